Source: an optimization exercise on an open RTL-to-GDS flow (aim: small area, a short achievable clock period and few clock cycles). Production flows keep margins and buffers that such runs may drop. Only simulation tests tie the RTL to the original design; equivalence was not proved. The runs stand in the order in which they began. Some may have run side by side, so a run need not build on the results above it, and the first need not be the original design. Not every run is shown, and edits may drop behaviour that the tests do not exercise. Power figures rest on the tool's default switching activity, not on a simulated workload.

[config.mk]
export PLATFORM = sky130hd
export DESIGN_NAME = mmu_4x4
export DESIGN_NICKNAME = mmu_4x4
export VERILOG_FILES = /design/flow/design.v
export SDC_FILE = /design/flow/constraint.sdc
export NUM_CORES = 4
export LEC_CHECK = 0
export CAP_MARGIN = 20
export CORE_MARGIN = 2
export CORE_UTILIZATION = 40
export PLACE_DENSITY = 0.6
export SLEW_MARGIN = 20
[constraint.sdc]
create_clock -name core_clock -period 10.0 [get_ports {clk}]
set_input_delay 2.0000 -clock core_clock [delete_from_list [all_inputs] [get_ports {clk}]]
set_output_delay 2.0000 -clock core_clock [all_outputs]
set_load 0.01 [all_outputs]
[design.v]
module mac (
    input logic rst_n,
    input logic clk,
    input logic run,
    input logic [7:0] weight_in,
    output logic [7:0] weight_out,
    input logic load_weight,
    input logic swap_weights,
    input  logic [7:0] data_in,
    output logic [7:0] data_out,
    input  logic [31:0] acc_in,
    output logic [31:0] acc_out
);
  logic [7:0] weight_buf[2];
  logic active_weight;
  always_ff @(posedge clk or negedge rst_n) begin
    if (~rst_n) begin
      weight_buf[0] <= 0;
      weight_buf[1] <= 0;
    end else if (load_weight) begin
      weight_buf[~active_weight] <= weight_in;
    end
  end
  always_ff @(posedge clk) begin
    if (load_weight) begin
      weight_out <= weight_in;
    end
  end
  always_ff @(posedge clk or negedge rst_n) begin
    if (~rst_n) begin
      active_weight <= 1;
    end else if (swap_weights) begin
      active_weight <= ~active_weight;
    end
  end
  always_ff @(posedge clk or negedge rst_n) begin
    if (~rst_n) begin
      acc_out  <= 0;
      data_out <= 0;
    end else if (run) begin
      acc_out  <= weight_buf[active_weight] * data_in + acc_in;
      data_out <= data_in;
    end
  end
endmodule
module mmu_array #(
    parameter SIZE = 2
) (
    input logic clk,
    input logic rst_n,
    input logic run,
    input logic load_weight,
    input logic swap_weights,
    input  logic [SIZE-1:0][ 7:0] weight_in,   
    input  logic [SIZE-1:0][ 7:0] data_in,     
    output logic [SIZE-1:0][31:0] acc_out      
);
  logic [SIZE-1:0][SIZE-1:0][7:0] mac_weight_out;
  logic [SIZE-1:0][SIZE-1:0][7:0] mac_data_out;
  logic [SIZE-1:0][SIZE-1:0][31:0] mac_acc_out;
  genvar row;
  genvar col;
  generate
    for (row = 0; row < SIZE; row++) begin
      for (col = 0; col < SIZE; col++) begin
        mac mac_unit (
            .clk(clk),
            .rst_n(rst_n),
            .run(run),
            .load_weight(load_weight),
            .swap_weights(swap_weights),
            .weight_in(col == 0 ? weight_in[row] : mac_weight_out[row][col-1]),
            .weight_out(mac_weight_out[row][col]),
            .data_in(col == 0 ? data_in[row] : mac_data_out[row][col-1]),
            .data_out(mac_data_out[row][col]),
            .acc_in(row == 0 ? 0 : mac_acc_out[row-1][col]),
            .acc_out(mac_acc_out[row][col])
        );
      end
    end
  endgenerate
  generate
    for (col = 0; col < SIZE; col++) begin
      assign acc_out[col] = mac_acc_out[SIZE-1][col];
    end
  endgenerate
endmodule
module tile_fifo #(
    parameter BITS  = 8,
    parameter SIZE  = 2,
    parameter DEPTH = 3
) (
    input logic rst_n,
    input logic clk,
    input  logic push,
    output logic push_rdy,
    input  logic pop,
    output logic pop_rdy,
    input logic [SIZE-1:0][SIZE-1:0][BITS-1:0] din,
    output logic [SIZE-1:0][SIZE-1:0][BITS-1:0] dout,
    output logic [$clog2(DEPTH + 1) - 1:0] count
);
  logic [$clog2(DEPTH + 1) - 1:0] head, tail, count_pad;
  logic [SIZE-1:0][SIZE-1:0][BITS-1:0] fifo_buf[DEPTH + 1];
  assign count = (tail >= head) ? (tail - head) : (DEPTH - head + tail + 1);
  assign push_rdy = count < DEPTH;
  assign pop_rdy = count > 0;
  always_ff @(posedge clk or negedge rst_n) begin
    if (~rst_n) begin
      tail <= 0;
    end else begin
      if (push_rdy && push) begin
        tail <= tail + 1;
      end
    end
  end
  always_ff @(posedge clk) begin
    if (push_rdy && push) begin
      fifo_buf[tail] <= din;
    end
  end
  always_ff @(posedge clk or negedge rst_n) begin
    if (~rst_n) begin
      head <= 0;
    end else begin
      if (pop_rdy && pop) begin
        head <= head + 1;
      end
    end
  end
  always_ff @(posedge clk) begin
    if (pop_rdy && pop) begin
      dout <= fifo_buf[head];
    end
  end
endmodule
module mmu #(
    parameter SIZE = 2,
    parameter WEIGHT_FIFO_DEPTH = 3,
    parameter DATA_FIFO_DEPTH = 3,
    parameter OUT_FIFO_DEPTH = 3
) (
    input logic rst_n,
    input logic clk,
    input logic [SIZE-1:0][SIZE-1:0][7:0] new_weight_in,
    output logic new_weight_rdy,
    input logic new_weight_push,
    input logic [SIZE-1:0][SIZE-1:0][7:0] data_in,
    output logic data_in_rdy,
    input logic data_in_push,
    output logic [SIZE-1:0][SIZE-1:0][31:0] acc_out,
    output logic acc_out_rdy,
    input logic acc_out_pop,
    output logic weight_ld_rdy,
    input  logic weight_ld_start,
    output logic weight_ld_done,
    input  logic weight_swap,
    output logic mult_rdy,
    input  logic mult_start,
    output logic mult_done
);
  logic mmu_arr_run, mmu_arr_ld_weight;
  logic [SIZE-1:0][7:0] mmu_arr_weight_in;
  logic [SIZE-1:0][7:0] mmu_arr_din;
  logic [SIZE-1:0][31:0] mmu_arr_acc_out;
  mmu_array #(
      .SIZE(SIZE)
  ) mmu_array_unit (
      .clk(clk),
      .rst_n(rst_n),
      .run(mmu_arr_run),
      .load_weight(mmu_arr_ld_weight),
      .swap_weights(weight_swap),
      .weight_in(mmu_arr_weight_in),
      .data_in(mmu_arr_din),
      .acc_out(mmu_arr_acc_out)
  );
  typedef enum logic [3:0] {
    WEIGHT_LD_IDLE,
    WEIGHT_LD_POP_1,
    WEIGHT_LD_POP_2,
    WEIGHT_LD_SHIFT,
    WEIGHT_LD_DONE
  } weight_ld_state_t;
  logic weight_fifo_pop, weight_fifo_pop_rdy;
  logic [SIZE-1:0][SIZE-1:0][7:0] weight_fifo_out;
  weight_ld_state_t weight_ld_cur_state, weight_ld_next_state;
  logic [$clog2(SIZE):0] weight_ld_cnt;
  assign weight_ld_rdy = weight_fifo_pop_rdy && weight_ld_cur_state == WEIGHT_LD_IDLE;
  tile_fifo #(
      .BITS (8),
      .SIZE (SIZE),
      .DEPTH(WEIGHT_FIFO_DEPTH)
  ) weight_fifo_unit (
      .rst_n(rst_n),
      .clk(clk),
      .push(new_weight_push),
      .push_rdy(new_weight_rdy),
      .pop(weight_fifo_pop),
      .pop_rdy(weight_fifo_pop_rdy),
      .din(new_weight_in),
      .dout(weight_fifo_out),
      .count()
  );
  always_ff @(posedge clk or negedge rst_n) begin
    if (~rst_n) weight_ld_cur_state <= WEIGHT_LD_IDLE;
    else weight_ld_cur_state <= weight_ld_next_state;
  end
  always_comb begin
    case (weight_ld_cur_state)
      WEIGHT_LD_IDLE: begin
        if (weight_ld_rdy && weight_ld_start) weight_ld_next_state = WEIGHT_LD_POP_1;
        else weight_ld_next_state = weight_ld_cur_state;
      end
      WEIGHT_LD_POP_1: weight_ld_next_state = WEIGHT_LD_POP_2;
      WEIGHT_LD_POP_2: weight_ld_next_state = WEIGHT_LD_SHIFT;
      WEIGHT_LD_SHIFT: begin
        if (weight_ld_cnt == SIZE) weight_ld_next_state = WEIGHT_LD_DONE;
        else weight_ld_next_state = weight_ld_cur_state;
      end
      WEIGHT_LD_DONE: weight_ld_next_state = WEIGHT_LD_IDLE;
      default: weight_ld_next_state = WEIGHT_LD_IDLE;
    endcase
  end
  always_comb begin
    weight_fifo_pop = 0;
    mmu_arr_ld_weight = 0;
    weight_ld_done = 0;
    case (weight_ld_cur_state)
      WEIGHT_LD_POP_1: weight_fifo_pop = 1;
      WEIGHT_LD_SHIFT: mmu_arr_ld_weight = 1;
      WEIGHT_LD_DONE:  weight_ld_done = 1;
      default: begin
        weight_fifo_pop = 0;
        mmu_arr_ld_weight = 0;
        weight_ld_done = 0;
      end
    endcase
  end
  always_ff @(posedge clk or negedge rst_n) begin
    if (~rst_n) begin
      weight_ld_cnt <= 0;
    end else begin
      case (weight_ld_next_state)
        WEIGHT_LD_SHIFT: begin
          weight_ld_cnt <= weight_ld_cnt + 1;
        end
        default: weight_ld_cnt <= 0;
      endcase
    end
  end
  genvar row;
  for (row = 0; row < SIZE; row++) begin
    always_ff @(posedge clk) begin
      if (weight_ld_next_state == WEIGHT_LD_SHIFT)
        mmu_arr_weight_in[row] <= weight_fifo_out[SIZE-weight_ld_cnt-1][row];
    end
  end
  logic data_fifo_pop;
  logic [SIZE-1:0][SIZE-1:0][7:0] data_fifo_out;
  logic [31:0] mult_count;
  tile_fifo #(
      .BITS (8),
      .SIZE (SIZE),
      .DEPTH(DATA_FIFO_DEPTH)
  ) data_fifo_unit (
      .rst_n(rst_n),
      .clk(clk),
      .push(data_in_push),
      .push_rdy(data_in_rdy),
      .pop(data_fifo_pop),
      .pop_rdy(mult_rdy),
      .din(data_in),
      .dout(data_fifo_out),
      .count()
  );
  logic acc_out_fifo_rdy, acc_out_fifo_push;
  logic [SIZE-1:0][SIZE-1:0][31:0] acc_out_fifo_in;
  tile_fifo #(
      .BITS (32),
      .SIZE (SIZE),
      .DEPTH(OUT_FIFO_DEPTH)
  ) out_fifo_unit (
      .rst_n(rst_n),
      .clk(clk),
      .push(acc_out_fifo_push),
      .push_rdy(acc_out_fifo_rdy),
      .pop(acc_out_pop),
      .pop_rdy(acc_out_rdy),
      .din(acc_out_fifo_in),
      .dout(acc_out),
      .count()
  );
  typedef enum logic [3:0] {
    MMU_STATE_IDLE,
    MMU_STATE_DATA_POP_1,
    MMU_STATE_DATA_POP_2,
    MMU_STATE_RUN,
    MMU_STATE_OUT_PUSH_1,
    MMU_STATE_OUT_PUSH_2,
    MMU_STATE_DONE
  } mmu_state_t;
  mmu_state_t cur_state, next_state;
  always_ff @(posedge clk or negedge rst_n) begin
    if (~rst_n) cur_state <= MMU_STATE_IDLE;
    else cur_state <= next_state;
  end
  always_comb begin
    case (cur_state)
      MMU_STATE_IDLE: begin
        if (mult_rdy && mult_start) next_state = MMU_STATE_DATA_POP_1;
        else next_state = cur_state;
      end
      MMU_STATE_DATA_POP_1: next_state = MMU_STATE_DATA_POP_2;
      MMU_STATE_DATA_POP_2: next_state = MMU_STATE_RUN;
      MMU_STATE_RUN: begin
        if (mult_count > (3 * SIZE - 2)) next_state = MMU_STATE_OUT_PUSH_1;
        else next_state = cur_state;
      end
      MMU_STATE_OUT_PUSH_1: next_state = MMU_STATE_OUT_PUSH_2;
      MMU_STATE_OUT_PUSH_2: next_state = MMU_STATE_DONE;
      MMU_STATE_DONE: next_state = MMU_STATE_IDLE;
      default: begin
        next_state = MMU_STATE_IDLE;
      end
    endcase
  end
  always_comb begin
    data_fifo_pop = 0;
    mmu_arr_run = 0;
    acc_out_fifo_push = 0;
    case (cur_state)
      MMU_STATE_DATA_POP_1: data_fifo_pop = 1;
      MMU_STATE_RUN: mmu_arr_run = 1;
      MMU_STATE_OUT_PUSH_2: acc_out_fifo_push = 1;
      default: begin
        data_fifo_pop = 0;
        mmu_arr_run = 0;
        acc_out_fifo_push = 0;
      end
    endcase
  end
  always_ff @(posedge clk or negedge rst_n) begin
    if (~rst_n) begin
      mult_count <= 0;
      mult_done  <= 0;
    end else begin
      case (next_state)
        MMU_STATE_RUN:  mult_count <= mult_count + 1;
        MMU_STATE_DONE: mult_done <= 1;
        default: begin
          mult_count <= 0;
          mult_done  <= 0;
        end
      endcase
    end
  end
  generate
    for (row = 0; row < SIZE; row++) begin
      always_ff @(posedge clk or negedge rst_n) begin
        if (~rst_n) begin
          mmu_arr_din[row] <= 0;
        end else begin
          case (next_state)
            MMU_STATE_RUN:
            if ((row > 0 && mult_count < row) || ((mult_count - row) >= SIZE))
              mmu_arr_din[row] <= 0;
            else mmu_arr_din[row] <= data_fifo_out[row][mult_count-row];
            default: mmu_arr_din[row] <= 0;
          endcase
        end
      end
    end
  endgenerate
  always_ff @(posedge clk) begin
    for (int col = 0; col < SIZE; col++) begin
      for (int i = 0; i < SIZE; i++) begin
        if (cur_state == MMU_STATE_RUN && mult_count == SIZE + col + 1 + i) begin
          acc_out_fifo_in[col][i] <= mmu_arr_acc_out[col];
        end
      end
    end
  end
endmodule
module mmu_4x4 (
    input logic rst_n,
    input logic clk,
    input  logic [127:0] new_weight_in,
    output logic new_weight_rdy,
    input  logic new_weight_push,
    input  logic [127:0] data_in,
    output logic data_in_rdy,
    input  logic data_in_push,
    output logic [511:0] acc_out,
    output logic acc_out_rdy,
    input  logic acc_out_pop,
    output logic weight_ld_rdy,
    input  logic weight_ld_start,
    output logic weight_ld_done,
    input  logic weight_swap,
    output logic mult_rdy,
    input  logic mult_start,
    output logic mult_done
);
  mmu #(
      .SIZE(4),
      .WEIGHT_FIFO_DEPTH(3),
      .DATA_FIFO_DEPTH(3),
      .OUT_FIFO_DEPTH(3)
  ) mmu_unit (
      .*
  );
endmodule
[run.sh]
#!/bin/bash
# synth_recipe.tcl (not shown) runs the flow's synth.tcl, then flattens the netlist and writes it again
# the make line also repeats each setting of config.mk as NAME=value (left out here)
make -C /OpenROAD-flow-scripts/flow DESIGN_CONFIG=/design/flow/config.mk WORK_HOME=/design/flow/orfs CLKGATE_MAP_FILE= SYNTH_SCRIPT=/design/flow/synth_recipe.tcl finish
==> flow_summary.yaml, run 1 <==
place:
  port_buffers: 574
  hpwl_um: 296000
  dp_cells: 18600
  place.gp.congestion: 0.838
setup_path:
  arrival_ns: 7.68
  critPathMaxFanout: 11
  rrSetupSlack_ns: 3.26
  critPathRequiredTime_ns: 10.93
  path_cells: "mux2i_1, nor2b_1, fa_1, inv_1, fa_1, inv_1, fa_1, inv_1, fa_1, inv_1, ha_1, nor2b_1, o21a_1, nor2_1, xnor2_1, ha_1, and3_1, nand2_1, o211ai_1, nand4_1, a41oi_1, a21oi_1, or4b_2, nand3_1"
  crit_family: "adder cells"
  max_stage_delay_ns: 0.70
  critPathLaunchType: "register"
  crit_buf_inv: 4
  critPathSlowestCell: "dfstp_2"
  endpoint_kind: "register"
  reg2regPathDepth: 24
  path_class: "register to register"
yosys:
  postSynthAreaPerCell_um2: 15.5
  synth_area_um2: 188000
  syn-instance-count: 12100
  synth_flop_cell: "edfxtp_1"
  yosysWarnings: 5
  synth.distinct_cells: 83
  seq_area_frac_synth_pct: 61.4
  synthArstFlopShare_pct: 18.5
  yosys_register_bits: 3968
  synth_edf_count: 3232
sta:
  fin_skew_ns: 0.0943
  max_freq_mhz: 148
  slew_headroom_pct: 28.2
  finalSetupViolations: 0
  tightest_slew_ns: 1.08
  rsz0062_at_grt: "no"
  setup_tns_ns: 0
  period_minus_slack_ns: 6.74
  slew_violations: 0
  finalHoldViolCount: 0
  post-route-period-util_pct: 67.4
worst_hold_path:
  worstHoldStart: "mmu_unit.acc_out_fifo_in[7]"
  hold_depth: 0
  whs_endpoint: "mmu_unit.out_fifo_unit.fifo_buf[0][7]"
  hold_path.class: "register to register"
drt:
  drt_iter0_drc: 7140
  drt_wl_total_um: 431000
  vias: 98900
  drc_errors: 0
  vias_per_cell: 5.10
  ant_nets: 0
  wl_per_cell_um: 22.2
  drt-pass1-iter-count: 5
layout:
  seq_area_um2: 116000
  final_cells: 19400
  mostFrequentLayoutCells: "edfxtp_1 (3,232), nand2_1 (1,020), inv_1 (907)"
  final_common_cell: "edfxtp_1"
  layout-area-overhead-vs-synth_pct: 13.7
  multi_input_area_um2: 67100
  finish.utilization_pct: 45.7
  fillers: 40700
  nNetsFinal: 14500
  drive_above_1_share_pct: 14.0
power:
  p_clk_share_pct: 36.2
  internal_power_mw: 30.6
  cellPowerDensity_nw_per_um2: 192
  p_seq_share_pct: 50.9
  switching_share_pct: 25.4
  netSwitchingPower_mw: 10.4
  p_leak_nw: 79.1
  power_frac_comb_pct: 13.0
  peakVddDrop_v: 0.000197
clocking:
  clock_sinks: 3968
  cts_tree: "yes"
  cts_inserted_buffers: 408
  holdBufCountCts: 0
  insertion_delay_ns: 1.02
  cts_setup_buffers: 0
  cts_buffer_depth: 4
  path_clk_slew_ns: 0.07
  cts_resized: 0
  root_buffer: "clkbuf_16"
  htreeDepth: 5
global_routing:
  grt_use_total_pct: 18.0
  grt_pass1_vias: 101000
  grt_max_degree: 157
  antenna_found_initial: 54
  gr-total-overflow: 0
  grt_pass1_wl_um: 651000
floorplan:
  rows: 251
  die_y_um: 690
  die_w_um: 690
  start_util_pct: 40.2
  fp.coreArea_um2: 468000
  design.die.area_um2: 476000
  ios: 783
status:
  status: "complete, no violations"
job:
  max_cap_violations: 0
-- flip-flops by register name (all words and copies together) (netlist names), 32 cells and up, named ones only --
signal / cells
mmu_unit.mmu_arr_din: 32
mmu_unit.mult_count: 32
mmu_unit.out_fifo_unit.dout: 304
mmu_unit.mmu_arr_weight_in: 32
mmu_unit.mmu_array_unit.genblk1.genblk1.mac_unit.weight_out: 96
mmu_unit.data_fifo_unit.fifo_buf: 512
mmu_unit.mmu_array_unit.genblk1.genblk1.mac_unit.acc_out: 280
mmu_unit.weight_fifo_unit.dout: 128
mmu_unit.out_fifo_unit.fifo_buf: 1216
mmu_unit.acc_out_fifo_in: 304
mmu_unit.weight_fifo_unit.fifo_buf: 512
mmu_unit.mmu_array_unit.genblk1.genblk1.mac_unit.data_out: 96
mmu_unit.data_fifo_unit.dout: 128
mmu_unit.mmu_array_unit.genblk1.genblk1.mac_unit.weight_buf: 256
-- synth_stat cells (all sizes together), types with 34 or more instances --
cell type / count / area [um2]
fa: 588 / 11800
a21oi: 263 / 1320
xor2: 194 / 1700
inv: 909 / 3410
and3: 34 / 213
or3: 36 / 230
xnor2: 231 / 2020
and2: 220 / 1380
nand2: 1021 / 3830
mux2i: 128 / 1280
nor2b: 654 / 4090
nor2: 224 / 841
nor3: 108 / 546
buf: 347 / 2160
o21ai: 328 / 1640
o21a: 49 / 368
clkbuf: 235 / 883
dfrtp: 720 / 18000
mux2: 314 / 3540
ha: 809 / 10100
a211oi: 54 / 445
nand2b: 135 / 845
edfxtp: 3232 / 97100
mux4: 704 / 15900
nand3: 101 / 505
a21o: 91 / 683
o211ai: 34 / 255
-- kinds of logic after synthesis --
kind of cell | synth area share (%)
buffers and inverters | 3.43
and+or+nand+nor | 7.11
adders and majority gates | 11.6
muxes | 11.0
xor gates and xnor gates | 1.98
other | 0.00199
AOI/OAI and AO/OA | 3.44
DFF | 61.4
-- routing by layer --
metal	track usage, %	wire, um
met3	2.59	22400
met5	0	330
met1	25.3	192000
met4	4.22	9970
met2	29.7	206000
-- power groups by stage --
stage | combinational [mW] | clock (mW) | sequential (mW)
after floorplan | 4.00 | 0 | 20.7
after global placement | 5.40 | 0 | 21.2
after detailed placement | 5.44 | 0 | 21.2
after CTS | 5.45 | 15.2 | 20.9
after global routing | 5.76 | 15.9 | 21.0
final | 5.32 | 14.8 | 20.9
-- cell type report --
cell class | count | area share [%]
diodes | 20 | 0.0234
clock buffers | 526 | 5.11
clock inverters | 231 | 1.02
inverters | 909 | 1.60
multi-input cells | 6856 | 31.4
flip-flops and latches | 3968 | 54.0
well taps | 6198 | 3.63
repair buffers | 686 | 3.20
-- stage by stage --
step	setup WS, ns	hold WS (ns)	power, mW	cell area (um2)
after CTS	3.19	0.432	41.6	214000
after detailed placement	3.22	0.463	26.7	201000
after global placement	3.35	0.458	26.6	201000
after floorplan	0.209	0.440	24.7	189000
after global routing	2.80	0.476	42.6	214000
final	3.26	0.438	41.0	214000
-- how the worst max path moves through the flow --
stage	end	slack (ns)	cells after the start
5_1_grt	register	2.80	24
6_report	register	3.26	24
4_1_cts	register	3.19	24
3_5_place_dp	register	3.22	24
3_3_place_gp	register	3.35	24
2_1_floorplan	mmu_unit.out_fifo_unit.head[1]	0.21	3
Testbench counts, summed over its fixed seeds: cycles 2,946.
==> run 2, diff against run 1 <==
==> design.v (replaced) <==
module mac (
    input  logic [ 7:0] a0,
    input  logic [ 7:0] d0,
    input  logic [ 7:0] a1,
    input  logic [ 7:0] d1,
    output logic [16:0] sum
);
  assign sum = 17'(a0 * d0) + 17'(a1 * d1);
endmodule
module mmu_array (
    input  logic clk,
    input  logic [1:0][3:0][7:0] a,     
    input  logic [3:0][3:0][7:0] d,     
    output logic [1:0][3:0][17:0] res   
);
  logic [1:0][3:0][16:0] p01, p23;
  genvar r, j;
  for (r = 0; r < 2; r++) begin : g_row
    for (j = 0; j < 4; j++) begin : g_col
      logic [16:0] s01, s23;
      mac m01 (.a0(a[r][0]), .d0(d[0][j]), .a1(a[r][1]), .d1(d[1][j]), .sum(s01));
      mac m23 (.a0(a[r][2]), .d0(d[2][j]), .a1(a[r][3]), .d1(d[3][j]), .sum(s23));
      always_ff @(posedge clk) begin
        p01[r][j] <= s01;
        p23[r][j] <= s23;
      end
      assign res[r][j] = 18'(p01[r][j]) + 18'(p23[r][j]);
    end
  end
endmodule
module tile_fifo (
    input  logic rst_n,
    input  logic clk,
    input  logic wr_lo,                   
    input  logic wr_hi,                   
    input  logic [1:0][3:0][17:0] din,    
    input  logic pop,
    output logic pop_rdy,
    output logic [3:0][3:0][17:0] dout
);
  logic [3:0][3:0][17:0] q[3];
  logic [1:0] ndone;   
  logic [1:0] wpos;    
  logic do_pop;
  assign pop_rdy = ndone != 0;
  assign do_pop  = pop && pop_rdy;
  logic [1:0] lo_pos, hi_pos;
  assign lo_pos = ndone - 2'(do_pop);
  assign hi_pos = wpos - 2'(do_pop);
  always_ff @(posedge clk or negedge rst_n) begin
    if (~rst_n) begin
      ndone <= 0;
      wpos  <= 0;
    end else begin
      ndone <= ndone + 2'(wr_hi) - 2'(do_pop);
      if (wr_lo) wpos <= lo_pos;
    end
  end
  always_ff @(posedge clk) begin
    if (do_pop) dout <= q[0];
  end
  genvar e;
  for (e = 0; e < 3; e++) begin : g_ent
    logic lo_here, hi_here;
    assign lo_here = wr_lo && lo_pos == e;
    assign hi_here = wr_hi && hi_pos == e;
    if (e < 2) begin : g_shift
      always_ff @(posedge clk) begin
        if (lo_here) q[e][1:0] <= din;
        else if (do_pop) q[e][1:0] <= q[e+1][1:0];
        if (hi_here) q[e][3:2] <= din;
        else if (do_pop) q[e][3:2] <= q[e+1][3:2];
      end
    end else begin : g_last
      always_ff @(posedge clk) begin
        if (lo_here) q[e][1:0] <= din;
        if (hi_here) q[e][3:2] <= din;
      end
    end
  end
endmodule
module mmu (
    input logic rst_n,
    input logic clk,
    input  logic [3:0][3:0][7:0] new_weight_in,
    output logic new_weight_rdy,
    input  logic new_weight_push,
    input  logic [3:0][3:0][7:0] data_in,
    output logic data_in_rdy,
    input  logic data_in_push,
    output logic [3:0][3:0][17:0] acc_out,
    output logic acc_out_rdy,
    input  logic acc_out_pop,
    output logic weight_ld_rdy,
    input  logic weight_ld_start,
    output logic weight_ld_done,
    input  logic weight_swap,
    output logic mult_rdy,
    input  logic mult_start,
    output logic mult_done
);
  logic [3:0][3:0][7:0] wq, wa, ws;   
  logic wq_v;   
  logic za, zs;   
  logic swapped;   
  logic push_w, ld;
  assign new_weight_rdy = ~wq_v;
  assign push_w = new_weight_push & ~wq_v;
  assign weight_ld_rdy = wq_v & ~(swapped & mult_rdy);
  assign ld = weight_ld_start & weight_ld_rdy;
  always_ff @(posedge clk or negedge rst_n) begin
    if (~rst_n) begin
      wq_v <= 0;
      za <= 1;
      zs <= 1;
      swapped <= 0;
      weight_ld_done <= 0;
    end else begin
      if (push_w) wq_v <= 1;
      else if (ld) wq_v <= 0;
      if (weight_swap) begin
        za <= zs;
        zs <= za;
      end else if (ld) zs <= 0;
      swapped <= weight_swap;
      weight_ld_done <= ld;
    end
  end
  always_ff @(posedge clk) begin
    if (push_w) wq <= new_weight_in;
    if (weight_swap) wa <= ws;
    if (weight_swap) ws <= wa;
    else if (ld) ws <= wq;
  end
  logic [3:0][3:0][7:0] dh, dt;   
  logic dh_v, dt_v;
  logic phase;   
  logic push_d, start;
  assign mult_rdy = dh_v & ~phase;
  assign start = mult_start & mult_rdy;
  assign data_in_rdy = ~(dh_v & dt_v) | phase;
  assign push_d = data_in_push & data_in_rdy;
  always_ff @(posedge clk or negedge rst_n) begin
    if (~rst_n) begin
      dh_v <= 0;
      dt_v <= 0;
      phase <= 0;
      mult_done <= 0;
    end else begin
      if (phase) begin
        dh_v <= dt_v | push_d;
        dt_v <= dt_v & push_d;
      end else if (push_d) begin
        if (dh_v) dt_v <= 1;
        else dh_v <= 1;
      end
      phase <= start;
      mult_done <= start;
    end
  end
  always_ff @(posedge clk) begin
    if (phase) dh <= dt_v ? dt : data_in;
    else if (push_d & ~dh_v) dh <= data_in;
    if (push_d & (phase ? dt_v : dh_v)) dt <= data_in;
  end
  logic [1:0][3:0][7:0] arow;
  logic [1:0][3:0][17:0] res;
  logic wr_hi;
  assign arow = za ? '0 : phase ? wa[3:2] : wa[1:0];
  mmu_array array_unit (
      .clk(clk),
      .a  (arow),
      .d  (dh),
      .res(res)
  );
  always_ff @(posedge clk or negedge rst_n) begin
    if (~rst_n) wr_hi <= 0;
    else wr_hi <= phase;
  end
  tile_fifo out_fifo_unit (
      .rst_n(rst_n),
      .clk(clk),
      .wr_lo(phase),
      .wr_hi(wr_hi),
      .din(res),
      .pop(acc_out_pop),
      .pop_rdy(acc_out_rdy),
      .dout(acc_out)
  );
endmodule
module mmu_4x4 (
    input logic rst_n,
    input logic clk,
    input  logic [127:0] new_weight_in,
    output logic new_weight_rdy,
    input  logic new_weight_push,
    input  logic [127:0] data_in,
    output logic data_in_rdy,
    input  logic data_in_push,
    output logic [511:0] acc_out,
    output logic acc_out_rdy,
    input  logic acc_out_pop,
    output logic weight_ld_rdy,
    input  logic weight_ld_start,
    output logic weight_ld_done,
    input  logic weight_swap,
    output logic mult_rdy,
    input  logic mult_start,
    output logic mult_done
);
  logic [3:0][3:0][17:0] acc;
  mmu mmu_unit (
      .rst_n(rst_n),
      .clk(clk),
      .new_weight_in(new_weight_in),
      .new_weight_rdy(new_weight_rdy),
      .new_weight_push(new_weight_push),
      .data_in(data_in),
      .data_in_rdy(data_in_rdy),
      .data_in_push(data_in_push),
      .acc_out(acc),
      .acc_out_rdy(acc_out_rdy),
      .acc_out_pop(acc_out_pop),
      .weight_ld_rdy(weight_ld_rdy),
      .weight_ld_start(weight_ld_start),
      .weight_ld_done(weight_ld_done),
      .weight_swap(weight_swap),
      .mult_rdy(mult_rdy),
      .mult_start(mult_start),
      .mult_done(mult_done)
  );
  for (genvar e = 0; e < 16; e++) begin : g_out
    assign acc_out[e*32+:32] = {14'b0, acc[e/4][e%4]};
  end
endmodule
==> run 2 against run 1 <==
Against the previous run: count of clock-buffer cells in the layout down 256; sequential share of layout area down 19 points; non-clock buffer count up 61; worst hold slack worse by 0.051 ns; critical path depth up 4; die area down 20%; global-route usage up 3.5 points; routed wire length down 5.0%; flip-flop and latch count down 1891; cell count about the same; largest cell class is now multi-input combinational cells.
==> flow_summary.yaml, run 2 <==
sta:
  post-route-period-util_pct: 91.5
  worst_hold_slack_ns: 0.387
  period_minus_slack_ns: 9.15
  finalSetupViolations: 0
  rsz0062_at_grt: "no"
  timing.final.ws_setup_ns: 0.854
  slew_violations: 0
  tightest_slew_ns: 1.23
  fin_skew_ns: 0.103
  slew_headroom_pct: 17.8
  max_freq_mhz: 109
  finalHoldViolCount: 0
layout:
  layout-area-overhead-vs-synth_pct: 12.1
  top_regs: "mmu_unit.out_fifo_unit.q: 864 flops, mmu_unit.out_fifo_unit.dout: 288 flops"
  mostFrequentLayoutCells: "inv_1 (2,215), edfxtp_1 (1,792), nand2_1 (1,706)"
  top_register: "mmu_unit.out_fifo_unit.q"
  final_cells: 19400
  drive_above_1_share_pct: 6.83
  final_common_cell: "inv_1"
  largest_reg_flops: 864
  fillers: 35000
  nNetsFinal: 17200
setup_path:
  path_class: "register to register"
  endpoint_kind: "register"
  crit_top_cell: "fa_1"
  crit_buf_inv: 6
  critPathLaunchType: "register"
  reg2regPathDepth: 28
  critPathSlowestCell: "dfrtp_4"
  arrival_ns: 9.94
  critical_path_depth: 28
  crit_family: "adder cells"
  critPathMaxFanout: 31
  max_stage_delay_ns: 0.88
  critPathRequiredTime_ns: 10.79
yosys:
  synth_top_cell_area_share_pct: 35.6
  synth.distinct_cells: 81
  yosys.area.top_type: "edfxtp_1"
  yosysWarnings: 4
  synth_flop_cell: "edfxtp_1"
  synthMuxAreaShare_pct: 2.80
  synth_compound_area_share_pct: 5.42
  postSynthAreaPerCell_um2: 11.0
  synth.top_cells.by_area: "edfxtp_1 (36%), fa_1 (18%), ha_1 (11%), and2_1 (5.5%), inv_1 (5.5%)"
  synth_top_family_by_area: "adder cells"
  synth_area_um2: 151000
  yosys_register_bits: 2077
  seq_area_frac_synth_pct: 39.4
  synth_edf_count: 1792
  synth.most_common_cell: "inv_1"
  synthArstFlopShare_pct: 0.626
  syn-instance-count: 13800
  synth_commonest_cells: "inv_1 (2,216), edfxtp_1 (1,792), nand2_1 (1,711), fa_1 (1,386), and2_1 (1,338)"
  synth_fa_ha_area_share_pct: 29.2
  synthSimpleGateAreaFrac_pct: 12.4
  synthXorXnorAreaFrac_pct: 2.77
place:
  place_ws_ns: 0.907
  dp_cells: 19000
  place.gp.congestion: 0.894
  port_buffers: 558
  hpwl_um: 313000
floorplan:
  start_util_pct: 40.2
  die_w_um: 619
  die_y_um: 619
  rows: 225
  design.die.area_um2: 383000
  ios: 783
  fp.coreArea_um2: 376000
status:
  status: "complete, no violations"
worst_hold_path:
  hold_path.class: "register to register"
  hold_depth: 0
clocking:
  insertion_delay_ns: 0.96
  root_buffer: "clkbuf_16"
  clock_sinks: 2077
  cts_buffer_depth: 4
  holdBufCountCts: 0
  path_clk_slew_ns: 0.06
  cts_setup_buffers: 0
  cts_inserted_buffers: 227
  htreeDepth: 4
  cts_tree: "yes"
  cts_resized: 0
drt:
  vias_per_cell: 4.96
  ant_nets: 0
  wl_per_cell_um: 21.1
  drt_wl_total_um: 409000
  vias: 96200
  drc_errors: 0
  drt-pass1-iter-count: 6
  drt_iter0_drc: 6666
global_routing:
  grt_max_degree: 152
  gr-total-overflow: 0
  grt_use_total_pct: 21.4
  grt_pass1_vias: 97300
  antenna_found_initial: 35
  grt_pass1_wl_um: 618000
job:
  max_cap_violations: 0
-- run 2: cell types whose count changed after synthesis, sizes merged, moves of 553 or more --
cell    before   now
edfxtp    3232  1792
inv        909  2216
and2       220  1338
fa         588  1386
dfrtp      720    11
mux4       704     0
nand2     1021  1711
nor2b      654   101
-- run 2: kinds of logic after synthesis --
kind of cell / count (synthesis)
AND/OR/NAND/NOR: 3797
multiplexers: 381
buffers and inverters: 2966
other: 1
flip-flops: 2077
AO/OA/AOI/OAI: 1358
XOR/XNOR: 478
adder cells (fa/ha/maj): 2694
-- run 2: layout make-up --
cell class                      instances  area [um2]  share of cell area, %
Timing Repair Buffer                  747        7180                   4.24
Antenna cell                           21        52.6                 0.0310
Clock inverter                        147        1330                  0.785
Sequential cell                      2077       59600                   35.2
Tap cell                             4994        6250                   3.69
Clock buffer                          270        5920                   3.50
Inverter                             2216        8320                   4.91
Multi-Input combinational cell       8932       80700                   47.7
-- run 2: path summary, 6_finish.rpt --
path,start,slack (ns),to
max in group asynchronous,rst_n,8.15,mmu_unit.za
min,mmu_unit.out_fifo_unit.q[0][37],0.39,mmu_unit.out_fifo_unit.dout[37]
min in group asynchronous,rst_n,1.47,mmu_unit.out_fifo_unit.wpos[0]
min reg2reg,mmu_unit.out_fifo_unit.q[0][37],0.39,mmu_unit.out_fifo_unit.dout[37]
max reg2reg,mmu_unit.mult_done,0.85,mmu_unit.array_unit.p23[31]
max,mmu_unit.mult_done,0.85,mmu_unit.array_unit.p23[31]
-- run 2: through the flow --
| stage | instance area, um2 | util, % | TNS (ns) |
|---|---|---|---|
| finish | 169000 | 45.1 | 0 |
| global route | 169000 | 45.1 | 0 |
| CTS | 169000 | 45.0 | 0 |
| floorplan | 152000 | - | -982.68 |
| global placement | 162000 | 43.1 | 0 |
| detailed placement | 162000 | 43.1 | 0 |
-- run 2: metal layers --
metal | share of wire, % | track usage [%] | routed length (um) | up-vias
li1 | - | - | - | 44900
met1 | 47 | 30.9 | 191000 | 48100
met2 | 44 | 33.1 | 179000 | 2613
met3 | 6.1 | 3.29 | 25100 | 481
met4 | 3.4 | 6.99 | 14000 | 24
met5 | 0.038 | 0 | 157 | -
Testbench counts for the RTL of run 2, summed over its fixed seeds: cycles 445.
Power of run 2 is not shown: default switching activity piles up to over one toggle a cycle in this logic, so the estimate is an artifact.
## Run 3: large edit since run 2, in outline
design.v: 235 -> 12860 lines; modules unchanged: 1
  mac: edited, 9 -> 10 lines
  mmu_array: edited, 21 -> 12657 lines, shown in part
  tile_fifo: edited, 51 -> 46 lines
  mmu: edited, 109 -> 102 lines
==> module mac as of run 3 <==
module mac (
    input  logic [1:0][3:0][7:0] d,
    output logic [1:0][3:0][9:0] t
);
  for (genvar r = 0; r < 2; r++) begin : g_r
    for (genvar k = 0; k < 4; k++) begin : g_k
      assign t[r][k] = {2'b0, d[r][k]} + {1'b0, d[r][k], 1'b0};
    end
  end
endmodule
==> module mmu_array, changes in run 3, first 71 of 12667 lines <==
@@ -5,17 +5,12653 @@
     output logic [1:0][3:0][17:0] res   
 );
-  logic [1:0][3:0][16:0] p01, p23;
-  genvar r, j;
-  for (r = 0; r < 2; r++) begin : g_row
-    for (j = 0; j < 4; j++) begin : g_col
-      logic [16:0] s01, s23;
-      mac m01 (.a0(a[r][0]), .d0(d[0][j]), .a1(a[r][1]), .d1(d[1][j]), .sum(s01));
-      mac m23 (.a0(a[r][2]), .d0(d[2][j]), .a1(a[r][3]), .d1(d[3][j]), .sum(s23));
-      always_ff @(posedge clk) begin
-        p01[r][j] <= s01;
-        p23[r][j] <= s23;
-      end
-      assign res[r][j] = 18'(p01[r][j]) + 18'(p23[r][j]);
-    end
+  logic r0j0_p0_0_0;
+  logic r0j0_p0_0_1;
+  logic r0j0_p0_0_2;
+  logic r0j0_p0_0_3;
+  logic r0j0_p0_0_4;
+  logic r0j0_p0_0_5;
+  logic r0j0_p0_0_6;
+  logic r0j0_p0_0_7;
+  logic r0j0_p0_1_0;
+  logic r0j0_p0_1_1;
+  logic r0j0_p0_1_2;
+  logic r0j0_p0_1_3;
+  logic r0j0_p0_1_4;
+  logic r0j0_p0_1_5;
+  logic r0j0_p0_1_6;
+  logic r0j0_p0_1_7;
+  logic r0j0_p0_2_0;
+  logic r0j0_p0_2_1;
+  logic r0j0_p0_2_2;
+  logic r0j0_p0_2_3;
+  logic r0j0_p0_2_4;
+  logic r0j0_p0_2_5;
+  logic r0j0_p0_2_6;
+  logic r0j0_p0_2_7;
+  logic r0j0_p0_3_0;
+  logic r0j0_p0_3_1;
+  logic r0j0_p0_3_2;
+  logic r0j0_p0_3_3;
+  logic r0j0_p0_3_4;
+  logic r0j0_p0_3_5;
+  logic r0j0_p0_3_6;
+  logic r0j0_p0_3_7;
+  logic r0j0_p0_4_0;
+  logic r0j0_p0_4_1;
+  logic r0j0_p0_4_2;
+  logic r0j0_p0_4_3;
+  logic r0j0_p0_4_4;
+  logic r0j0_p0_4_5;
+  logic r0j0_p0_4_6;
+  logic r0j0_p0_4_7;
+  logic r0j0_p0_5_0;
+  logic r0j0_p0_5_1;
+  logic r0j0_p0_5_2;
+  logic r0j0_p0_5_3;
+  logic r0j0_p0_5_4;
+  logic r0j0_p0_5_5;
+  logic r0j0_p0_5_6;
+  logic r0j0_p0_5_7;
+  logic r0j0_p0_6_0;
+  logic r0j0_p0_6_1;
+  logic r0j0_p0_6_2;
+  logic r0j0_p0_6_3;
+  logic r0j0_p0_6_4;
+  logic r0j0_p0_6_5;
+  logic r0j0_p0_6_6;
==> module tile_fifo as of run 3 <==
module tile_fifo (
    input  logic rst_n,
    input  logic clk,
    input  logic wr_lo,                   
    input  logic wr_hi,                   
    input  logic [1:0][3:0][17:0] din,    
    input  logic pop,
    output logic pop_rdy,
    output logic [3:0][3:0][17:0] dout
);
  logic [3:0][3:0][17:0] q[3];
  logic [1:0] ndone;   
  logic [2:0] wsel;   
  logic [2:0] rsel;   
  logic do_pop;
  assign do_pop = pop & pop_rdy;
  logic [1:0] ndone_n;
  assign ndone_n = ndone + 2'(wr_hi) - 2'(do_pop);
  always_ff @(posedge clk or negedge rst_n) begin
    if (~rst_n) begin
      ndone <= 0;
      pop_rdy <= 0;
      wsel <= 3'b001;
      rsel <= 3'b001;
    end else begin
      ndone <= ndone_n;
      pop_rdy <= ndone_n != 0;
      if (wr_hi) wsel <= {wsel[1:0], wsel[2]};
      if (do_pop) rsel <= {rsel[1:0], rsel[2]};
    end
  end
  logic [3:0][3:0][17:0] head;
  always_comb begin
    head = '0;
    for (int e = 0; e < 3; e++) if (rsel[e]) head = head | q[e];
  end
  always_ff @(posedge clk) begin
    if (do_pop) dout <= head;
  end
  for (genvar e = 0; e < 3; e++) begin : g_ent
    always_ff @(posedge clk) begin
      if (wr_lo & wsel[e]) q[e][1:0] <= din;
      if (wr_hi & wsel[e]) q[e][3:2] <= din;
    end
  end
endmodule
==> module mmu as of run 3 <==
module mmu (
    input logic rst_n,
    input logic clk,
    input  logic [3:0][3:0][7:0] new_weight_in,
    output logic new_weight_rdy,
    input  logic new_weight_push,
    input  logic [3:0][3:0][7:0] data_in,
    output logic data_in_rdy,
    input  logic data_in_push,
    output logic [3:0][3:0][17:0] acc_out,
    output logic acc_out_rdy,
    input  logic acc_out_pop,
    output logic weight_ld_rdy,
    input  logic weight_ld_start,
    output logic weight_ld_done,
    input  logic weight_swap,
    output logic mult_rdy,
    input  logic mult_start,
    output logic mult_done
);
  logic wq_v;   
  logic act;   
  logic [1:0] zero;   
  logic dh_v;   
  logic phase;   
  logic push_w, ld, push_d, start;
  assign push_w = new_weight_push & new_weight_rdy;
  assign ld = weight_ld_start & weight_ld_rdy;
  assign push_d = data_in_push & data_in_rdy;
  assign start = mult_start & mult_rdy;
  logic wq_v_n, dh_v_n;
  assign wq_v_n = push_w | (wq_v & ~ld);
  assign dh_v_n = push_d | (dh_v & ~phase);
  always_ff @(posedge clk or negedge rst_n) begin
    if (~rst_n) begin
      wq_v <= 0;
      act <= 0;
      zero <= 2'b11;
      dh_v <= 0;
      phase <= 0;
      mult_done <= 0;
      weight_ld_done <= 0;
      new_weight_rdy <= 1;
      data_in_rdy <= 1;
      mult_rdy <= 0;
      weight_ld_rdy <= 0;
    end else begin
      wq_v <= wq_v_n;
      if (weight_swap) act <= ~act;
      else if (ld) zero[~act] <= 0;
      dh_v <= dh_v_n;
      phase <= start;
      mult_done <= start;
      weight_ld_done <= ld;
      new_weight_rdy <= ~wq_v_n;
      data_in_rdy <= ~dh_v_n | start;
      mult_rdy <= dh_v_n & ~start;
      weight_ld_rdy <= wq_v_n & ~(weight_swap & dh_v_n & ~start);
    end
  end
  logic [3:0][3:0][7:0] wq;   
  logic [3:0][3:0][7:0] wset[2];
  always_ff @(posedge clk) begin
    if (push_w) wq <= new_weight_in;
    if (ld & ~weight_swap) wset[~act] <= wq;
  end
  logic [3:0][3:0][7:0] dh;   
  always_ff @(posedge clk) begin
    if (push_d) dh <= data_in;
  end
  logic [1:0][3:0][7:0] arow_n, arow;
  logic [1:0][3:0][17:0] res;
  logic wr_hi;
  logic nact;   
  assign nact = act ^ (weight_swap & ~start);
  always_comb begin
    if (zero[nact]) arow_n = '0;
    else if (start) arow_n = wset[nact][3:2];
    else arow_n = wset[nact][1:0];
  end
  always_ff @(posedge clk) arow <= arow_n;
  mmu_array array_unit (
      .clk(clk),
      .a  (arow),
      .d  (dh),
      .res(res)
  );
  always_ff @(posedge clk or negedge rst_n) begin
    if (~rst_n) wr_hi <= 0;
    else wr_hi <= phase;
  end
  tile_fifo out_fifo_unit (
      .rst_n(rst_n),
      .clk(clk),
      .wr_lo(phase),
      .wr_hi(wr_hi),
      .din(res),
      .pop(acc_out_pop),
      .pop_rdy(acc_out_rdy),
      .dout(acc_out)
  );
endmodule
removed: run.sh
==> flow/run.sh (new file) <==
#!/bin/bash
set -euo pipefail
export SETUP_SLACK_MARGIN=6.2
bash standard.sh > standard.log 2>&1
==> standard.sh (new file) <==
#!/bin/bash
# synth_recipe.tcl (not shown) runs the flow's synth.tcl, then flattens the netlist and writes it again
# the make line also repeats each setting of config.mk as NAME=value (left out here)
make -C /OpenROAD-flow-scripts/flow DESIGN_CONFIG=/design/flow/config.mk WORK_HOME=/design/flow/orfs CLKGATE_MAP_FILE= SYNTH_SCRIPT=/design/flow/synth_recipe.tcl "${@:-finish}"
==> run 3 against run 2 <==
Against the previous run: clock skew is 0.0058 ns higher; sequential share of layout area is 4.9 points higher; critical path type unchanged; die area is 13% lower; via count is 16% lower.
==> flow_summary.yaml, run 3 <==
setup_path:
  rrSetupSlack_ns: 5.92
  path_class: "register to register"
  critPathLaunchType: "register"
  endpoint_kind: "register"
  arrival_ns: 4.92
  critPathMaxFanout: 8
  critPathRequiredTime_ns: 10.84
floorplan:
  die_y_um: 578
  fp.coreArea_um2: 327000
  rows: 210
  die_w_um: 578
  design.die.area_um2: 334000
  ios: 783
  start_util_pct: 40.2
layout:
  drive_above_1_share_pct: 12.3
  top_regs: "mmu_unit.out_fifo_unit.q: 864 flops, mmu_unit.out_fifo_unit.dout: 288 flops, mmu_unit.wset: 256 flops"
  layout-area-overhead-vs-synth_pct: 17.8
  mostFrequentLayoutCells: "edfxtp_1 (1,664), fa_1 (1,663), inv_1 (1,662)"
  final_common_cell: "edfxtp_1"
  largest_reg_flops: 864
  nNetsFinal: 13200
  top_register: "mmu_unit.out_fifo_unit.q"
sta:
  rsz0062_at_grt: "yes"
  finalHoldViolCount: 0
  tightest_slew_ns: 1.20
  slew_violations: 0
  period_minus_slack_ns: 4.08
  slew_headroom_pct: 19.8
  post-route-period-util_pct: 40.8
  setup_tns_ns: 0
  fin_skew_ns: 0.109
  max_freq_mhz: 245
  finalSetupViolations: 0
global_routing:
  antenna_found_initial: 64
  gr-total-overflow: 0
  grt_pass1_vias: 86100
  grt_pass1_wl_um: 565000
  grt_max_degree: 122
  grt_use_total_pct: 23.2
worst_hold_path:
  hold_path.class: "register to register"
yosys:
  syn-instance-count: 10100
  yosys.area.top_type: "edfxtp_1"
  seq_area_frac_synth_pct: 47.1
  synthArstFlopShare_pct: 0.929
  synth.most_common_cell: "fa_1"
  synth_commonest_cells: "fa_1 (1,784), inv_1 (1,782), edfxtp_1 (1,664), and2_1 (1,473), nand2_1 (639)"
  postSynthAreaPerCell_um2: 13.1
  synth_top_cell_area_share_pct: 37.9
  yosys_register_bits: 2261
  yosysWarnings: 4
  synth_flop_cell: "edfxtp_1"
  synth.top_cells.by_area: "edfxtp_1 (38%), fa_1 (27%), dfxtp_1 (8.8%), and2_1 (7.0%), inv_1 (5.1%)"
  synth.distinct_cells: 75
  synth_area_um2: 132000
  synth_edf_count: 1664
clocking:
  root_buffer: "clkbuf_16"
  cts_inserted_buffers: 241
  cts_buffer_depth: 4
  insertion_delay_ns: 0.98
  clock_sinks: 2261
  cts_tree: "yes"
  htreeDepth: 4
  path_clk_slew_ns: 0.06
place:
  place.gp.congestion: 0.875
  port_buffers: 558
  hpwl_um: 256000
drt:
  ant_nets: 0
  wl_per_cell_um: 25.2
  vias: 80600
  drt_wl_total_um: 391000
  drt_iter0_drc: 8806
  drt-pass1-iter-count: 11
  vias_per_cell: 5.20
  drc_errors: 0
job:
  max_cap_violations: 0
status:
  status: "complete, no violations"
-- run 3: cell types whose count changed in the layout (fill, tap and decap cells not counted), moves of 249 or more --
cell             change
dfxtp_1            +261
a21oi_1            -249
clkdlybuf4s50_1    -294
ha_1              -1067
nand2_1           -1073
fa_1               +277
a222oi_1           +288
o21ai_0            -486
mux2_2             -301
xnor2_1            -261
inv_1              -553
dlygate4sd2_1      +293
-- run 3: critical path, cell delays in order, from the launching register on --
cell     delay (ns)
dfxtp_4        0.37
buf_12         0.16
and2_4         0.15
fa_2           0.56
inv_2          0.04
fa_2           0.45
fa_1           0.51
inv_2          0.04
fa_2           0.57
inv_2          0.04
fa_2           0.56
inv_2          0.04
fa_2           0.51
-- run 3: repair_timing --
| action | 4_1_cts | 5_1_grt |
|---|---|---|
| cloned | 10 | 6 |
| pin swaps | 152 | 164 |
| buffers inserted | 295 | 46 |
| hold buffers | 0 | 0 |
| setup endpoints to repair | 996 | 612 |
| resized for setup | 647 | 272 |
-- run 3: final timing paths --
kind	startpoint	endpoint	depth (start not counted)
min	mmu_unit.wq_v	mmu_unit.new_weight_rdy	1
max	mmu_unit.arow[1]	mmu_unit.array_unit.r0j3_q2044	12
min in group asynchronous	rst_n	mmu_unit.out_fifo_unit.wsel[1]	2
max reg2reg	mmu_unit.arow[1]	mmu_unit.array_unit.r0j3_q2044	12
min reg2reg	mmu_unit.wq_v	mmu_unit.new_weight_rdy	1
max in group asynchronous	rst_n	mmu_unit.phase	2
-- run 3: kinds of logic (layout without fill, tap and decap cells) --
group           after synthesis  count (layout)  share of synthesized area, %
compound gates              760             760                          4.68
buf+inv                    2473            3305                          7.70
mux                          75              75                         0.575
other cells                   1             276                       0.00285
simple gates               2358            2358                          9.83
fa+ha+maj                  2026            2026                          29.4
flops                      2261            2261                          47.1
xor+xnor                    101             101                         0.672
-- run 3: per-stage QoR --
step	instance area [um2]	utilization [%]	worst slack [ns]	std cells	hold WS (ns)
2_1_floorplan	133000	-	2.29	10300	0.393
3_3_place_gp	141000	43.2	4.91	14600	0.414
3_5_place_dp	141000	43.2	4.80	14600	0.430
4_1_cts	154000	46.9	5.84	15400	0.442
5_1_grt	155000	47.4	5.86	15500	0.455
6_report	155000	47.4	5.92	15500	0.435
-- run 3: routing by layer --
| layer | vias up | track usage [%] | routed length (um) |
|---|---|---|---|
| met1 | 41800 | 30.7 | 154000 |
| li1 | 33600 | - | - |
| met4 | 30 | 9.29 | 17300 |
| met5 | - | 0 | 330 |
| met2 | 4200 | 36.2 | 177000 |
| met3 | 979 | 6.48 | 43000 |
-- run 3: cell type report --
class,count,area [um2]
Timing Repair Buffer,1070,11100
Sequential cell,2261,62100
Clock inverter,135,1560
Clock buffer,318,6540
Tap cell,4346,5440
Antenna cell,52,130
Inverter,1782,6690
Multi-Input combinational cell,5544,61600
Fill cell,28800,172000
Testbench counts for the RTL of run 3, summed over its fixed seeds: cycles 445.
Power of run 3 is left out for the same reason.
## Run 4: large edit since run 3, in outline
design.v: 12860 -> 8022 lines; modules unchanged: 3
  mmu_array: edited, 12657 -> 7810 lines, shown in part
  mmu: edited, 102 -> 111 lines
==> module mmu_array, changes in run 4, first 79 of 18200 lines <==
@@ -2,4 +2,5 @@
     input  logic clk,
     input  logic [1:0][3:0][7:0] a,     
+    input  logic [1:0][3:0][9:0] a3,    
     input  logic [3:0][3:0][7:0] d,     
     output logic [1:0][3:0][17:0] res   
@@ -13,4 +14,6 @@
   logic r0j0_p0_0_6;
   logic r0j0_p0_0_7;
+  logic r0j0_p0_0_8;
+  logic r0j0_p0_0_9;
   logic r0j0_p0_1_0;
   logic r0j0_p0_1_1;
@@ -21,4 +24,6 @@
   logic r0j0_p0_1_6;
   logic r0j0_p0_1_7;
+  logic r0j0_p0_1_8;
+  logic r0j0_p0_1_9;
   logic r0j0_p0_2_0;
   logic r0j0_p0_2_1;
@@ -29,4 +34,6 @@
   logic r0j0_p0_2_6;
   logic r0j0_p0_2_7;
+  logic r0j0_p0_2_8;
+  logic r0j0_p0_2_9;
   logic r0j0_p0_3_0;
   logic r0j0_p0_3_1;
@@ -37,36 +44,6 @@
   logic r0j0_p0_3_6;
   logic r0j0_p0_3_7;
-  logic r0j0_p0_4_0;
-  logic r0j0_p0_4_1;
-  logic r0j0_p0_4_2;
-  logic r0j0_p0_4_3;
-  logic r0j0_p0_4_4;
-  logic r0j0_p0_4_5;
-  logic r0j0_p0_4_6;
-  logic r0j0_p0_4_7;
-  logic r0j0_p0_5_0;
-  logic r0j0_p0_5_1;
-  logic r0j0_p0_5_2;
-  logic r0j0_p0_5_3;
-  logic r0j0_p0_5_4;
-  logic r0j0_p0_5_5;
-  logic r0j0_p0_5_6;
-  logic r0j0_p0_5_7;
-  logic r0j0_p0_6_0;
-  logic r0j0_p0_6_1;
-  logic r0j0_p0_6_2;
-  logic r0j0_p0_6_3;
-  logic r0j0_p0_6_4;
-  logic r0j0_p0_6_5;
-  logic r0j0_p0_6_6;
-  logic r0j0_p0_6_7;
-  logic r0j0_p0_7_0;
-  logic r0j0_p0_7_1;
-  logic r0j0_p0_7_2;
-  logic r0j0_p0_7_3;
-  logic r0j0_p0_7_4;
-  logic r0j0_p0_7_5;
-  logic r0j0_p0_7_6;
-  logic r0j0_p0_7_7;
+  logic r0j0_p0_3_8;
+  logic r0j0_p0_3_9;
   logic r0j0_p1_0_0;
   logic r0j0_p1_0_1;
@@ -77,4 +54,6 @@
   logic r0j0_p1_0_6;
   logic r0j0_p1_0_7;
+  logic r0j0_p1_0_8;
+  logic r0j0_p1_0_9;
   logic r0j0_p1_1_0;
   logic r0j0_p1_1_1;
@@ -85,4 +64,6 @@
   logic r0j0_p1_1_6;
   logic r0j0_p1_1_7;
+  logic r0j0_p1_1_8;
+  logic r0j0_p1_1_9;
   logic r0j0_p1_2_0;
==> module mmu, changes in run 4 <==
@@ -70,4 +70,5 @@
   end
   logic [1:0][3:0][7:0] arow_n, arow;
+  logic [1:0][3:0][9:0] arow3_n, arow3;
   logic [1:0][3:0][17:0] res;
   logic wr_hi;
@@ -79,8 +80,16 @@
     else arow_n = wset[nact][1:0];
   end
-  always_ff @(posedge clk) arow <= arow_n;
+  mac triple_unit (
+      .d(arow_n),
+      .t(arow3_n)
+  );
+  always_ff @(posedge clk) begin
+    arow  <= arow_n;
+    arow3 <= arow3_n;
+  end
   mmu_array array_unit (
       .clk(clk),
       .a  (arow),
+      .a3 (arow3),
       .d  (dh),
       .res(res)
==> run 4 against run 3 <==
Against the previous run: still clean; non-clock buffer count grew 96; critical path depth decreased by 1; core utilization is 0.19 points higher; synthesized cell count decreased by 4.9%; count of clock-buffer cells in the layout fell by 21; global-route usage up 5.5 points; flip-flop and latch count shrank 32; register-to-register slack improved by 0.04 ns; routed wire length increased by 21%; final area fell by 3.3%.
==> flow_summary.yaml, run 4 <==
status:
  status: "complete, no violations"
sta:
  fin_skew_ns: 0.131
  finalSetupViolations: 0
  max_freq_mhz: 248
  rsz0062_at_grt: "yes"
  tightest_slew_ns: 1.15
  slew_headroom_pct: 22.6
  period_minus_slack_ns: 4.04
  slew_violations: 0
  finalHoldViolCount: 0
  post-route-period-util_pct: 40.4
  setup_tns_ns: 0
place:
  place_area_um2: 137000
  hpwl_um: 317000
  place.gp.congestion: 0.955
  port_buffers: 558
yosys:
  synth_top_cell_area_share_pct: 39.4
  synthArstFlopShare_pct: 0.942
  synth.most_common_cell: "edfxtp_1"
  yosys.area.top_type: "edfxtp_1"
  synth_flop_cell: "edfxtp_1"
  synth.distinct_cells: 77
  synth_area_um2: 127000
  yosys_register_bits: 2229
  seq_area_frac_synth_pct: 48.4
  synth.top_cells.by_area: "edfxtp_1 (39%), fa_1 (16%), mux2_2 (8.7%), dfxtp_1 (8.6%), inv_1 (3.5%)"
  postSynthAreaPerCell_um2: 13.3
  synth_edf_count: 1664
  synth_commonest_cells: "edfxtp_1 (1,664), inv_1 (1,192), fa_1 (1,016), mux2_2 (975), clkbuf_1 (663)"
  yosysWarnings: 4
  syn-instance-count: 9558
setup_path:
  crit_start: "mmu_unit.dh[28]"
  endpoint_kind: "register"
  r2r-start: "mmu_unit.dh[28]"
  critPathSlowestCell: "fa_2"
  crit_buf_inv: 4
  arrival_ns: 4.82
  critPathRequiredTime_ns: 10.78
  path_class: "register to register"
  critPathMaxFanout: 5
  max_stage_delay_ns: 0.56
  critPathLaunchType: "register"
  crit_top_cell: "fa_2"
  path_cells: "buf_6, clkbuf_16, mux2_2, a22o_1, fa_2, inv_2, fa_2, fa_2, inv_1, fa_2, fa_2"
  crit_family: "adder cells"
floorplan:
  start_util_pct: 40.2
  fp.coreArea_um2: 315000
  rows: 206
  ios: 783
  design.die.area_um2: 322000
  die_y_um: 567
  die_w_um: 567
global_routing:
  grt_use_total_pct: 28.7
  grt_max_degree: 159
  grt_pass1_wl_um: 660000
  antenna_found_initial: 60
  gr-total-overflow: 0
  grt_pass1_vias: 85000
layout:
  layout-area-overhead-vs-synth_pct: 18.3
  top_regs: "mmu_unit.out_fifo_unit.q: 864 flops, mmu_unit.out_fifo_unit.dout: 288 flops, mmu_unit.wset: 256 flops"
  drive_above_1_share_pct: 25.2
  largest_reg_flops: 864
  nNetsFinal: 11800
  final_common_cell: "edfxtp_1"
  finish.instance_area_um2: 150000
  mostFrequentLayoutCells: "edfxtp_1 (1,664), inv_1 (1,068), mux2_2 (971)"
  top_register: "mmu_unit.out_fifo_unit.q"
  finish.utilization_pct: 47.6
drt:
  drt-pass1-iter-count: 10
  drt_iter0_drc: 12800
  wl_per_cell_um: 32.5
  ant_nets: 0
  drc_errors: 0
  vias_per_cell: 5.90
  drt_wl_total_um: 476000
  vias: 86200
clocking:
  cts_buffer_depth: 4
  cts_tree: "yes"
  clock_sinks: 2229
  cts_inserted_buffers: 236
  htreeDepth: 4
  path_clk_slew_ns: 0.06
  root_buffer: "clkbuf_16"
  insertion_delay_ns: 0.96
worst_hold_path:
  worstHoldStart: "mmu_unit.wq[11]"
  hold_path.class: "register to register"
job:
  max_cap_violations: 0
[run 4: cell count changes after synthesis, moves of 63 or more]
| cell | change |
|---|---|
| nand2_1 | -425 |
| clkbuf_1 | +220 |
| a22oi_1 | +380 |
| ha_1 | +72 |
| fa_1 | -768 |
| mux2_2 | +970 |
| and3_1 | +96 |
| mux2i_1 | +63 |
| inv_1 | -590 |
| nor2b_1 | +124 |
| and2_1 | -1374 |
| a22o_1 | +495 |
[run 4: routing by layer]
layer  vias up  wire (um)  track usage, %
li1      35200          -               -
met1     43800     202000            41.7
met2      6076     190000            39.1
met3      1146      60300            8.83
met4        30      23100            12.7
met5         -        189               0
[run 4: metrics by stage]
| step | hold WS (ns) | worst slack, ns | instances |
|---|---|---|---|
| 2_1_floorplan | 0.393 | 2.29 | 9781 |
| 3_3_place_gp | 0.416 | 3.42 | 13800 |
| 3_5_place_dp | 0.423 | 3.38 | 13800 |
| 4_1_cts | 0.416 | 6.00 | 14500 |
| 5_1_grt | 0.421 | 5.95 | 14600 |
| 6_report | 0.434 | 5.96 | 14600 |
[run 4: area by class of cell]
| type | count | area [um2] |
|---|---|---|
| Antenna cell | 32 | 80.1 |
| Clock buffer | 297 | 6320 |
| Clock inverter | 142 | 1670 |
| Fill cell | 27600 | 165000 |
| Inverter | 1192 | 4490 |
| Multi-Input combinational cell | 5405 | 59300 |
| Sequential cell | 2229 | 61600 |
| Tap cell | 4160 | 5200 |
| Timing Repair Buffer | 1166 | 11300 |
[run 4: repair_timing]
item	in CTS	in global routing
gates resized for setup	692	256
setup buffers	240	82
endpoints found under the hold margin	0	0
pin swaps	171	211
cloned	15	8
setup endpoints to repair	793	230
hold buffers	0	0
[run 4: cell families (layout without fill, tap and decap cells)]
group	after synthesis	after routing	share of synthesized area, %
flip-flops	2229	2229	48.4
buffers and inverters	2152	2797	7.08
AO/OA/AOI/OAI	1746	1746	11.1
adder cells (fa/ha/maj)	1330	1330	19.1
multiplexers	1109	1110	9.72
AND/OR/NAND/NOR	822	826	3.43
XOR/XNOR	169	169	1.17
other	1	256	0.00296
[run 4: path summary, 6_finish.rpt]
kind / endpoint / slack, ns / cells after the start
min reg2reg: mmu_unit.wset[1][11] / 0.43 / 0
min: mmu_unit.wset[1][11] / 0.43 / 0
max reg2reg: mmu_unit.array_unit.r0j3_q1258 / 5.96 / 11
min in group asynchronous: mmu_unit.wq_v / 1.49 / 2
max in group asynchronous: mmu_unit.out_fifo_unit.rsel[1] / 8.04 / 2
max: mmu_unit.array_unit.r0j3_q1258 / 5.96 / 11
Testbench counts for the RTL of run 4, summed over its fixed seeds: cycles 445.
Power of run 4 is left out for the same reason.
==> run 5, diff against run 4 <==
==> design.v: back to that of run 3 <==
--- a/config.mk
+++ b/config.mk
@@ -8,5 +8,5 @@
 export CAP_MARGIN = 20
 export CORE_MARGIN = 2
-export CORE_UTILIZATION = 40
-export PLACE_DENSITY = 0.6
+export CORE_UTILIZATION = 46
+export PLACE_DENSITY = 0.65
 export SLEW_MARGIN = 20
==> run 5 against run 4 <==
Against the previous run: critical path depth increased by 1; non-clock buffer count decreased by 92; count of clock-buffer cells in the layout decreased by 7; synthesized area increased by 3.8%; core utilization increased by 6.5 points; global-route usage decreased by 2.3 points; cell count increased by 2.0%; setup slack got worse by 0.052 ns; fmax decreased by 1.3%; critical path type unchanged.
==> flow_summary.yaml, run 5 <==
status:
  status: "complete, no violations"
yosys:
  synth.most_common_cell: "fa_1"
  syn-instance-count: 10100
  synth_edf_count: 1664
  synth_area_um2: 132000
  postSynthAreaPerCell_um2: 13.1
  synth_commonest_cells: "fa_1 (1,784), inv_1 (1,782), edfxtp_1 (1,664), and2_1 (1,473), nand2_1 (639)"
  synth_top_cell_area_share_pct: 37.9
  synth_flop_cell: "edfxtp_1"
  yosysWarnings: 4
  seq_area_frac_synth_pct: 47.1
  synth.top_cells.by_area: "edfxtp_1 (38%), fa_1 (27%), dfxtp_1 (8.8%), and2_1 (7.0%), inv_1 (5.1%)"
  yosys_register_bits: 2261
  yosys.area.top_type: "edfxtp_1"
  synth.distinct_cells: 75
  synthArstFlopShare_pct: 0.929
global_routing:
  grt_pass1_wl_um: 560000
  antenna_found_initial: 42
  gr-total-overflow: 0
  grt_pass1_vias: 85100
  grt_use_total_pct: 26.4
  grt_max_degree: 137
setup_path:
  critPathMaxFanout: 3
  critPathLaunchType: "register"
  path_class: "register to register"
  critPathRequiredTime_ns: 10.88
  reg2regPathDepth: 12
  endpoint_kind: "register"
  arrival_ns: 4.96
clocking:
  clock_sinks: 2261
  cts_tree: "yes"
  path_clk_slew_ns: 0.07
  htreeDepth: 4
  cts_inserted_buffers: 235
  root_buffer: "clkbuf_16"
  insertion_delay_ns: 0.94
  cts_buffer_depth: 4
job:
  max_cap_violations: 0
layout:
  finish.utilization_pct: 54.1
  top_regs: "mmu_unit.out_fifo_unit.q: 864 flops, mmu_unit.out_fifo_unit.dout: 288 flops, mmu_unit.wset: 256 flops"
  final_common_cell: "edfxtp_1"
  layout-area-overhead-vs-synth_pct: 17.1
  largest_reg_flops: 864
  top_register: "mmu_unit.out_fifo_unit.q"
  nNetsFinal: 13200
  mostFrequentLayoutCells: "edfxtp_1 (1,664), inv_1 (1,655), fa_1 (1,627)"
  drive_above_1_share_pct: 12.8
drt:
  drt_wl_total_um: 387000
  drt-pass1-iter-count: 9
  drt_iter0_drc: 10100
  wl_per_cell_um: 26.0
  drc_errors: 0
  ant_nets: 0
  vias_per_cell: 5.47
  vias: 81700
worst_hold_path:
  hold_depth: 0
  hold_path.class: "register to register"
floorplan:
  fp.coreArea_um2: 285000
  design.die.area_um2: 291000
  start_util_pct: 46.2
  die_w_um: 539
  ios: 783
  rows: 196
  die_y_um: 539
sta:
  finalHoldViolCount: 0
  slew_violations: 0
  tightest_slew_ns: 1.14
  fin_skew_ns: 0.0951
  setup_tns_ns: 0
  rsz0062_at_grt: "yes"
  slew_headroom_pct: 23.7
  worst_hold_slack_ns: 0.432
  max_freq_mhz: 245
  finalSetupViolations: 0
  period_minus_slack_ns: 4.09
  post-route-period-util_pct: 40.9
place:
  port_buffers: 558
  hpwl_um: 244000
  place.gp.congestion: 0.879
-- run 5: cell types whose count changed after synthesis, sizes merged, moves of 72 or more --
cell    delta
inv      +590
a22o     -495
nor2b    -124
ha        -72
mux2     -971
a22oi    -380
and2    +1375
and3      -96
nand2    +424
fa       +768
clkbuf   -222
-- run 5: through the flow --
| stage | cell area (um2) | worst slack (ns) | std cells |
|---|---|---|---|
| after floorplan | 133000 | 2.29 | 10300 |
| after global placement | 141000 | 5.05 | 14000 |
| after detailed placement | 141000 | 5.03 | 14000 |
| after CTS | 153000 | 5.91 | 14800 |
| after global routing | 154000 | 5.86 | 14900 |
| final | 154000 | 5.91 | 14900 |
-- run 5: worst paths after layout --
check                      slack [ns]                        endpoint            start
max in group asynchronous        8.05  mmu_unit.out_fifo_unit.rsel[1]            rst_n
max reg2reg                      5.91  mmu_unit.array_unit.r1j0_q2578   mmu_unit.dh[2]
min in group asynchronous        1.52                   mmu_unit.wq_v            rst_n
min reg2reg                      0.43            mmu_unit.wset[1][21]  mmu_unit.wq[21]
max                              5.91  mmu_unit.array_unit.r1j0_q2578   mmu_unit.dh[2]
min                              0.43            mmu_unit.wset[1][21]  mmu_unit.wq[21]
-- run 5: what timing repair did --
item,4_1_cts,5_1_grt
pin swaps,149,204
resized for setup,611,285
setup buffers,302,61
endpoints found under the setup margin,718,456
hold buffers,0,0
gates cloned,13,2
-- run 5: final cells by class --
cell class	instances	area, um2
Clock buffer	290	6220
Multi-Input combinational cell	5544	61700
Fill cell	23300	131000
Clock inverter	150	1710
Timing Repair Buffer	1074	10900
Inverter	1782	6690
Tap cell	3762	4710
Sequential cell	2261	62200
Timing Repair inverter	1	5.00
Antenna cell	51	128
-- run 5: routing by layer --
metal / part of all wire, % / track usage (%) / vias up
li1: - / - / 33600
met1: 39 / 36.6 / 42000
met2: 43 / 38.7 / 5076
met3: 13 / 7.93 / 985
met4: 5.0 / 11.2 / 10
met5: 0.018 / 0 / -
-- run 5: critical path, cell delays in order (launching register included) --
cell,delay [ns]
edfxtp_1,0.51
buf_6,0.19
and2_4,0.16
fa_2,0.57
inv_2,0.04
fa_2,0.38
fa_2,0.54
inv_2,0.04
fa_1,0.49
inv_2,0.04
fa_2,0.53
inv_2,0.04
fa_2,0.51
-- run 5: cells by family after synthesis --
| kind of cell | share of synthesized area, % |
|---|---|
| AOI/OAI and AO/OA | 4.68 |
| xor gates and xnor gates | 0.672 |
| adders and majority gates | 29.4 |
| buffers and inverters | 7.70 |
| DFF | 47.1 |
| muxes | 0.575 |
| other | 0.00285 |
| and+or+nand+nor | 9.83 |
Testbench counts for the RTL of run 5, summed over its fixed seeds: cycles 445.
Power of run 5 is left out for the same reason.
==> run 6, diff against run 5 <==
==> design.v: back to that of run 4 <==
==> flow/run.sh (replaced) <==
#!/bin/bash
set -euo pipefail
export SETUP_SLACK_MARGIN=6.0
bash standard.sh > standard.log 2>&1
--- a/config.mk
+++ b/config.mk
@@ -8,5 +8,5 @@
 export CAP_MARGIN = 20
 export CORE_MARGIN = 2
-export CORE_UTILIZATION = 46
-export PLACE_DENSITY = 0.65
+export CORE_UTILIZATION = 40
+export PLACE_DENSITY = 0.6
 export SLEW_MARGIN = 20
==> run 6 against run 5 <==
Against the previous run: still clean; setup slack better by 0.013 ns; flip-flop and latch count down 32; via count up 4.8%; global-route usage up 2.0 points; register-to-register slack about the same; die area up 11%.
==> flow_summary.yaml, run 6 <==
yosys:
  synth_commonest_cells: "edfxtp_1 (1,664), inv_1 (1,192), fa_1 (1,016), mux2_2 (975), clkbuf_1 (663)"
  yosysWarnings: 4
  synth_area_um2: 127000
  synth_edf_count: 1664
  synth_flop_cell: "edfxtp_1"
  synth.most_common_cell: "edfxtp_1"
  seq_area_frac_synth_pct: 48.4
  synth.top_cells.by_area: "edfxtp_1 (39%), fa_1 (16%), mux2_2 (8.7%), dfxtp_1 (8.6%), inv_1 (3.5%)"
  synth_top_cell_area_share_pct: 39.4
  synth.distinct_cells: 77
  synthArstFlopShare_pct: 0.942
  yosys_register_bits: 2229
  syn-instance-count: 9558
  yosys.area.top_type: "edfxtp_1"
  postSynthAreaPerCell_um2: 13.3
setup_path:
  crit_buf_inv: 4
  critPathLaunchType: "register"
  path_class: "register to register"
  reg2regPathDepth: 11
  crit_start: "mmu_unit.dh[27]"
  critPathRequiredTime_ns: 10.73
  path_cells: "buf_12, buf_4, mux2_2, a22o_1, fa_1, inv_2, fa_2, inv_1, fa_1, fa_1, fa_1"
  r2r-start: "mmu_unit.dh[27]"
  endpoint_kind: "register"
  crit_top_cell: "fa_1"
  critPathMaxFanout: 7
  rrSetupSlack_ns: 5.93
  critPathSlowestCell: "edfxtp_1"
  crit_family: "adder cells"
  max_stage_delay_ns: 0.54
  timing.rr.end: "mmu_unit.array_unit.r1j3_q2563"
  crit_path_end: "mmu_unit.array_unit.r1j3_q2563"
  critical_path_depth: 11
  arrival_ns: 4.80
layout:
  final_cells: 14500
  largest_reg_flops: 864
  fillers: 27700
  multi_input_area_um2: 58600
  drive_above_1_share_pct: 21.1
  final_common_cell: "edfxtp_1"
  seq_area_um2: 61600
  mostFrequentLayoutCells: "edfxtp_1 (1,664), inv_1 (1,164), mux2_2 (974)"
  top_regs: "mmu_unit.out_fifo_unit.q: 864 flops, mmu_unit.out_fifo_unit.dout: 288 flops, mmu_unit.wset: 256 flops"
  finish.utilization_pct: 46.8
  nNetsFinal: 11700
  top_register: "mmu_unit.out_fifo_unit.q"
  layout-area-overhead-vs-synth_pct: 16.4
floorplan:
  rows: 206
  start_util_pct: 40.2
  design.die.area_um2: 322000
  die_y_um: 567
  die_w_um: 567
  ios: 783
  fp.coreArea_um2: 315000
drt:
  ant_nets: 0
  drt_wl_total_um: 470000
  wl_per_cell_um: 32.5
  drc_errors: 0
  drt_iter0_drc: 12900
  drt-pass1-iter-count: 9
  vias_per_cell: 5.91
  vias: 85600
clocking:
  cts_tree: "yes"
  insertion_delay_ns: 0.96
  clock_sinks: 2229
  root_buffer: "clkbuf_16"
  htreeDepth: 4
  cts_inserted_buffers: 236
  holdBufCountCts: 0
  cts_buffer_depth: 4
  path_clk_slew_ns: 0.06
place:
  place.gp.congestion: 0.955
  port_buffers: 558
  place_ws_ns: 3.38
  hpwl_um: 317000
  dp_cells: 13800
global_routing:
  gr-total-overflow: 0
  grt_pass1_vias: 84100
  grt_pass1_wl_um: 654000
  grt_max_degree: 163
  grt_use_total_pct: 28.4
  antenna_found_initial: 51
sta:
  post-route-period-util_pct: 40.7
  finalSetupViolations: 0
  fin_skew_ns: 0.136
  timing.final.ws_setup_ns: 5.93
  setup_tns_ns: 0
  slew_violations: 0
  tightest_slew_ns: 1.16
  max_freq_mhz: 245
  slew_headroom_pct: 22.4
  finalHoldViolCount: 0
  rsz0062_at_grt: "yes"
  period_minus_slack_ns: 4.07
worst_hold_path:
  worstHoldStart: "mmu_unit.wq[11]"
  hold_path.class: "register to register"
status:
  status: "complete, no violations"
job:
  max_cap_violations: 0
[run 6: final cells by class]
class	instances	share of cell area, %
flip-flops and latches	2229	41.7
clock inverters	142	1.13
diodes	46	0.0780
repair buffers	1012	6.58
multi-input cells	5404	39.7
well taps	4160	3.53
clock buffers	297	4.28
inverters	1192	3.04
[run 6: worst min-delay path by stage]
stage                         endpoint  cells after the start
2_1_floorplan  mmu_unit.new_weight_rdy                      1
3_3_place_gp   mmu_unit.new_weight_rdy                      1
3_5_place_dp   mmu_unit.new_weight_rdy                      1
4_1_cts           mmu_unit.wset[1][11]                      0
5_1_grt           mmu_unit.wset[0][11]                      0
6_report          mmu_unit.wset[1][11]                      0
[run 6: worst reg2reg max path: stages (launching register included)]
cell and delay (ns):
edfxtp_1 0.54, buf_12 0.18, buf_4 0.13, mux2_2 0.33
a22o_1 0.21, fa_1 0.52, inv_2 0.06, fa_2 0.39
inv_1 0.10, fa_1 0.52, fa_1 0.48, fa_1 0.45
[run 6: kinds of logic after synthesis]
kind of cell | share of synthesized area [%]
xor+xnor | 1.17
other cells | 0.00296
mux | 9.72
fa+ha+maj | 19.1
compound gates | 11.1
buf+inv | 7.08
flops | 48.4
simple gates | 3.43
[run 6: routing by layer]
layer	share of wire, %	vias to the layer above	GRT usage (%)
met4	4.8	22	12.2
met1	43	43600	41.4
met3	13	1085	8.71
li1	-	34900	-
met2	40	5989	38.8
met5	0.028	-	0
[run 6: per-stage QoR]
step | hold WS, ns | area [um2]
floorplan | 0.393 | 128000
global placement | 0.416 | 137000
detailed placement | 0.423 | 137000
CTS | 0.416 | 147000
global route | 0.421 | 148000
finish | 0.427 | 148000
[run 6: repair_timing]
| item | in CTS | in global routing |
|---|---|---|
| pin swaps | 21 | 44 |
| gates cloned | 5 | 4 |
| setup buffers | 134 | 47 |
| setup endpoints to repair | 489 | 258 |
| gates resized for setup | 142 | 143 |
| hold endpoints to repair | 0 | 0 |
Testbench counts for the RTL of run 6, summed over its fixed seeds: cycles 445.
Power of run 6 is left out for the same reason.
==> run 7, diff against run 6 <==
--- a/config.mk
+++ b/config.mk
@@ -9,4 +9,6 @@
 export CORE_MARGIN = 2
 export CORE_UTILIZATION = 40
+export CTS_CLUSTER_DIAMETER = 60
+export CTS_CLUSTER_SIZE = 30
 export PLACE_DENSITY = 0.6
 export SLEW_MARGIN = 20
==> run 7 against run 6 <==
Against the previous run: cell count fell by 0.65%; worst hold slack gained 0.0095 ns; count of clock-buffer cells in the layout is 116 lower; die area stayed put; routed wire length down 0.19%; first-iteration DRC count grew 2.4%; global-route usage fell by 0.10 points; critical path type unchanged; critical endpoint is now mmu_unit.array_unit.r0j3_q1246; largest cell class unchanged.
==> flow_summary.yaml, run 7 <==
status:
  status: "complete, no violations"
clocking:
  path_clk_slew_ns: 0.09
  cts_buffer_depth: 4
  insertion_delay_ns: 0.93
  cts_inserted_buffers: 175
  root_buffer: "clkbuf_16"
  clock_sinks: 2229
  cts_tree: "yes"
  holdBufCountCts: 0
  htreeDepth: 4
sta:
  tightest_slew_ns: 1.15
  rsz0062_at_grt: "yes"
  slew_violations: 0
  finalSetupViolations: 0
  max_freq_mhz: 244
  finalHoldViolCount: 0
  setup_tns_ns: 0
  slew_headroom_pct: 22.9
  period_minus_slack_ns: 4.10
  post-route-period-util_pct: 41.0
  fin_skew_ns: 0.117
setup_path:
  critPathMaxFanout: 6
  endpoint_kind: "register"
  reg2regPathDepth: 13
  critPathRequiredTime_ns: 10.70
  arrival_ns: 4.79
  path_class: "register to register"
  critPathLaunchType: "register"
  crit_start: "mmu_unit.dh[27]"
  r2r-start: "mmu_unit.dh[27]"
yosys:
  yosysWarnings: 4
  syn-instance-count: 9558
  synth_top_family_by_area: "adder cells"
  synth_compound_area_share_pct: 11.1
  synth_edf_count: 1664
  synth_top_cell_area_share_pct: 39.4
  yosys.area.top_type: "edfxtp_1"
  postSynthAreaPerCell_um2: 13.3
  synth_fa_ha_area_share_pct: 19.1
  synth.top_cells.by_area: "edfxtp_1 (39%), fa_1 (16%), mux2_2 (8.7%), dfxtp_1 (8.6%), inv_1 (3.5%)"
  synth_flop_cell: "edfxtp_1"
  synthArstFlopShare_pct: 0.942
  synth.distinct_cells: 77
  synth.most_common_cell: "edfxtp_1"
  synthSimpleGateAreaFrac_pct: 3.43
  synthMuxAreaShare_pct: 9.72
  synth_commonest_cells: "edfxtp_1 (1,664), inv_1 (1,192), fa_1 (1,016), mux2_2 (975), clkbuf_1 (663)"
  yosys_register_bits: 2229
  synthXorXnorAreaFrac_pct: 1.17
  synth_area_um2: 127000
  seq_area_frac_synth_pct: 48.4
layout:
  top_regs: "mmu_unit.out_fifo_unit.q: 864 flops, mmu_unit.out_fifo_unit.dout: 288 flops, mmu_unit.wset: 256 flops"
  drive_above_1_share_pct: 21.1
  top_register: "mmu_unit.out_fifo_unit.q"
  fillers: 27800
  largest_reg_flops: 864
  mostFrequentLayoutCells: "edfxtp_1 (1,664), inv_1 (1,165), mux2_2 (974)"
  finish.utilization_pct: 46.5
  nNetsFinal: 11600
  final_cells: 14400
  final_common_cell: "edfxtp_1"
  layout-area-overhead-vs-synth_pct: 15.5
worst_hold_path:
  hold_path.class: "register to register"
  hold_depth: 1
  worstHoldStart: "mmu_unit.wq_v"
drt:
  drt_wl_total_um: 469000
  ant_nets: 0
  vias_per_cell: 5.91
  drc_errors: 0
  wl_per_cell_um: 32.6
  drt-pass1-iter-count: 12
  vias: 85100
  drt_iter0_drc: 13200
floorplan:
  ios: 783
  rows: 206
  design.die.area_um2: 322000
  start_util_pct: 40.2
  die_y_um: 567
  die_w_um: 567
  fp.coreArea_um2: 315000
place:
  dp_cells: 13800
  place.gp.congestion: 0.955
  hpwl_um: 317000
  port_buffers: 558
global_routing:
  grt_pass1_wl_um: 652000
  grt_pass1_vias: 83600
  grt_use_total_pct: 28.3
  gr-total-overflow: 0
  antenna_found_initial: 53
  grt_max_degree: 163
job:
  max_cap_violations: 0
run 7: path summary, 6_finish.rpt:
path,endpoint,slack [ns]
hold reg to reg,mmu_unit.new_weight_rdy,0.44
max in group asynchronous,mmu_unit.out_fifo_unit.rsel[1],8.07
min in group asynchronous,mmu_unit.dh_v,1.50
hold / removal,mmu_unit.new_weight_rdy,0.44
setup reg to reg,mmu_unit.array_unit.r0j3_q1246,5.90
setup / recovery,mmu_unit.array_unit.r0j3_q1246,5.90
run 7: final cells by class:
type | instances | area, um2 | area share, %
clock inverter | 142 | 1990 | 1.36
multi-input combinational | 5404 | 58600 | 40.0
sequential | 2229 | 61600 | 42.0
tap | 4160 | 5200 | 3.55
clock buffer | 181 | 4480 | 3.06
inverter | 1192 | 4480 | 3.06
timing repair buffer | 1034 | 10000 | 6.83
antenna | 46 | 115 | 0.0786
run 7: through the flow:
stage          instance area (um2)  setup WS [ns]  hold WS [ns]
6_report                    146000           5.90         0.437
5_1_grt                     146000           5.89         0.465
4_1_cts                     145000           5.87         0.429
3_5_place_dp                137000           3.38         0.423
3_3_place_gp                137000           3.42         0.416
2_1_floorplan               128000           2.29         0.393
run 7: cell families after synthesis:
kind of cell             after synthesis
flip-flops                          2229
buffers and inverters               2152
AO/OA/AOI/OAI                       1746
adder cells (fa/ha/maj)             1330
multiplexers                        1109
AND/OR/NAND/NOR                      822
XOR/XNOR                             169
other                                  1
run 7: worst max-delay path: stages, from the launching register on:
cell and delay [ns]:
edfxtp_1 0.53, buf_12 0.17, buf_4 0.12, mux2_2 0.32, a22o_1 0.19, fa_2 0.54
inv_2 0.05, fa_2 0.58, inv_2 0.05, fa_2 0.33, inv_2 0.06, fa_1 0.41
inv_2 0.08, fa_2 0.45
run 7: what timing repair did:
item,4_1_cts,5_1_grt
setup endpoints to repair,501,264
cloned,7,2
buffers inserted,134,69
gates resized for setup,154,145
pin swaps,28,61
run 7: per-layer routing:
metal  wire length (um)  up-vias  share of wire (%)  global-route usage, %
met5                161        -              0.034                      0
met4              21600       18                4.6                   11.9
met3              58000     1029                 12                   8.77
met2             187000     5719                 40                   38.6
met1             202000    43500                 43                   41.3
li1                   -    34800                  -                      -
Power of run 7 is left out for the same reason.
==> run 8, diff against run 7 <==
--- a/config.mk
+++ b/config.mk
@@ -13,2 +13,3 @@
 export PLACE_DENSITY = 0.6
 export SLEW_MARGIN = 20
+export TNS_END_PERCENT = 5
==> run 8 against run 7 <==
Against the previous run: worst hold slack got worse by 0.015 ns; setup slack got worse by 0.14 ns; fmax decreased by 3.2%; first-iteration DRC count about the same; highest routed layer unchanged; final area decreased by 1.4%; global-route usage decreased by 0.14 points; routed wire length decreased by 1.0%; critical path depth decreased by 5; via count decreased by 0.49%; non-clock buffer count decreased by 103.
==> flow_summary.yaml, run 8 <==
setup_path:
  critPathLaunchType: "register"
  crit_start: "mmu_unit.dh[78]"
  critPathRequiredTime_ns: 10.76
  path_class: "register to register"
  timing.rr.end: "mmu_unit.array_unit.r0j1_q610"
  arrival_ns: 5.00
  critPathMaxFanout: 21
  reg2regPathDepth: 8
  rrSetupSlack_ns: 5.77
  endpoint_kind: "register"
  r2r-start: "mmu_unit.dh[78]"
yosys:
  postSynthAreaPerCell_um2: 13.3
  yosys.area.top_type: "edfxtp_1"
  synth_flop_cell: "edfxtp_1"
  synth.distinct_cells: 77
  synth.most_common_cell: "edfxtp_1"
  synth_area_um2: 127000
  yosysWarnings: 4
  synth.top_cells.by_area: "edfxtp_1 (39%), fa_1 (16%), mux2_2 (8.7%), dfxtp_1 (8.6%), inv_1 (3.5%)"
  synth_top_cell_area_share_pct: 39.4
  syn-instance-count: 9558
  seq_area_frac_synth_pct: 48.4
  synth_commonest_cells: "edfxtp_1 (1,664), inv_1 (1,192), fa_1 (1,016), mux2_2 (975), clkbuf_1 (663)"
  synth_edf_count: 1664
  yosys_register_bits: 2229
  synthArstFlopShare_pct: 0.942
drt:
  drc_errors: 0
  vias: 84700
  wl_per_cell_um: 32.5
  drt-pass1-iter-count: 14
  drt_iter0_drc: 13200
  vias_per_cell: 5.93
  drt_wl_total_um: 464000
  ant_nets: 0
sta:
  setup_tns_ns: 0
  rsz0062_at_grt: "yes"
  tightest_slew_ns: 1.19
  period_minus_slack_ns: 4.23
  slew_violations: 0
  finalHoldViolCount: 0
  fin_skew_ns: 0.121
  finalSetupViolations: 0
  post-route-period-util_pct: 42.3
  max_freq_mhz: 236
  slew_headroom_pct: 20.4
global_routing:
  antenna_found_initial: 57
  grt_use_total_pct: 28.2
  grt_pass1_vias: 83700
  grt_max_degree: 168
  gr-total-overflow: 0
  grt_pass1_wl_um: 650000
clocking:
  insertion_delay_ns: 0.92
  htreeDepth: 4
  path_clk_slew_ns: 0.09
  clock_sinks: 2229
  cts_tree: "yes"
  cts_buffer_depth: 4
  cts_inserted_buffers: 174
  root_buffer: "clkbuf_16"
layout:
  largest_reg_flops: 864
  nNetsFinal: 11500
  mostFrequentLayoutCells: "edfxtp_1 (1,664), inv_1 (1,191), fa_1 (1,016)"
  layout-area-overhead-vs-synth_pct: 13.9
  drive_above_1_share_pct: 18.6
  top_register: "mmu_unit.out_fifo_unit.q"
  top_regs: "mmu_unit.out_fifo_unit.q: 864 flops, mmu_unit.out_fifo_unit.dout: 288 flops, mmu_unit.wset: 256 flops"
  final_common_cell: "edfxtp_1"
place:
  place.gp.congestion: 0.957
  hpwl_um: 316000
  port_buffers: 558
status:
  status: "complete, no violations"
floorplan:
  die_y_um: 567
  rows: 206
  die_w_um: 567
  design.die.area_um2: 322000
  ios: 783
  start_util_pct: 40.2
  fp.coreArea_um2: 315000
worst_hold_path:
  hold_path.class: "register to register"
  whs_endpoint: "mmu_unit.new_weight_rdy"
  worstHoldStart: "mmu_unit.wq_v"
  hold_depth: 1
job:
  max_cap_violations: 0
## run 8: metrics by stage
stage | utilization (%) | instances | instance area, um2 | worst slack (ns) | hold WS, ns
4_1_cts | 45.7 | 14200 | 144000 | 5.83 | 0.424
3_3_place_gp | 43.2 | 13800 | 136000 | 3.75 | 0.405
5_1_grt | 45.8 | 14200 | 144000 | 5.77 | 0.450
6_report | 45.8 | 14300 | 144000 | 5.77 | 0.422
2_1_floorplan | - | 9781 | 128000 | 2.29 | 0.393
3_5_place_dp | 43.2 | 13800 | 136000 | 3.56 | 0.411
## run 8: routing by layer
layer	vias up	wire length, um	share of wire (%)	GRT usage, %
met3	1039	58200	13	8.92
li1	34600	-	-	-
met1	43100	197000	42	40.9
met4	24	21500	4.6	10.9
met2	5918	188000	40	39.0
met5	-	153	0.033	0
## run 8: worst max-delay path by stage
| stage | end | slack, ns | depth (start not counted) |
|---|---|---|---|
| 2_1_floorplan | mmu_unit.out_fifo_unit.pop_rdy | 2.29 | 8 |
| 3_3_place_gp | mmu_unit.arow3[49] | 3.75 | 18 |
| 3_5_place_dp | mmu_unit.arow3[18] | 3.56 | 12 |
| 4_1_cts | mmu_unit.array_unit.r1j2_q2236 | 5.83 | 9 |
| 5_1_grt | mmu_unit.array_unit.r1j2_q2230 | 5.77 | 11 |
| 6_report | mmu_unit.array_unit.r0j1_q610 | 5.77 | 8 |
## run 8: worst max-delay path: stages (launching register included)
cell	delay [ns]
edfxtp_1	1.13
nor2b_2	0.43
a22o_1	0.37
fa_1	0.45
fa_1	0.61
inv_1	0.08
fa_1	0.41
inv_1	0.09
fa_1	0.47
## run 8: layout make-up
type,count,area [um2]
Inverter,1192,4480
Fill cell,27900,171000
Sequential cell,2229,61500
Tap cell,4160,5200
Clock inverter,133,1790
Clock buffer,186,4520
Timing Repair Buffer,931,8820
Antenna cell,32,80.1
Multi-Input combinational cell,5405,58000
## run 8: repair_timing
action                     4_1_cts  5_1_grt
hold endpoints to repair         0        0
cloned                           7        1
hold buffers                     0        0
pin swaps                        4        0
buffers inserted                80       22
setup endpoints to repair      490      358
gates resized for setup        114       14
## run 8: cells by family (layout without fill, tap and decap cells)
| group | after synthesis | after routing | share of synthesized area, % |
|---|---|---|---|
| buffers and inverters | 2152 | 2442 | 7.08 |
| multiplexers | 1109 | 1113 | 9.72 |
| AO/OA/AOI/OAI | 1746 | 1746 | 11.1 |
| adder cells (fa/ha/maj) | 1330 | 1330 | 19.1 |
| flip-flops | 2229 | 2229 | 48.4 |
| other | 1 | 256 | 0.00296 |
| AND/OR/NAND/NOR | 822 | 823 | 3.43 |
| XOR/XNOR | 169 | 169 | 1.17 |
Power of run 8 is left out for the same reason.

## what the ideal ports hide
No port has a modelled driver above. Below, the same layouts with a new extraction and two added sets of constraints. Step 1 sets driving cells, clkbuf_16 on the clock port and buf_2 on the other inputs (assumed; they add their load-dependent delay and slew). Step 2 times the ports against the registers' clock, not the clock port: input delays grow and output delays shrink by t, the midpoint of the rising clock arrivals with the driver on. Three values: ideal, step 1, step 2; two values: the first two.
run | t (ns) | setup WS [ns] | hold slack, ns | worst setup path after step 2
run 1 | 1.086 | 3.255 / 3.255 / 3.255 | 0.438 / 0.438 / 0.438 | register to register
run 2 | 1.020 | 0.854 / 0.854 / 0.854 | 0.387 / 0.387 / 0.387 | register to register
run 3 | 1.027 | 5.920 / 5.920 / 5.320 | 0.435 / 0.435 / 0.435 | input to register
run 4 | 0.994 | 5.964 / 5.964 / 5.216 | 0.434 / 0.434 / 0.434 | input to register
run 5 | 0.990 | 5.912 / 5.912 / 5.439 | 0.432 / 0.432 / 0.432 | input to register
run 6 | 1.004 | 5.926 / 5.926 / 5.165 | 0.427 / 0.427 / 0.427 | input to register
run 7 | 0.966 | 5.904 / 5.904 / 5.187 | 0.437 / 0.437 / 0.437 | input to register
run 8 | 0.962 | 5.767 / 5.767 / 5.013 | 0.422 / 0.422 / 0.422 | input to register
After both steps setup and hold are still met in every run listed. For run 6, which loses most, drivers alone change the setup slack by 0.000 ns; drivers and shift together by -0.761 ns.
